What follows belongs to an exercise in optimizing a design on an open flow for small area; a production flow would make more cautious choices. Where RTL was checked, it was by simulation tests only, not by an equivalence proof against the original. The runs stand in the order in which they began. Some may have run side by side, so a run need not build on the results above it, and the first need not be the original design. The series may have gaps, and a smaller design here may also do less where the tests do not look. Function not checked in runs 3 to 8: the RTL went through the layout flow alone. The clock cells of runs 7 to 12 come from the design's own scripts or RTL, not from TritonCTS. The clock input has no modelled driver; a real chip could not lean on it and would need a root buffer or a full tree. No activity file was given, so power comes from the tool's default toggle rates.

--- flow/config.mk ---
export PLATFORM = sky130hd
export DESIGN_NAME = top
export DESIGN_NICKNAME = top
export VERILOG_FILES = /design/flow/design.v
export SDC_FILE = /design/flow/constraint.sdc
export NUM_CORES = 4
export LEC_CHECK = 0
export CAP_MARGIN = 20
export CORE_MARGIN = 2
export CORE_UTILIZATION = 40
export SLEW_MARGIN = 20
--- flow/constraint.sdc ---
create_clock -name core_clock -period 10.0 [get_ports {clk}]
set_input_delay 2.0000 -clock core_clock [delete_from_list [all_inputs] [get_ports {clk}]]
set_output_delay 2.0000 -clock core_clock [all_outputs]
set_load 0.01 [all_outputs]
--- flow/design.v ---
module pwm #(
    parameter PWM_INTERVAL = 1200        
)(
    input logic clk, 
    input logic rst,
    input logic [$clog2(PWM_INTERVAL) - 1:0] pwm_value, 
    output logic pwm_out
);
    logic [$clog2(PWM_INTERVAL) - 1:0] pwm_count;
    always_ff @(posedge clk) begin
        if (rst) begin
            pwm_count <= 0;
        end
        else if (pwm_count == PWM_INTERVAL - 1) begin
            pwm_count <= 0;
        end
        else begin
            pwm_count <= pwm_count + 1;
        end
    end
    assign pwm_out = (pwm_count > pwm_value) ? 1'b0 : 1'b1;
endmodule
module fade #(
    parameter INITIAL_STATE = 3'b000,        
    parameter INC_DEC_INTERVAL = 12000,      
    parameter INC_DEC_MAX = 166,             
    parameter PWM_INTERVAL = 1200,           
    parameter INC_DEC_VAL = PWM_INTERVAL / INC_DEC_MAX
)(
    input logic clk, 
    input logic rst,
    output logic [$clog2(PWM_INTERVAL) - 1:0] pwm_value
);
    localparam PWM_INC = 3'b000;
    localparam PWM_HI = 3'b001;
    localparam PWM_HI2 = 3'b010;
    localparam PWM_DEC = 3'b011;
    localparam PWM_LO = 3'b100;
    localparam PWM_LO2 = 3'b101;
    logic [2:0] current_state;
    logic [2:0] next_state;
    logic [$clog2(INC_DEC_INTERVAL) - 1:0] count;
    logic [$clog2(INC_DEC_MAX) - 1:0] inc_dec_count;
    logic time_to_inc_dec;
    logic time_to_transition;
    assign time_to_inc_dec = (count == INC_DEC_INTERVAL - 1);
    assign time_to_transition = time_to_inc_dec && (inc_dec_count == INC_DEC_MAX - 1);
    always_ff @(posedge clk) begin
        if (rst)
            current_state <= INITIAL_STATE;
        else if (time_to_transition)
            current_state <= next_state;
    end
    always_comb begin
        next_state = PWM_INC;
        case (current_state)
            PWM_INC:
                next_state = PWM_HI;
            PWM_HI:
                next_state = PWM_HI2;
            PWM_HI2:
                next_state = PWM_DEC;
            PWM_DEC:
                next_state = PWM_LO;
            PWM_LO:
                next_state = PWM_LO2;
            PWM_LO2:
                next_state = PWM_INC;
            default:
                next_state = PWM_INC;
        endcase
    end
    always_ff @(posedge clk) begin
        if (rst) begin
            count <= 0;
        end
        else if (count == INC_DEC_INTERVAL - 1) begin
            count <= 0;
        end
        else begin
            count <= count + 1;
        end
    end
    always_ff @(posedge clk) begin
        if (rst) begin
            if (INITIAL_STATE == PWM_HI || INITIAL_STATE == PWM_HI2 || INITIAL_STATE == PWM_DEC)
                pwm_value <= INC_DEC_VAL * (INC_DEC_MAX);
            else
                pwm_value <= 0;
        end
        else if (time_to_inc_dec) begin
            case (current_state)
                PWM_INC:
                    pwm_value <= pwm_value + INC_DEC_VAL;
                PWM_DEC:
                    pwm_value <= pwm_value - INC_DEC_VAL;
                default: ;
            endcase
        end
    end
    always_ff @(posedge clk) begin
        if (rst) begin
            inc_dec_count <= 0;
        end
        else if (time_to_inc_dec) begin
            if (inc_dec_count == INC_DEC_MAX - 1) begin
                inc_dec_count <= 0;
            end
            else begin
                inc_dec_count <= inc_dec_count + 1;
            end
        end
    end
endmodule
module top #(
    parameter PWM_INTERVAL = 1200        
)(
    input logic     clk, 
    input logic     rst,
    output logic    RGB_R,
    output logic    RGB_G,
    output logic    RGB_B
);
    logic [$clog2(PWM_INTERVAL) - 1:0] rgb_r_pwm_value;
    logic [$clog2(PWM_INTERVAL) - 1:0] rgb_g_pwm_value;
    logic [$clog2(PWM_INTERVAL) - 1:0] rgb_b_pwm_value;
    logic rgb_r_pwm_out;
    logic rgb_g_pwm_out;
    logic rgb_b_pwm_out;
    fade #(
        .INITIAL_STATE  (3'b010),  
        .PWM_INTERVAL   (PWM_INTERVAL)
    ) u1 (
        .clk            (clk), 
        .rst            (rst),
        .pwm_value      (rgb_r_pwm_value)
    );
    pwm #(
        .PWM_INTERVAL   (PWM_INTERVAL)
    ) u2 (
        .clk            (clk), 
        .rst            (rst),
        .pwm_value      (rgb_r_pwm_value), 
        .pwm_out        (rgb_r_pwm_out)
    );
    fade #(
        .INITIAL_STATE  (3'b000),  
        .PWM_INTERVAL   (PWM_INTERVAL)
    ) u3 (
        .clk            (clk), 
        .rst            (rst),
        .pwm_value      (rgb_g_pwm_value)
    );
    pwm #(
        .PWM_INTERVAL   (PWM_INTERVAL)
    ) u4 (
        .clk            (clk), 
        .rst            (rst),
        .pwm_value      (rgb_g_pwm_value), 
        .pwm_out        (rgb_g_pwm_out)
    );
    fade #(
        .INITIAL_STATE  (3'b100),    
        .PWM_INTERVAL   (PWM_INTERVAL)
    ) u5 (
        .clk            (clk), 
        .rst            (rst),
        .pwm_value      (rgb_b_pwm_value)
    );
    pwm #(
        .PWM_INTERVAL   (PWM_INTERVAL)
    ) u6 (
        .clk            (clk), 
        .rst            (rst),
        .pwm_value      (rgb_b_pwm_value), 
        .pwm_out        (rgb_b_pwm_out)
    );
    assign RGB_R = ~rgb_r_pwm_out;
    assign RGB_G = ~rgb_g_pwm_out;
    assign RGB_B = ~rgb_b_pwm_out;
endmodule
--- flow/run.sh ---
#!/bin/bash
# synth_recipe.tcl (not shown) runs the flow's synth.tcl, then flattens the netlist and writes it again
# the make line also repeats each setting of config.mk as NAME=value (left out here)
make -C /OpenROAD-flow-scripts/flow DESIGN_CONFIG=/design/flow/config.mk WORK_HOME=/design/flow/orfs CLKGATE_MAP_FILE= SYNTH_SCRIPT=/design/flow/synth_recipe.tcl finish
==> results.sh, run 1 <==
export IMPL_cts_sinks=141
export IMPL_grt_max_degree=53
export IMPL_ys_warn_count=4
export IMPL_slew_limit_headroom_pct=30.3
export IMPL_fp_dieW_um=145
export IMPL_dr_total_vias=6164
export IMPL_grt_pass1_vias=5829
export IMPL_yosysSeqAreaShare_pct=35.6
export IMPL_rows=51
export IMPL_slew_viol_final=0
export IMPL_ir_drop_mv=0.110
export IMPL_coreArea_sq_um=19500
export IMPL_yosys_top_cells_area="dfxtp_1, ha_1, xor2_1"
export IMPL_clkTransAtPathRegs_ns=0.06
export IMPL_hold_viol=0
export IMPL_worst_slack_ns=5.44
export IMPL_wire_per_inst_um=12.3
export IMPL_final_area_sq_um=8830
export IMPL_period_needed_ns=4.56
export IMPL_regToRegSetupSlack_ns=6.83
export IMPL_place_area_sq_um=8260
export IMPL_p_leak_nw=3.46
export IMPL_crit_type="flop to output port"
export IMPL_clk_latency_ns=0.42
export IMPL_io_pins=5
export IMPL_dp_hpwl_mm=10.3
export IMPL_hold_buffers=0
export IMPL_hold_path_end="u2.pwm_count[0]"
export IMPL_cts_resized=0
export IMPL_drv_cap=0
export IMPL_syn_inst=934
export IMPL_htree_num_levels=4
export IMPL_min_path_type="flop to flop"
export IMPL_dr_first_iter_drc_count=173
export IMPL_maxUsedRoutingLayer="met4"
export IMPL_numCtsBuffers=17
export IMPL_viasPerCell=5.06
export IMPL_nets=1020
export IMPL_yosysMostFrequentCell="nor2_1"
export IMPL_route_met2_wl_mm=6.60
export IMPL_cts_setup_buffers=0
export IMPL_grt_use_total_pct=15.4
export IMPL_grt_setup_unrepaired="no"
export IMPL_yosys_area_top_type="dfxtp_1"
export IMPL_cp_end_kind="output port"
export IMPL_drive_gt1_share_pct=5.24
export IMPL_worstMarginPinSlew_ns=1.04
export IMPL_clock_skew_ns=0.00810
export IMPL_ys_types=62
export IMPL_period_share_pct=45.6
export IMPL_hold_ws_ns=0.461
export IMPL_antenna_left=0
export IMPL_port_buffers=4
export IMPL_clk_path_buf_depth=2
export IMPL_initial_core_util_pct=40.8
export IMPL_r2r_start="u1.current_state[1]"
export IMPL_outcome="timing/DRC/antenna clean"
export IMPL_syn2layout_area_growth_pct=11.4
export IMPL_ff2ff_path_depth=10
export IMPL_die_h_um=145
export IMPL_first_pass_iters=4
export IMPL_min_delay_start="u2.pwm_count[0]"
export IMPL_r2r_end="u1.pwm_value[10]"
export IMPL_fin_setup_tns_ns=0
export IMPL_setup_violations=0
export IMPL_path_max_fanout=3
export IMPL_synthTopCellsByCount="nor2_1, dfxtp_1, ha_1, nand2_1, xor2_1"
export IMPL_hold_depth=1
export IMPL_synth_fp_nets=1011
export IMPL_synth_area_sq_um=7930
export IMPL_fin_cells=1219
export IMPL_drc=0
export IMPL_antennaDiodeCount=0
export IMPL_p_per_area_nw_per_um2=140
export IMPL_gp_congestion=0.789
export IMPL_ys_ff_latch=141
export IMPL_wl_mm=15.0
export IMPL_cts_root_buffer="clkbuf_16"
export IMPL_m1WireLength_mm=7.94
export IMPL_ys_flop_type="dfxtp_1"
export IMPL_arrival_ns=2.56
export IMPL_synth_edf_count=0
export IMPL_grt_pass1_wl_mm=26.4
export IMPL_post_place_cells=1189
export IMPL_cp_data_required_time_ns=8.00
export IMPL_pre_cts_ws_ns=5.91
export IMPL_dieArea_sq_um=21000
export IMPL_antenna_found_initial=0
export IMPL_max_freq_mhz=219
export IMPL_start_kind="flop"
export IMPL_total_power_mw=1.23
export IMPL_route_met3_wl_um=243
export IMPL_synth_avg_cell_area_sq_um=8.49
export IMPL_cts_tree="yes"
export IMPL_ys_async_sr_fraction_pct=0
export IMPL_grt_overflow=0
export IMPL_final_util_pct=45.4
export IMPL_synth_top_area_share_pct=35.6
[state kept, by name, indices dropped and copies added, names as in the netlist]
register,cells
u1.count,14
u3.count,14
u5.count,14
u1.pwm_value,11
u2.pwm_count,11
u3.pwm_value,11
u4.pwm_count,11
u5.pwm_value,11
u6.pwm_count,11
u1.inc_dec_count,8
u3.inc_dec_count,8
u5.inc_dec_count,8
u1.current_state,3
u3.current_state,3
u5.current_state,3
[worst max-delay path, stage by stage (launching register included)]
cell and delay, ns:
dfxtp_1 0.35, inv_1 0.05, ha_1 0.30, a21o_1 0.16
a21oi_1 0.15, nor2b_1 0.06, a2111oi_0 0.45, a21oi_1 0.12
clkdlybuf4s50_1 0.50
[how the worst max path moves through the flow]
stage / from / to / slack, ns
4_1_cts: u3.pwm_value[6] / RGB_G / 5.45
3_3_place_gp: u3.pwm_value[6] / RGB_G / 5.90
6_report: u3.pwm_value[6] / RGB_G / 5.44
3_5_place_dp: u3.pwm_value[6] / RGB_G / 5.91
5_1_grt: u3.pwm_value[6] / RGB_G / 5.27
2_1_floorplan: u1.pwm_value[1] / RGB_R / 6.49
[cell usage in the layout (no fill, tap or decap), drive strengths merged, types with 5 or more instances in the layout]
| cell type | count |
|---|---|
| a211oi | 9 |
| a21o | 10 |
| a21oi | 48 |
| and3 | 10 |
| and4 | 8 |
| buf | 5 |
| clkbuf | 23 |
| dfxtp | 141 |
| ha | 72 |
| inv | 56 |
| mux2i | 7 |
| nand2 | 67 |
| nand3 | 58 |
| nand4 | 28 |
| nor2 | 151 |
| nor2b | 16 |
| nor3 | 8 |
| nor4 | 5 |
| nor4b | 5 |
| o21a | 17 |
| o21ai | 21 |
| o21bai | 5 |
| or2 | 6 |
| or3 | 5 |
| xnor2 | 33 |
| xor2 | 67 |
[logic make-up (layout without fill, tap and decap cells)]
group / Yosys count / after routing / share of synthesized area (%)
DFF: 141 / 141 / 35.6
AOI/OAI and AO/OA: 148 / 148 / 12.4
and+or+nand+nor: 388 / 388 / 24.3
adders and majority gates: 75 / 75 / 12.1
buffers and inverters: 74 / 94 / 3.63
muxes: 8 / 8 / 1.03
xor gates and xnor gates: 100 / 100 / 11.0
[layer usage]
metal	global-route usage (%)	up-vias
met3	3.13	18
met1	20.9	2820
li1	-	3274
met2	24.2	52
met4	5.67	0
met5	0	-
[final cells by class]
type | instances | area [sq um]
well taps | 265 | 332
flip-flops and latches | 141 | 2820
multi-input cells | 719 | 4830
clock buffers | 23 | 488
fillers | 1931 | 10600
clock inverters | 7 | 87.6
inverters | 56 | 210
repair buffers | 8 | 65.1
[where the power goes]
part / switching, mW / internal, mW
Combinational: 0.0233 / 0.0172
Sequential: 0.00698 / 0.568
Clock: 0.230 / 0.389
Total: 0.260 / 0.974
==> run 2, diff against run 1 <==
==> flow/design.v (replaced) <==
module pwm (
    input  logic       clk,
    input  logic       rst,
    output logic [7:0] c,
    output logic       wrap        
);
    logic [2:0] b;
    assign wrap = c[7] & c[5] & c[3] & c[2] & b[1];
    always_ff @(posedge clk) begin
        if (rst || wrap) begin
            b <= 3'd0;
            c <= 8'd0;
        end else begin
            b <= (b == 3'd6) ? 3'd0 : b + 3'd1;
            if (b == 3'd0)
                c <= c + 8'd1;
        end
    end
endmodule
module fade (
    input  logic       clk,
    input  logic       rst,
    input  logic       wrap,
    output logic [7:0] m,
    output logic [2:0] j
);
    logic [3:0] q;       
    logic       step;
    logic       up;
    logic       last;
    assign step = wrap & q[3] & q[0];    
    assign up   = j[0] ^ j[1] ^ j[2];
    assign last = up ? (m == 8'd165) : (m == 8'd1);
    always_ff @(posedge clk) begin
        if (rst)
            q <= 4'd0;
        else if (wrap)
            q <= step ? 4'd0 : q + 4'd1;
    end
    always_ff @(posedge clk) begin
        if (rst)
            m <= 8'd0;
        else if (step)
            m <= up ? m + 8'd1 : m - 8'd1;
    end
    always_ff @(posedge clk) begin
        if (rst)
            j <= 3'b001;
        else if (step && last)
            j <= {j[1], j[0], ~j[2]};
    end
endmodule
module top (
    input  logic clk,
    input  logic rst,
    output logic RGB_R,
    output logic RGB_G,
    output logic RGB_B
);
    logic [7:0] c;
    logic       wrap;
    logic [7:0] m;
    logic [2:0] j;
    pwm u_pwm (.clk(clk), .rst(rst), .c(c), .wrap(wrap));
    fade u_fade (.clk(clk), .rst(rst), .wrap(wrap), .m(m), .j(j));
    logic hi_on, ramp_on, lo_on;
    assign hi_on   = ~(c[7] & c[5] & (c[3] | (c[2] & c[1] & c[0])));   
    assign ramp_on = (c <= m);
    assign lo_on   = (c == 8'd0);
    function automatic logic chan(input logic x, input logic y,
                                  input logic h, input logic r, input logic l);
        chan = (x & y) ? h : ((x | y) ? r : l);
    endfunction
    assign RGB_G = ~chan( j[0],  j[1], hi_on, ramp_on, lo_on);
    assign RGB_R = ~chan(~j[1], ~j[2], hi_on, ramp_on, lo_on);
    assign RGB_B = ~chan( j[2], ~j[0], hi_on, ramp_on, lo_on);
endmodule
==> run 2 against run 1 <==
Against the previous run:
- utilization is 0.32 points higher
- first-iteration DRC count down 76%
- still clean
- design area shrank 79%
- highest routed layer unchanged
- largest cell class unchanged
- register-to-register slack improved by 1.0 ns
- count of clock-buffer cells in the layout is 20 lower
==> results.sh, run 2 <==
export IMPL_outcome="timing/DRC/antenna clean"
export IMPL_dr_first_iter_drc_count=42
export IMPL_cts_sinks=26
export IMPL_ys_async_sr_fraction_pct=0
export IMPL_dieArea_sq_um=4850
export IMPL_antennaDiodeCount=0
export IMPL_min_path_type="flop to flop"
export IMPL_clk_path_buf_depth=2
export IMPL_p_per_area_nw_per_um2=122
export IMPL_htree_num_levels=1
export IMPL_slew_limit_headroom_pct=48.3
export IMPL_grt_use_total_pct=14.0
export IMPL_crit_type="flop to output port"
export IMPL_clock_skew_ns=0.00511
export IMPL_largestRegisters="u_fade.m x8, u_pwm.c x8, u_fade.q x4"
export IMPL_gp_congestion=0.810
export IMPL_layout_common_cells="nor2_1, dfxtp_1, ha_1"
export IMPL_antenna_found_initial=0
export IMPL_io_pins=5
export IMPL_grt_setup_unrepaired="no"
export IMPL_wl_mm=3.22
export IMPL_hold_path_end="u_fade.q[3]"
export IMPL_min_delay_start="u_fade.q[3]"
export IMPL_syn2layout_area_growth_pct=8.27
export IMPL_path_max_fanout=7
export IMPL_ir_drop_mv=0.0860
export IMPL_synth_avg_cell_area_sq_um=8.46
export IMPL_n_fill_cell=432
export IMPL_regToRegSetupSlack_ns=7.85
export IMPL_yosys_area_top_type="dfxtp_1"
export IMPL_drv_cap=0
export IMPL_arrival_ns=2.59
export IMPL_hold_depth=2
export IMPL_rows=23
export IMPL_dr_total_vias=1328
export IMPL_worstMarginPinSlew_ns=0.771
export IMPL_period_share_pct=45.9
export IMPL_clkTransAtPathRegs_ns=0.09
export IMPL_synthTopCellsByCount="nor2_1, dfxtp_1, ha_1, inv_1, xnor2_1"
export IMPL_port_buffers=4
export IMPL_hold_viol=0
export IMPL_viasPerCell=5.17
export IMPL_cp_data_required_time_ns=8.00
export IMPL_clk_latency_ns=0.27
export IMPL_synth_top_area_share_pct=30.2
export IMPL_grt_pass1_wl_mm=5.56
export IMPL_synth_edf_count=0
export IMPL_ys_types=46
export IMPL_wire_per_inst_um=12.5
export IMPL_cts_setup_buffers=0
export IMPL_total_power_mw=0.228
export IMPL_r2r_start="u_fade.j[1]"
export IMPL_initial_core_util_pct=42.2
export IMPL_period_needed_ns=4.59
export IMPL_pre_cts_ws_ns=5.76
export IMPL_setup_violations=0
export IMPL_grt_overflow=0
export IMPL_ys_warn_count=3
export IMPL_place_area_sq_um=1800
export IMPL_fin_setup_tns_ns=0
export IMPL_ff2ff_path_depth=7
export IMPL_slew_viol_final=0
export IMPL_cts_tree="yes"
export IMPL_p_leak_nw=0.699
export IMPL_max_freq_mhz=218
export IMPL_synth_area_sq_um=1730
export IMPL_worst_slack_ns=5.41
export IMPL_ys_ff_latch=26
export IMPL_fp_dieW_um=69.7
export IMPL_drive_gt1_share_pct=8.21
export IMPL_ys_flop_type="dfxtp_1"
export IMPL_yosys_top_cells_area="dfxtp_1, ha_1, nor2_1"
export IMPL_nets=230
export IMPL_dp_hpwl_mm=2.40
export IMPL_yosysSeqAreaShare_pct=30.2
export IMPL_r2r_end="u_fade.m[2]"
export IMPL_numCtsBuffers=3
export IMPL_grt_max_degree=18
export IMPL_final_area_sq_um=1870
export IMPL_drc=0
export IMPL_final_util_pct=45.7
export IMPL_hold_buffers=0
export IMPL_start_kind="flop"
export IMPL_coreArea_sq_um=4090
export IMPL_grt_pass1_vias=1190
export IMPL_yosysMostFrequentCell="nor2_1"
export IMPL_die_h_um=69.7
export IMPL_antenna_left=0
export IMPL_synth_fp_nets=226
export IMPL_first_pass_iters=4
export IMPL_final_common_cell="nor2_1"
export IMPL_syn_inst=204
export IMPL_cts_root_buffer="clkbuf_8"
export IMPL_cts_resized=0
export IMPL_critPathLaunch="u_fade.m[1]"
export IMPL_cp_end_kind="output port"
run 2: cell types whose count changed after synthesis, moves of 14 or more:
cell,delta
a21oi_1,-38
dfxtp_1,-115
ha_1,-52
inv_1,-39
nand2_1,-56
nand3_1,-49
nand4_1,-25
nor2_1,-122
nor2b_1,-14
o21a_1,-17
xnor2_1,-21
xor2_1,-62
run 2: worst max-delay path by stage:
stage	to	cells after the start
final	RGB_G	8
after global routing	RGB_G	8
after CTS	RGB_G	8
after detailed placement	RGB_G	8
after global placement	RGB_G	8
after floorplan	RGB_G	7
run 2: metrics by stage:
step | hold WS (ns) | instances
5_1_grt | 0.529 | 257
3_5_place_dp | 0.469 | 253
2_1_floorplan | 0.443 | 204
6_report | 0.480 | 257
3_3_place_gp | 0.463 | 253
4_1_cts | 0.483 | 257
run 2: worst max-delay path, cell delays in order, from the launching register on:
cell and delay [ns]:
dfxtp_1 0.46, inv_1 0.14, ha_1 0.31, nor2b_1 0.13, o211ai_1 0.09, a21oi_1 0.16
o21ai_0 0.13, o311ai_0 0.31, clkdlybuf4s50_1 0.60
run 2: cell type report:
class                   instances  area [sq um]  area share (%)
repair buffers                  5          47.5            2.55
clock buffers                   3          41.3            2.21
clock inverters                 1          30.0            1.61
multi-input cells             155          1100            59.0
flip-flops and latches         26           520            27.9
well taps                      50          62.6            3.35
inverters                      17          63.8            3.42
run 2: routing by layer:
metal / track usage [%] / share of wire [%] / up-vias
met1: 19.5 / 53 / 605
met2: 21.9 / 44 / 11
met5: 0 / 0 / -
met3: 3.63 / 2.3 / 2
met4: 2.56 / 0.93 / 0
li1: - / - / 710
run 2: power by group:
part	internal [mW]	switching, mW
clock network	0.0535	0.0335
logic	0.0158	0.0158
registers	0.106	0.00301
run 2: cell families (layout without fill, tap and decap cells):
kind of cell | after synthesis | in the layout | synth area share [%]
flip-flops | 26 | 26 | 30.2
AND/OR/NAND/NOR | 82 | 82 | 25.0
multiplexers | 2 | 2 | 1.23
adder cells (fa/ha/maj) | 20 | 20 | 14.5
AO/OA/AOI/OAI | 33 | 33 | 12.9
XOR/XNOR | 18 | 18 | 10.2
buffers and inverters | 23 | 26 | 5.95
==> run 3, diff against run 2 <==
--- a/flow/design.v
+++ b/flow/design.v
@@ -5,14 +5,14 @@
     output logic       wrap        
 );
     logic [2:0] b;
-    assign wrap = c[7] & c[5] & c[3] & c[2] & b[1];
+    assign wrap = c[7] & c[5] & c[3] & c[2] & b[0];
     always_ff @(posedge clk) begin
         if (rst || wrap) begin
-            b <= 3'd0;
+            b <= 3'b001;
             c <= 8'd0;
         end else begin
-            b <= (b == 3'd6) ? 3'd0 : b + 3'd1;
-            if (b == 3'd0)
+            b <= {b[1:0], b[2] ^ b[1]};
+            if (b == 3'b001)
                 c <= c + 8'd1;
         end
     end
@@ -28,9 +28,15 @@
     logic       step;
     logic       up;
     logic       last;
+    logic [8:0] t;       
     assign step = wrap & q[3] & q[0];    
     assign up   = j[0] ^ j[1] ^ j[2];
-    assign last = up ? (m == 8'd165) : (m == 8'd1);
+    assign last = up ? (m[7] & m[5] & m[2] & m[0]) : (m[7:1] == 7'd0);
+    always_comb begin
+        t[0] = step;
+        for (int i = 0; i < 8; i++)
+            t[i+1] = t[i] & (m[i] ~^ up);
+    end
     always_ff @(posedge clk) begin
         if (rst)
             q <= 4'd0;
@@ -40,8 +46,8 @@
     always_ff @(posedge clk) begin
         if (rst)
             m <= 8'd0;
-        else if (step)
-            m <= up ? m + 8'd1 : m - 8'd1;
+        else
+            m <= m ^ t[7:0];
     end
     always_ff @(posedge clk) begin
         if (rst)
@@ -65,7 +71,11 @@
     fade u_fade (.clk(clk), .rst(rst), .wrap(wrap), .m(m), .j(j));
     logic hi_on, ramp_on, lo_on;
     assign hi_on   = ~(c[7] & c[5] & (c[3] | (c[2] & c[1] & c[0])));   
-    assign ramp_on = (c <= m);
+    always_comb begin
+        ramp_on = 1'b1;
+        for (int i = 0; i < 8; i++)
+            ramp_on = (m[i] & ~c[i]) | ((m[i] | ~c[i]) & ramp_on);
+    end
     assign lo_on   = (c == 8'd0);
     function automatic logic chan(input logic x, input logic y,
                                   input logic h, input logic r, input logic l);
==> flow/flow/run.sh (new file) <==
#!/bin/bash
# Standard ORFS layout, with two changes:
#  - synthesis maps logic with an area-oriented ABC script (flow/abc_area.script)
#    and without the half/full adder cell map; everything else in synthesis,
#    including flip-flop mapping and naming, is the standard synth_recipe.tcl.
#  - port buffers use the smallest buffer cell.
set -euo pipefail
cd "$(dirname "$0")/.."
W=$PWD
rm -rf "$W/scripts_area"
cp -r "$FLOW_HOME/scripts" "$W/scripts_area"
cp "$W/flow/abc_area.script" "$W/scripts_area/abc_speed.script"
bash standard.sh SCRIPTS_DIR="$W/scripts_area" ADDER_MAP_FILE= synth > "$W/synth.log" 2>&1
bash standard.sh "BUFFER_PORTS_ARGS=-buffer_cell sky130_fd_sc_hd__buf_1" finish > "$W/layout.log" 2>&1
==> flow/flow/abc_area.script (new file) <==
strash
dc2
dch -f
amap
strash
dc2
dch -f
amap
==> flow/standard.sh (new file) <==
#!/bin/bash
# synth_recipe.tcl (not shown) runs the flow's synth.tcl, then flattens the netlist and writes it again
# the make line also repeats each setting of config.mk as NAME=value (left out here)
make -C /OpenROAD-flow-scripts/flow DESIGN_CONFIG=/design/flow/config.mk WORK_HOME=/design/flow/orfs CLKGATE_MAP_FILE= SYNTH_SCRIPT=/design/flow/synth_recipe.tcl "${@:-finish}"
--- a/flow/config.mk
+++ b/flow/config.mk
@@ -8,4 +8,5 @@
 export CAP_MARGIN = 20
 export CORE_MARGIN = 2
 export CORE_UTILIZATION = 40
+export CTS_BUF_LIST = sky130_fd_sc_hd__clkbuf_8
 export SLEW_MARGIN = 20
removed: flow/run.sh
==> run 3 against run 2 <==
Against the previous run:
- still clean on timing, DRC and antenna
- routed wire length is 22% lower
- clock power decreased by 33%
- design area decreased by 29%
- clock skew decreased by 0.0035 ns
- critical path type unchanged
==> results.sh, run 3 <==
export IMPL_outcome="timing/DRC/antenna clean"
export IMPL_seqCellArea_sq_um=520
export IMPL_crit_type="flop to output port"
export IMPL_grt_pass1_wl_mm=4.46
export IMPL_cellInternalPower_mw=0.139
export IMPL_coreArea_sq_um=2980
export IMPL_yosysSeqAreaShare_pct=42.5
export IMPL_cts_resized=0
export IMPL_dr_first_iter_drc_count=42
export IMPL_grt_setup_unrepaired="no"
export IMPL_ys_flop_type="dfxtp_1"
export IMPL_grt_busiest_layer="met2"
export IMPL_start_kind="flop"
export IMPL_antenna_found_initial=0
export IMPL_arrival_ns=2.23
export IMPL_p_per_area_nw_per_um2=136
export IMPL_switching_share_pct=22.9
export IMPL_cts_root_buffer="clkbuf_8"
export IMPL_cp_data_required_time_ns=8.00
export IMPL_synth_avg_cell_area_sq_um=7.42
export IMPL_die_h_um=59.3
export IMPL_yosysMostFrequentCell="nor2_1"
export IMPL_io_pins=5
export IMPL_crit_end="RGB_B"
export IMPL_use_met3_pct=2.62
export IMPL_use_met2_pct=28.3
export IMPL_drc=0
export IMPL_hold_viol=0
export IMPL_clock_skew_ns=0.00163
export IMPL_ys_async_sr_fraction_pct=0
export IMPL_largestRegisters="u_fade.m x8, u_pwm.c x8, u_fade.q x4"
export IMPL_wire_per_inst_um=12.2
export IMPL_multi_input_area_sq_um=602
export IMPL_cts_sinks=26
export IMPL_syn2layout_area_growth_pct=7.98
export IMPL_grt_overflow=0
export IMPL_rows=20
export IMPL_slew_limit_headroom_pct=58.4
export IMPL_grt_pass1_vias=1059
export IMPL_synth_fp_nets=167
export IMPL_syn_inst=165
export IMPL_cp_end_kind="output port"
export IMPL_period_share_pct=42.3
export IMPL_port_buffers=4
export IMPL_clkTransAtPathRegs_ns=0.08
export IMPL_nets=176
export IMPL_htree_num_levels=1
export IMPL_grt_use_total_pct=16.4
export IMPL_total_power_mw=0.180
export IMPL_dr_total_vias=1155
export IMPL_r2r_end="u_fade.j[2]"
export IMPL_grt_use_met1_pct=19.9
export IMPL_yosys_area_top_type="dfxtp_1"
export IMPL_fin_setup_tns_ns=0
export IMPL_initial_core_util_pct=41.1
export IMPL_clk_latency_ns=0.27
export IMPL_min_path_type="flop to flop"
export IMPL_fp_dieW_um=59.3
export IMPL_ys_types=23
export IMPL_ff2ff_path_depth=10
export IMPL_wl_mm=2.50
export IMPL_antennaDiodeCount=0
export IMPL_viasPerCell=5.63
export IMPL_p_leak_nw=0.405
export IMPL_n_fill_cell=314
export IMPL_pwr_share_comb_pct=7.9
export IMPL_path_max_fanout=4
export IMPL_clock_power_share_pct=32.7
export IMPL_dp_hpwl_mm=1.95
export IMPL_layout_common_cells="nor2_1, clkinv_1, dfxtp_1"
export IMPL_ys_ff_latch=26
export IMPL_critPathLaunch="u_fade.m[1]"
export IMPL_synthTopCellsByCount="nor2_1, clkinv_1, dfxtp_1, nand2_1, nor3_1"
export IMPL_post_place_cells=202
export IMPL_gp_congestion=0.878
export IMPL_drive_gt1_share_pct=1.74
export IMPL_worstMarginPinSlew_ns=0.624
export IMPL_slew_viol_final=0
export IMPL_clk_path_buf_depth=2
export IMPL_regToRegSetupSlack_ns=7.06
export IMPL_antenna_left=0
export IMPL_place_area_sq_um=1280
export IMPL_p_switching_mw=0.0412
export IMPL_ir_drop_mv=0.0420
export IMPL_p_seq_share_pct=59.4
export IMPL_ys_warn_count=3
export IMPL_final_area_sq_um=1320
export IMPL_numCtsBuffers=3
export IMPL_grt_max_degree=16
export IMPL_setup_violations=0
export IMPL_period_needed_ns=4.23
export IMPL_final_common_cell="nor2_1"
export IMPL_r2r_start="u_fade.j[2]"
export IMPL_fin_cells=205
export IMPL_first_pass_iters=4
export IMPL_final_util_pct=44.4
export IMPL_max_freq_mhz=236
export IMPL_drv_cap=0
export IMPL_synth_top_area_share_pct=42.5
export IMPL_dieArea_sq_um=3520
export IMPL_cts_tree="yes"
export IMPL_hold_buffers=0
export IMPL_synth_edf_count=0
export IMPL_synth_area_sq_um=1220
export IMPL_yosys_top_cells_area="dfxtp_1, nor2_1, clkinv_1"
export IMPL_cts_setup_buffers=0
run 3: changes by cell type in the layout (fill, tap and decap cells not counted), moves of 4 or more:
cell / change
o221ai_1: +7
a211oi_1: +6
ha_1: -20
clkinv_1: +27
inv_1: -17
buf_1: +4
a22oi_1: +4
nand3_1: -5
xor2_1: -5
xnor2_1: -12
nor3_1: +7
clkdlybuf4s50_1: -4
run 3: worst max-delay path, cell delays in order, from the launching register on:
cell and delay (ns):
dfxtp_1 0.38, clkinv_1 0.13, o211ai_1 0.17, o221ai_1 0.13, o221ai_1 0.08, o221ai_1 0.13
o21ai_0 0.08, o21ai_0 0.09, o221ai_1 0.07, o221ai_1 0.13, o21a_1 0.15, a221o_1 0.29
buf_1 0.13
run 3: layout make-up:
cell class | count | share of cell area (%)
Multi-Input combinational cell | 112 | 45.5
Timing Repair Buffer | 4 | 1.14
Inverter | 27 | 7.67
Tap cell | 33 | 3.12
Sequential cell | 26 | 39.4
Clock buffer | 3 | 3.12
run 3: how the worst min path moves through the flow:
stage | from | endpoint | slack (ns) | cells past startpoint
2_1_floorplan | u_pwm.b[0] | u_pwm.b[1] | 0.42 | 2
3_3_place_gp | u_pwm.b[0] | u_pwm.b[1] | 0.44 | 2
3_5_place_dp | u_pwm.b[0] | u_pwm.b[1] | 0.43 | 2
4_1_cts | u_pwm.b[0] | u_pwm.b[1] | 0.45 | 2
5_1_grt | u_pwm.b[0] | u_pwm.b[1] | 0.46 | 2
6_report | u_pwm.b[0] | u_pwm.b[1] | 0.45 | 2
run 3: metrics by stage:
stage / hold slack (ns) / setup slack, ns
after floorplan: 0.419 / 6.26
after global placement: 0.439 / 6.10
after detailed placement: 0.432 / 6.05
after CTS: 0.448 / 5.75
after global routing: 0.458 / 5.55
final: 0.448 / 5.77
run 3: metal layers:
layer	share of wire (%)	wire length (um)	vias up
met3	1.7	43	5
li1	-	-	603
met2	48	1200	7
met4	1.8	46	0
met5	0	0	-
met1	48	1210	540
run 3: cells by family after synthesis:
group,synth area share [%]
buffers and inverters,8.28
AO/OA/AOI/OAI,25.9
flip-flops,42.5
AND/OR/NAND/NOR,23.3
run 3: power by group through the flow:
stage	clock [mW]	combinational, mW	sequential (mW)
floorplan	0	0.0110	0.109
global placement	0	0.0140	0.109
detailed placement	0	0.0142	0.109
CTS	0.0603	0.0143	0.107
global route	0.0645	0.0162	0.107
finish	0.0587	0.0142	0.107
==> run 4, diff against run 3 <==
==> flow/flow/run.sh (replaced) <==
#!/bin/bash
# Standard ORFS layout, with these changes:
#  - synthesis maps logic with an area-oriented ABC script (flow/abc_area.script)
#    and without the half/full adder cell map; everything else in synthesis,
#    including flip-flop mapping and naming, is the standard synth_recipe.tcl.
#  - port buffers use the smallest buffer cell.
#  - clock tree synthesis takes its arguments from flow/cts_args.
# Each tool's output goes to a log file in the work folder (synth.log, layout.log)
# besides ORFS's own per-step logs under orfs/logs.
set -euo pipefail
cd "$(dirname "$0")/.."
W=$PWD
rm -rf "$W/scripts_area"
cp -r "$FLOW_HOME/scripts" "$W/scripts_area"
cp "$W/flow/abc_area.script" "$W/scripts_area/abc_speed.script"
bash standard.sh SCRIPTS_DIR="$W/scripts_area" ADDER_MAP_FILE= synth > "$W/synth.log" 2>&1
bash standard.sh "BUFFER_PORTS_ARGS=-buffer_cell sky130_fd_sc_hd__buf_1" \
    "CTS_ARGS=$(cat "$W/flow/cts_args")" finish > "$W/layout.log" 2>&1
==> flow/flow/cts_args (new file) <==
-repair_clock_nets -root_buf sky130_fd_sc_hd__clkbuf_8 -buf_list sky130_fd_sc_hd__clkbuf_8
--- a/flow/config.mk
+++ b/flow/config.mk
@@ -8,5 +8,4 @@
 export CAP_MARGIN = 20
 export CORE_MARGIN = 2
 export CORE_UTILIZATION = 40
-export CTS_BUF_LIST = sky130_fd_sc_hd__clkbuf_8
 export SLEW_MARGIN = 20
==> run 4 against run 3 <==
Against the previous run:
- global-route usage unchanged
- via count unchanged
- die area unchanged
- critical path depth unchanged
- design area unchanged
- sequential power about the same
- clock skew unchanged
- synthesized area unchanged
- register-to-register slack about the same
- first-iteration DRC count unchanged
- critical path type unchanged
- largest cell class unchanged
- highest routed layer unchanged
==> results.sh, run 4 <==
export IMPL_ff2ff_path_depth=10
export IMPL_final_common_cell="nor2_1"
export IMPL_path_max_fanout=4
export IMPL_die_h_um=59.3
export IMPL_drive_gt1_share_pct=1.74
export IMPL_yosysMostFrequentCell="nor2_1"
export IMPL_cts_root_buffer="clkbuf_8"
export IMPL_outcome="timing/DRC/antenna clean"
export IMPL_rows=20
export IMPL_yosys_top_cells_area="dfxtp_1, nor2_1, clkinv_1"
export IMPL_hold_viol=0
export IMPL_ys_warn_count=3
export IMPL_p_leak_nw=0.405
export IMPL_r2r_start="u_fade.j[2]"
export IMPL_slew_limit_headroom_pct=58.4
export IMPL_syn_inst=165
export IMPL_min_delay_start="u_pwm.b[0]"
export IMPL_worstPathCellList="clkinv_1 > o211ai_1 > o221ai_1 > o221ai_1 > o221ai_1 > o21ai_0 > o21ai_0 > o221ai_1 > o221ai_1 > o21a_1 > a221o_1 > buf_1"
export IMPL_setup_violations=0
export IMPL_htree_num_levels=1
export IMPL_grt_pass1_wl_mm=4.46
export IMPL_n_fill_cell=314
export IMPL_hold_depth=2
export IMPL_start_kind="flop"
export IMPL_period_needed_ns=4.23
export IMPL_max_freq_mhz=236
export IMPL_synthTopCellsByCount="nor2_1, clkinv_1, dfxtp_1, nand2_1, nor3_1"
export IMPL_numCtsBuffers=3
export IMPL_clk_latency_ns=0.27
export IMPL_dp_hpwl_mm=1.95
export IMPL_syn2layout_area_growth_pct=7.98
export IMPL_io_pins=5
export IMPL_grt_pass1_vias=1059
export IMPL_period_share_pct=42.3
export IMPL_synth_avg_cell_area_sq_um=7.42
export IMPL_cts_tree="yes"
export IMPL_hold_path_end="u_pwm.b[1]"
export IMPL_antenna_left=0
export IMPL_cts_sinks=26
export IMPL_fin_setup_tns_ns=0
export IMPL_maxUsedRoutingLayer="met4"
export IMPL_worstMarginPinSlew_ns=0.624
export IMPL_place_area_sq_um=1280
export IMPL_post_place_cells=202
export IMPL_crit_path_max_incr_delay_ns=0.38
export IMPL_ys_ff_latch=26
export IMPL_route_met2_wl_mm=1.20
export IMPL_regToRegSetupSlack_ns=7.06
export IMPL_slew_viol_final=0
export IMPL_yosys_area_top_type="dfxtp_1"
export IMPL_grt_use_total_pct=16.4
export IMPL_synth_area_sq_um=1220
export IMPL_antennaDiodeCount=0
export IMPL_grt_overflow=0
export IMPL_route_met3_wl_um=43
export IMPL_cp_end_kind="output port"
export IMPL_nets=176
export IMPL_fin_cells=205
export IMPL_cts_resized=0
export IMPL_p_per_area_nw_per_um2=136
export IMPL_m1WireLength_mm=1.21
export IMPL_r2r_end="u_fade.j[2]"
export IMPL_min_path_type="flop to flop"
export IMPL_cp_slowest_cell="dfxtp_1"
export IMPL_synth_top_area_share_pct=42.5
export IMPL_wire_per_inst_um=12.2
export IMPL_wl_mm=2.50
export IMPL_coreArea_sq_um=2980
export IMPL_cts_setup_buffers=0
export IMPL_grt_max_degree=16
export IMPL_yosysSeqAreaShare_pct=42.5
export IMPL_layout_common_cells="nor2_1, clkinv_1, dfxtp_1"
export IMPL_arrival_ns=2.23
export IMPL_clkTransAtPathRegs_ns=0.08
export IMPL_initial_core_util_pct=41.1
export IMPL_grt_setup_unrepaired="no"
export IMPL_fp_dieW_um=59.3
export IMPL_gp_congestion=0.878
export IMPL_final_util_pct=44.4
export IMPL_clk_path_buf_depth=2
export IMPL_dr_total_vias=1155
export IMPL_hold_buffers=0
export IMPL_first_pass_iters=4
export IMPL_dr_first_iter_drc_count=42
export IMPL_drv_cap=0
export IMPL_ys_async_sr_fraction_pct=0
export IMPL_viasPerCell=5.63
export IMPL_synth_fp_nets=167
export IMPL_clock_skew_ns=0.00163
export IMPL_largestRegisters="u_fade.m x8, u_pwm.c x8, u_fade.q x4"
export IMPL_crit_top_cell="o221ai_1"
export IMPL_ys_types=23
export IMPL_cp_data_required_time_ns=8.00
export IMPL_ir_drop_mv=0.0420
export IMPL_port_buffers=4
export IMPL_antenna_found_initial=0
export IMPL_synth_edf_count=0
export IMPL_drc=0
export IMPL_final_area_sq_um=1320
export IMPL_dieArea_sq_um=3520
export IMPL_ys_flop_type="dfxtp_1"
export IMPL_crit_type="flop to output port"
## run 4: worst max-delay path: cells and delay by family, from the launching register on
| family | cells | cell delay (ns) |
|---|---|---|
| AO/OA/AOI/OAI | 10 | 1.32 |
| flip-flops | 1 | 0.38 |
| buffers and inverters | 2 | 0.26 |
## run 4: cell type report
class                   count  area [sq um]  share of cell area, %
flip-flops and latches     26           520                   39.4
multi-input cells         112           602                   45.5
inverters                  27           101                   7.67
well taps                  33          41.3                   3.12
repair buffers              4          15.0                   1.14
clock buffers               3          41.3                   3.12
## run 4: power by group
part / internal (mW) / switching, mW
logic: 0.00636 / 0.00785
registers: 0.105 / 0.00161
clock network: 0.0270 / 0.0317
## run 4: metrics by stage
| step | hold slack [ns] | setup WS, ns | total power [mW] |
|---|---|---|---|
| 3_3_place_gp | 0.439 | 6.10 | 0.123 |
| 5_1_grt | 0.458 | 5.55 | 0.188 |
| 4_1_cts | 0.448 | 5.75 | 0.181 |
| 2_1_floorplan | 0.419 | 6.26 | 0.120 |
| 3_5_place_dp | 0.432 | 6.05 | 0.123 |
| 6_report | 0.448 | 5.77 | 0.180 |
## run 4: how the worst max path moves through the flow
stage | depth (start not counted) | end | startpoint
after CTS | 12 | RGB_B | u_fade.m[1]
after floorplan | 11 | RGB_B | u_fade.m[1]
after detailed placement | 12 | RGB_B | u_fade.m[1]
final | 12 | RGB_B | u_fade.m[1]
after global placement | 12 | RGB_B | u_fade.m[1]
after global routing | 12 | RGB_B | u_fade.m[1]
## run 4: cells by family after synthesis
family          synth area share (%)
simple gates                    23.3
flops                           42.5
compound gates                  25.9
buf+inv                         8.28
## run 4: routing by layer
metal | GRT usage (%) | up-vias
met5 | 0 | -
met4 | 7.47 | 0
met3 | 2.62 | 5
met2 | 28.3 | 7
met1 | 19.9 | 540
li1 | - | 603
==> run 5, diff against run 4 <==
--- a/flow/flow/run.sh
+++ b/flow/flow/run.sh
@@ -4,7 +4,8 @@
 #    and without the half/full adder cell map; everything else in synthesis,
 #    including flip-flop mapping and naming, is the standard synth_recipe.tcl.
 #  - port buffers use the smallest buffer cell.
-#  - clock tree synthesis takes its arguments from flow/cts_args.
+#  - clock tree synthesis takes its arguments from flow/cts_args; then
+#    flow/post_cts.tcl resizes or collapses the tree as flow/clk_cells says.
 # Each tool's output goes to a log file in the work folder (synth.log, layout.log)
 # besides ORFS's own per-step logs under orfs/logs.
 set -euo pipefail
@@ -15,4 +16,5 @@
 cp "$W/flow/abc_area.script" "$W/scripts_area/abc_speed.script"
 bash standard.sh SCRIPTS_DIR="$W/scripts_area" ADDER_MAP_FILE= synth > "$W/synth.log" 2>&1
 bash standard.sh "BUFFER_PORTS_ARGS=-buffer_cell sky130_fd_sc_hd__buf_1" \
-    "CTS_ARGS=$(cat "$W/flow/cts_args")" finish > "$W/layout.log" 2>&1
+    "CTS_ARGS=$(cat "$W/flow/cts_args")" POST_CTS_TCL="$W/flow/post_cts.tcl" \
+    $(cat "$W/flow/clk_cells") finish > "$W/layout.log" 2>&1
==> flow/flow/clk_cells (new file) <==
CLK_COLLAPSE=1 CLK_LEAF_CELL=sky130_fd_sc_hd__clkbuf_8 CLK_ROOT_CELL=sky130_fd_sc_hd__clkbuf_16
==> flow/flow/cts_args (replaced) <==
-sink_clustering_enable -repair_clock_nets -buf_list sky130_fd_sc_hd__clkbuf_8
==> flow/flow/post_cts.tcl (new file) <==
# After clock tree synthesis: collapse the clock tree into one buffer.
# The clock port drives a single buffer (CLK_ROOT_CELL), which drives every
# register's clock pin; the leaf buffers CTS made are removed.
set block [ord::get_db_block]
set db [ord::get_db]
set root [$block findInst clkbuf_0_clk]
set rootnet [[$root findITerm X] getNet]
set leaves {}
foreach it [$rootnet getITerms] {
  set inst [$it getInst]
  if { $inst != $root && [string match "sky130_fd_sc_hd__clkbuf_*" [[$inst getMaster] getName]] } {
    lappend leaves $inst
  }
}
if { $::env(CLK_COLLAPSE) } {
  foreach inst $leaves {
    set leafnet [[$inst findITerm X] getNet]
    foreach it [$leafnet getITerms] {
      if { [$it getInst] != $inst } {
        $it disconnect
        $it connect $rootnet
      }
    }
    odb::dbInst_destroy $inst
    odb::dbNet_destroy $leafnet
  }
} else {
  foreach inst $leaves {
    $inst swapMaster [$db findMaster $::env(CLK_LEAF_CELL)]
  }
}
$root swapMaster [$db findMaster $::env(CLK_ROOT_CELL)]
detailed_placement
check_placement -verbose
==> run 5 against run 4 <==
Against the previous run:
- combinational power barely moved
- highest routed layer unchanged
- design area fell by 1.2%
- sequential cell count did not move
- power fell by 7.3%
- fmax rose by 2.1%
- die area did not move
- first-iteration DRC count rose by 140%
==> results.sh, run 5 <==
export IMPL_place_area_sq_um=1280
export IMPL_synth_top_area_share_pct=42.5
export IMPL_p_leak_nw=0.395
export IMPL_max_freq_mhz=241
export IMPL_crit_top_cell="o221ai_1"
export IMPL_slew_viol_final=0
export IMPL_min_delay_start="u_pwm.b[0]"
export IMPL_ff2ff_path_depth=10
export IMPL_period_needed_ns=4.14
export IMPL_arrival_ns=2.14
export IMPL_crit_type="flop to output port"
export IMPL_outcome="timing/DRC/antenna clean"
export IMPL_synth_edf_count=0
export IMPL_drv_cap=0
export IMPL_grt_pass1_wl_mm=4.39
export IMPL_antenna_found_initial=0
export IMPL_yosysSeqAreaShare_pct=42.5
export IMPL_drc=0
export IMPL_synth_fp_nets=167
export IMPL_antenna_left=0
export IMPL_nets=174
export IMPL_dr_first_iter_drc_count=102
export IMPL_initial_core_util_pct=41.1
export IMPL_ys_flop_type="dfxtp_1"
export IMPL_r2r_end="u_fade.j[2]"
export IMPL_worst_slack_ns=5.86
export IMPL_cp_slowest_cell="dfxtp_1"
export IMPL_largestRegisters="u_fade.m x8, u_pwm.c x8, u_fade.q x4"
export IMPL_min_path_type="flop to flop"
export IMPL_grt_setup_unrepaired="no"
export IMPL_period_share_pct=41.4
export IMPL_grt_max_degree=27
export IMPL_setup_violations=0
export IMPL_worstPathCellList="clkinv_1 > o211ai_1 > o221ai_1 > o221ai_1 > o221ai_1 > o21ai_0 > o21ai_0 > o221ai_1 > o221ai_1 > o21a_1 > a221o_1 > buf_1"
export IMPL_hold_depth=2
export IMPL_final_common_cell="nor2_1"
export IMPL_fp_dieW_um=59.3
export IMPL_dr_total_vias=1165
export IMPL_antennaDiodeCount=0
export IMPL_cp_data_required_time_ns=8.00
export IMPL_io_pins=5
export IMPL_final_area_sq_um=1310
export IMPL_rows=20
export IMPL_drive_gt1_share_pct=0.588
export IMPL_pre_cts_ws_ns=6.05
export IMPL_ys_warn_count=3
export IMPL_gp_congestion=0.878
export IMPL_regToRegSetupSlack_ns=7.06
export IMPL_ir_drop_mv=0.0630
export IMPL_crit_path_max_incr_delay_ns=0.39
export IMPL_coreArea_sq_um=2980
export IMPL_layout_common_cells="nor2_1, clkinv_1, dfxtp_1"
export IMPL_slew_limit_headroom_pct=58.5
export IMPL_viasPerCell=5.74
export IMPL_fin_setup_tns_ns=0
export IMPL_first_pass_iters=6
export IMPL_synth_avg_cell_area_sq_um=7.42
export IMPL_yosysMostFrequentCell="nor2_1"
export IMPL_synth_area_sq_um=1220
export IMPL_hold_ws_ns=0.448
export IMPL_yosys_area_top_type="dfxtp_1"
export IMPL_ys_types=23
export IMPL_grt_pass1_vias=1079
export IMPL_dieArea_sq_um=3520
export IMPL_syn2layout_area_growth_pct=6.65
export IMPL_clock_skew_ns=0.00346
export IMPL_p_per_area_nw_per_um2=128
export IMPL_path_max_fanout=4
export IMPL_total_power_mw=0.167
export IMPL_final_util_pct=43.8
export IMPL_clkTransAtPathRegs_ns=0.10
export IMPL_fin_cells=203
export IMPL_port_buffers=4
export IMPL_hold_viol=0
export IMPL_worstMarginPinSlew_ns=0.623
export IMPL_wl_mm=2.55
export IMPL_synthTopCellsByCount="nor2_1, clkinv_1, dfxtp_1, nand2_1, nor3_1"
export IMPL_clk_latency_ns=0.16
export IMPL_syn_inst=165
export IMPL_grt_overflow=0
export IMPL_hold_path_end="u_pwm.b[1]"
export IMPL_r2r_start="u_fade.j[2]"
export IMPL_dp_hpwl_mm=1.95
export IMPL_post_place_cells=202
export IMPL_yosys_top_cells_area="dfxtp_1, nor2_1, clkinv_1"
export IMPL_start_kind="flop"
export IMPL_grt_use_total_pct=18.4
export IMPL_ys_ff_latch=26
export IMPL_ys_async_sr_fraction_pct=0
export IMPL_cp_end_kind="output port"
export IMPL_wire_per_inst_um=12.6
export IMPL_die_h_um=59.3
export IMPL_cts_sinks=26
==> run 5: where the power goes <==
group	total [mW]	switching, mW	internal (mW)
clock	0.0455	0.0270	0.0185
combinational	0.0143	0.00794	0.00636
sequential	0.107	0.00157	0.105
total	0.167	0.0365	0.130
==> run 5: final cells by class <==
| type | instances | area (sq um) |
|---|---|---|
| fill | 313 | 1670 |
| clock buffer | 1 | 25.0 |
| inverter | 27 | 101 |
| tap | 33 | 41.3 |
| sequential | 26 | 520 |
| timing repair buffer | 4 | 15.0 |
| multi-input combinational | 112 | 602 |
==> run 5: cell families after synthesis <==
kind of cell,synth area share [%]
DFF,42.5
buffers and inverters,8.28
and+or+nand+nor,23.3
AOI/OAI and AO/OA,25.9
==> run 5: routing by layer <==
metal	vias up	wire [um]	global-route usage, %
met5	-	0	0
met3	2	116	2.18
met1	539	1160	23.0
met2	25	1260	32.8
li1	599	-	-
met4	0	19	5.84
==> run 5: worst max-delay path by stage <==
stage                      startpoint    end  slack, ns  cells past startpoint
after detailed placement  u_fade.m[1]  RGB_B       6.05                     12
after floorplan           u_fade.m[1]  RGB_B       6.26                     11
after global routing      u_fade.m[1]  RGB_B       5.62                     12
final                     u_fade.m[1]  RGB_B       5.86                     12
after global placement    u_fade.m[1]  RGB_B       6.10                     12
==> run 5: critical path: cells and delay by family, from the launching register on <==
family	cells	cell delay, ns
buffers and inverters	2	0.26
AOI/OAI and AO/OA	10	1.32
DFF	1	0.39
==> run 6, diff against run 5 <==
==> flow/flow/clk_cells (replaced) <==
CLK_COLLAPSE=0 CLK_LEAF_CELL=sky130_fd_sc_hd__clkbuf_8 CLK_ROOT_CELL=sky130_fd_sc_hd__clkbuf_2
==> run 6 against run 5 <==
Against the previous run:
- still clean
- worst setup slack got worse by 0.12 ns
- synthesized cell count unchanged
- utilization increased by 0.25 points
- via count decreased by 0.69%
- routed wire length decreased by 1.4%
- design area increased by 0.58%
- clock power increased by 16%
- die area unchanged
- global-route usage decreased by 2.0 points
- count of clock-buffer cells in the layout increased by 2
- sequential share of layout area decreased by 0.23 points
- largest cell class unchanged
- largest power group unchanged
==> results.sh, run 6 <==
export IMPL_ys_flop_type="dfxtp_1"
export IMPL_r2r_start="u_fade.j[2]"
export IMPL_coreArea_sq_um=2980
export IMPL_crit_family="compound AO/OA/AOI/OAI gates"
export IMPL_grt_overflow=0
export IMPL_min_path_type="flop to flop"
export IMPL_cts_tree="yes"
export IMPL_r2r_end="u_fade.j[2]"
export IMPL_clock_skew_ns=0.00126
export IMPL_synthTopCellsByCount="nor2_1, clkinv_1, dfxtp_1, nand2_1, nor3_1"
export IMPL_fin_cells=205
export IMPL_synth_edf_count=0
export IMPL_drive_gt1_share_pct=1.74
export IMPL_hold_viol=0
export IMPL_first_pass_iters=4
export IMPL_grt_use_total_pct=16.4
export IMPL_wire_per_inst_um=12.3
export IMPL_cp_end_kind="output port"
export IMPL_wl_mm=2.51
export IMPL_antennaDiodeCount=0
export IMPL_ff2ff_path_depth=10
export IMPL_dp_hpwl_mm=1.95
export IMPL_hold_path_end="u_pwm.b[1]"
export IMPL_worstPathCellList="clkinv_1 > o211ai_1 > o221ai_1 > o221ai_1 > o221ai_1 > o21ai_0 > o21ai_0 > o221ai_1 > o221ai_1 > o21a_1 > a221o_1 > buf_1"
export IMPL_cts_sinks=26
export IMPL_hold_depth=2
export IMPL_ys_types=23
export IMPL_slew_viol_final=0
export IMPL_dr_total_vias=1157
export IMPL_die_h_um=59.3
export IMPL_yosys_top_cells_area="dfxtp_1, nor2_1, clkinv_1"
export IMPL_dr_first_iter_drc_count=43
export IMPL_drv_cap=0
export IMPL_dieArea_sq_um=3520
export IMPL_path_max_fanout=4
export IMPL_grt_pass1_wl_mm=4.46
export IMPL_worst_path_buf_inv=2
export IMPL_crit_type="flop to output port"
export IMPL_ys_async_sr_fraction_pct=0
export IMPL_fp_dieW_um=59.3
export IMPL_syn2layout_area_growth_pct=7.26
export IMPL_nets=176
export IMPL_synth_area_sq_um=1220
export IMPL_grt_max_degree=16
export IMPL_yosysMostFrequentCell="nor2_1"
export IMPL_drc=0
export IMPL_arrival_ns=2.27
export IMPL_clkTransAtPathRegs_ns=0.08
export IMPL_cp_data_required_time_ns=8.00
export IMPL_setup_violations=0
export IMPL_worstMarginPinSlew_ns=0.620
export IMPL_rows=20
export IMPL_gp_congestion=0.878
export IMPL_viasPerCell=5.64
export IMPL_slew_limit_headroom_pct=58.6
export IMPL_post_place_cells=202
export IMPL_p_per_area_nw_per_um2=132
export IMPL_crit_top_cell="o221ai_1"
export IMPL_min_delay_start="u_pwm.b[0]"
export IMPL_clk_latency_ns=0.30
export IMPL_p_leak_nw=0.402
export IMPL_yosys_area_top_type="dfxtp_1"
export IMPL_final_area_sq_um=1310
export IMPL_initial_core_util_pct=41.1
export IMPL_layout_common_cells="nor2_1, clkinv_1, dfxtp_1"
export IMPL_synth_top_area_share_pct=42.5
export IMPL_antenna_found_initial=0
export IMPL_ys_ff_latch=26
export IMPL_grt_setup_unrepaired="no"
export IMPL_final_common_cell="nor2_1"
export IMPL_ir_drop_mv=0.0419
export IMPL_max_freq_mhz=234
export IMPL_regToRegSetupSlack_ns=7.06
export IMPL_antenna_left=0
export IMPL_period_share_pct=42.7
export IMPL_outcome="timing/DRC/antenna clean"
export IMPL_fin_setup_tns_ns=0
export IMPL_largestRegisters="u_fade.m x8, u_pwm.c x8, u_fade.q x4"
export IMPL_synth_fp_nets=167
export IMPL_io_pins=5
export IMPL_cp_slowest_cell="dfxtp_1"
export IMPL_syn_inst=165
export IMPL_crit_path_max_incr_delay_ns=0.38
export IMPL_period_needed_ns=4.27
export IMPL_synth_avg_cell_area_sq_um=7.42
export IMPL_start_kind="flop"
export IMPL_ys_warn_count=3
export IMPL_yosysSeqAreaShare_pct=42.5
export IMPL_grt_pass1_vias=1059
export IMPL_place_area_sq_um=1280
export IMPL_port_buffers=4
-- run 6: cell counts after synthesis --
Identical to the previous run, type by type.
-- run 6: logic make-up (layout without fill, tap and decap cells) --
family	count (synthesis)	count (layout)	share of synthesized area (%)
compound gates	46	46	25.9
buf+inv	27	34	8.28
flops	26	26	42.5
simple gates	66	66	23.3
-- run 6: stage by stage --
stage | hold slack (ns) | setup slack (ns) | total power [mW] | util [%]
2_1_floorplan | 0.419 | 6.26 | 0.120 | -
3_3_place_gp | 0.439 | 6.10 | 0.123 | 43.0
3_5_place_dp | 0.432 | 6.05 | 0.123 | 43.0
5_1_grt | 0.458 | 5.51 | 0.182 | 44.1
6_report | 0.450 | 5.73 | 0.174 | 44.1
-- run 6: metal layers --
metal | global-route usage (%) | routed length (um)
met1 | 19.9 | 1200
met2 | 28.3 | 1220
met3 | 2.62 | 44
met4 | 7.47 | 46
met5 | 0 | 0
-- run 6: worst register-to-register path, stage by stage, from the launching register on --
cell      delay (ns)
dfxtp_1         0.38
clkinv_1        0.16
a21oi_1         0.28
nor2_1          0.06
a21oi_1         0.39
clkinv_1        0.27
nor3_1          0.27
a31oi_1         0.11
nor3_1          0.44
clkinv_1        0.17
a221oi_1        0.30
-- run 6: power breakdown --
| part | internal (mW) | switching, mW |
|---|---|---|
| Clock | 0.0208 | 0.0319 |
| Sequential | 0.105 | 0.00161 |
| Combinational | 0.00636 | 0.00787 |
| Total | 0.132 | 0.0414 |
-- run 6: worst max-delay path by stage --
stage / cells after the start / to / from / slack (ns)
after global placement: 12 / RGB_B / u_fade.m[1] / 6.10
final: 12 / RGB_B / u_fade.m[1] / 5.73
after global routing: 12 / RGB_B / u_fade.m[1] / 5.51
after detailed placement: 12 / RGB_B / u_fade.m[1] / 6.05
after floorplan: 11 / RGB_B / u_fade.m[1] / 6.26
-- run 6: final cells by class --
class,count,area (sq um)
Multi-Input combinational cell,112,602
Timing Repair Buffer,4,15.0
Tap cell,33,41.3
Fill cell,314,1670
Sequential cell,26,520
Clock buffer,3,32.5
Inverter,27,101
==> run 7, diff against run 6 <==
--- a/flow/flow/run.sh
+++ b/flow/flow/run.sh
@@ -5,7 +5,7 @@
 #    including flip-flop mapping and naming, is the standard synth_recipe.tcl.
 #  - port buffers use the smallest buffer cell.
 #  - clock tree synthesis takes its arguments from flow/cts_args; then
-#    flow/post_cts.tcl resizes or collapses the tree as flow/clk_cells says.
+#    flow/post_cts.tcl replaces the tree by the cells in flow/clk_chain.
 # Each tool's output goes to a log file in the work folder (synth.log, layout.log)
 # besides ORFS's own per-step logs under orfs/logs.
 set -euo pipefail
@@ -17,4 +17,4 @@
 bash standard.sh SCRIPTS_DIR="$W/scripts_area" ADDER_MAP_FILE= synth > "$W/synth.log" 2>&1
 bash standard.sh "BUFFER_PORTS_ARGS=-buffer_cell sky130_fd_sc_hd__buf_1" \
     "CTS_ARGS=$(cat "$W/flow/cts_args")" POST_CTS_TCL="$W/flow/post_cts.tcl" \
-    $(cat "$W/flow/clk_cells") finish > "$W/layout.log" 2>&1
+    "CLK_CHAIN=$(cat "$W/flow/clk_chain")" finish > "$W/layout.log" 2>&1
==> flow/flow/clk_chain (new file) <==
sky130_fd_sc_hd__inv_1 sky130_fd_sc_hd__inv_12
==> flow/flow/post_cts.tcl (replaced) <==
# After clock tree synthesis: replace the clock tree by a chain of cells
# given in CLK_CHAIN (one buffer, or two inverters, for example). The clock
# port drives the first cell, the last one drives every register's clock pin.
set block [ord::get_db_block]
set db [ord::get_db]
set clkport [$block findBTerm clk]
set clknet [$clkport getNet]

# Remove the buffers CTS made, collecting the clock pins they drove.
set sinks {}
set todo [list $clknet]
set loc {}
while { [llength $todo] } {
  set net [lindex $todo 0]
  set todo [lrange $todo 1 end]
  foreach it [$net getITerms] {
    if { [[$it getMTerm] getIoType] ne "INPUT" } { continue }
    set inst [$it getInst]
    set master [[$inst getMaster] getName]
    if { [string match "sky130_fd_sc_hd__clkbuf_*" $master] } {
      if { $loc eq {} } { set loc [$inst getLocation] }
      set out [[$inst findITerm X] getNet]
      lappend todo $out
    } else {
      lappend sinks $it
    }
  }
}
foreach inst [$block getInsts] {
  if { [string match "sky130_fd_sc_hd__clkbuf_*" [[$inst getMaster] getName]] } {
    set out [[$inst findITerm X] getNet]
    foreach it [$out getITerms] { $it disconnect }
    [$inst findITerm A] disconnect
    odb::dbInst_destroy $inst
    odb::dbNet_destroy $out
  }
}
foreach it $sinks { $it disconnect }

set prev $clknet
set i 0
foreach cell $::env(CLK_CHAIN) {
  set master [$db findMaster $cell]
  set inst [odb::dbInst_create $block $master "clkchain_$i"]
  set in ""
  set out ""
  foreach mt [$master getMTerms] {
    if { [$mt getSigType] ne "SIGNAL" } { continue }
    if { [$mt getIoType] eq "INPUT" } { set in [$mt getName] } else { set out [$mt getName] }
  }
  [$inst findITerm $in] connect $prev
  set net [odb::dbNet_create $block "clknet_chain_$i"]
  $net setSigType CLOCK
  [$inst findITerm $out] connect $net
  $inst setLocation [lindex $loc 0] [lindex $loc 1]
  $inst setPlacementStatus PLACED
  set prev $net
  incr i
}
foreach it $sinks { $it connect $prev }
detailed_placement
check_placement -verbose
estimate_parasitics -placement
report_clock_min_period
removed: flow/flow/clk_cells
==> run 7 against run 6 <==
Against the previous run:
- combinational power about the same
- critical path depth did not move
- sequential power barely moved
- global-route usage down 0.68 points
- utilization decreased by 0.42 points
- final cell count shrank 0.49%
- worst setup slack improved by 0.060 ns
- fmax rose by 1.4%
- via count down 0.95%
- design area down 0.95%
- largest cell class unchanged
- largest power group unchanged
==> results.sh, run 7 <==
export IMPL_path_max_fanout=4
export IMPL_fin_cells=204
export IMPL_ys_flop_type="dfxtp_1"
export IMPL_cp_slowest_cell="dfxtp_1"
export IMPL_nets=175
export IMPL_final_area_sq_um=1300
export IMPL_p_per_area_nw_per_um2=125
export IMPL_grt_pass1_wl_mm=4.40
export IMPL_yosys_top_cells_area="dfxtp_1, nor2_1, clkinv_1"
export IMPL_cp_data_required_time_ns=8.00
export IMPL_synth_top_area_share_pct=42.5
export IMPL_antenna_left=0
export IMPL_yosys_area_top_type="dfxtp_1"
export IMPL_outcome="timing/DRC/antenna clean"
export IMPL_viasPerCell=5.62
export IMPL_hold_viol=0
export IMPL_synth_edf_count=0
export IMPL_yosysSeqAreaShare_pct=42.5
export IMPL_place_area_sq_um=1280
export IMPL_multi_input_area_sq_um=602
export IMPL_period_share_pct=42.1
export IMPL_yosysMostFrequentCell="nor2_1"
export IMPL_clk_latency_ns=0.23
export IMPL_post_place_cells=202
export IMPL_dp_hpwl_mm=1.95
export IMPL_rows=20
export IMPL_coreArea_sq_um=2980
export IMPL_regToRegSetupSlack_ns=7.06
export IMPL_drc=0
export IMPL_layout_common_cells="nor2_1, clkinv_1, dfxtp_1"
export IMPL_ir_drop_mv=0.0544
export IMPL_drv_cap=0
export IMPL_fp_dieW_um=59.3
export IMPL_dr_first_iter_drc_count=42
export IMPL_dr_total_vias=1146
export IMPL_clkTransAtPathRegs_ns=0.10
export IMPL_crit_type="flop to output port"
export IMPL_synth_avg_cell_area_sq_um=7.42
export IMPL_initial_core_util_pct=41.1
export IMPL_antennaDiodeCount=0
export IMPL_syn_inst=165
export IMPL_largestRegisters="u_fade.m x8, u_pwm.c x8, u_fade.q x4"
export IMPL_min_path_type="flop to flop"
export IMPL_seqCellArea_sq_um=520
export IMPL_antenna_found_initial=0
export IMPL_ys_ff_latch=26
export IMPL_worstPathCellList="clkinv_1 > o211ai_1 > o221ai_1 > o221ai_1 > o221ai_1 > o21ai_0 > o21ai_0 > o221ai_1 > o221ai_1 > o21a_1 > a221o_1 > buf_1"
export IMPL_worst_slack_ns=5.79
export IMPL_fin_setup_tns_ns=0
export IMPL_ys_warn_count=3
export IMPL_grt_pass1_vias=1043
export IMPL_start_kind="flop"
export IMPL_pre_cts_ws_ns=6.05
export IMPL_slew_viol_final=0
export IMPL_gp_congestion=0.878
export IMPL_ys_types=23
export IMPL_first_pass_iters=4
export IMPL_grt_use_total_pct=15.7
export IMPL_n_fill_cell=314
export IMPL_worstMarginPinSlew_ns=0.610
export IMPL_die_h_um=59.3
export IMPL_cp_end_kind="output port"
export IMPL_slew_limit_headroom_pct=59.3
export IMPL_final_util_pct=43.7
export IMPL_syn2layout_area_growth_pct=6.24
export IMPL_synth_fp_nets=167
export IMPL_setup_violations=0
export IMPL_cts_sinks=26
export IMPL_p_leak_nw=0.396
export IMPL_io_pins=5
export IMPL_grt_overflow=0
export IMPL_crit_path_max_incr_delay_ns=0.39
export IMPL_wl_mm=2.46
export IMPL_arrival_ns=2.21
export IMPL_drive_gt1_share_pct=0.585
export IMPL_synth_area_sq_um=1220
export IMPL_ys_async_sr_fraction_pct=0
export IMPL_period_needed_ns=4.21
export IMPL_final_common_cell="nor2_1"
export IMPL_dieArea_sq_um=3520
export IMPL_wire_per_inst_um=12.0
export IMPL_clock_skew_ns=0.00326
export IMPL_grt_setup_unrepaired="no"
export IMPL_max_freq_mhz=238
export IMPL_grt_max_degree=27
export IMPL_synthTopCellsByCount="nor2_1, clkinv_1, dfxtp_1, nand2_1, nor3_1"
export IMPL_port_buffers=4
export IMPL_crit_top_cell="o221ai_1"
==> run 7: layout make-up <==
| class | instances | area share [%] |
|---|---|---|
| timing repair buffer | 4 | 1.15 |
| tap | 33 | 3.18 |
| inverter | 29 | 9.34 |
| multi-input combinational | 112 | 46.3 |
| sequential | 26 | 40.0 |
==> run 7: final timing paths <==
kind,startpoint,end,cells past startpoint
setup reg to reg,u_fade.j[2],u_fade.j[2],10
hold / removal,u_pwm.b[0],u_pwm.b[1],2
hold reg to reg,u_pwm.b[0],u_pwm.b[1],2
setup / recovery,u_fade.m[1],RGB_B,12
==> run 7: metal layers <==
layer	wire length [um]	global-route usage [%]	vias up
met3	42	2.18	2
met1	1170	19.3	536
met4	17	3.57	0
met2	1230	28.7	6
met5	0	0	-
li1	-	-	602
==> run 7: kinds of logic (layout without fill, tap and decap cells) <==
| kind of cell | count (synthesis) | in the layout | synth area share (%) |
|---|---|---|---|
| compound gates | 46 | 46 | 25.9 |
| buf+inv | 27 | 33 | 8.28 |
| flops | 26 | 26 | 42.5 |
| simple gates | 66 | 66 | 23.3 |
==> run 7: worst max-delay path: cells and delay by family (launching register included) <==
| kind | cells | cell delay [ns] |
|---|---|---|
| AO/OA/AOI/OAI | 10 | 1.34 |
| flip-flops | 1 | 0.39 |
| buffers and inverters | 2 | 0.26 |
==> run 7: metrics by stage <==
step                total power, mW  hold WS (ns)
floorplan                     0.120         0.419
detailed placement            0.123         0.432
finish                        0.162         0.449
global route                  0.170         0.461
global placement              0.123         0.439
==> run 7: power by group <==
group | leakage [nW] | internal, mW | switching, mW
clock | 0.0126 | 0.00572 | 0.0351
sequential | 0.211 | 0.105 | 0.00162
combinational | 0.172 | 0.00636 | 0.00785
total | 0.396 | 0.117 | 0.0446
==> run 8, diff against run 7 <==
==> flow/flow/clk_chain (replaced) <==
sky130_fd_sc_hd__inv_1 sky130_fd_sc_hd__inv_8
==> run 8 against run 7 <==
Against the previous run:
- fmax rose by 0.29%
- synthesized area did not move
- worst hold slack gained 0.0044 ns
- utilization is 0.17 points lower
- register-to-register slack is essentially flat
- sequential cell count is the same
- design area down 0.39%
- power decreased by 2.5%
- global-route usage is the same
- final cell count did not move
- routed wire length unchanged
- critical endpoint unchanged
==> results.sh, run 8 <==
export IMPL_grt_max_degree=27
export IMPL_initial_core_util_pct=41.1
export IMPL_ys_warn_count=3
export IMPL_die_h_um=59.3
export IMPL_dr_total_vias=1146
export IMPL_max_freq_mhz=238
export IMPL_period_share_pct=41.9
export IMPL_ys_async_sr_fraction_pct=0
export IMPL_slew_viol_final=0
export IMPL_drive_gt1_share_pct=0.585
export IMPL_cp_data_required_time_ns=8.00
export IMPL_ff2ff_path_depth=10
export IMPL_synth_avg_cell_area_sq_um=7.42
export IMPL_period_needed_ns=4.19
export IMPL_nets=175
export IMPL_dieArea_sq_um=3520
export IMPL_grt_use_total_pct=15.7
export IMPL_worst_slack_ns=5.81
export IMPL_syn_inst=165
export IMPL_worstMarginPinSlew_ns=0.607
export IMPL_min_path_type="flop to flop"
export IMPL_r2r_start="u_fade.j[2]"
export IMPL_clk_latency_ns=0.21
export IMPL_start_kind="flop"
export IMPL_wl_mm=2.46
export IMPL_antennaDiodeCount=0
export IMPL_fp_dieW_um=59.3
export IMPL_r2r_end="u_fade.j[2]"
export IMPL_final_common_cell="nor2_1"
export IMPL_first_pass_iters=4
export IMPL_synth_fp_nets=167
export IMPL_regToRegSetupSlack_ns=7.05
export IMPL_largestRegisters="u_fade.m x8, u_pwm.c x8, u_fade.q x4"
export IMPL_ir_drop_mv=0.0514
export IMPL_synth_area_sq_um=1220
export IMPL_yosys_area_top_type="dfxtp_1"
export IMPL_grt_pass1_vias=1043
export IMPL_layout_common_cells="nor2_1, clkinv_1, dfxtp_1"
export IMPL_synth_edf_count=0
export IMPL_grt_pass1_wl_mm=4.40
export IMPL_min_delay_start="u_pwm.b[0]"
export IMPL_ys_types=23
export IMPL_cts_sinks=26
export IMPL_drv_cap=0
export IMPL_dr_first_iter_drc_count=36
export IMPL_cp_end_kind="output port"
export IMPL_pre_cts_ws_ns=6.05
export IMPL_slew_limit_headroom_pct=59.5
export IMPL_clkTransAtPathRegs_ns=0.13
export IMPL_hold_path_end="u_pwm.b[1]"
export IMPL_clock_skew_ns=0.00327
export IMPL_viasPerCell=5.62
export IMPL_antenna_left=0
export IMPL_p_leak_nw=0.394
export IMPL_p_per_area_nw_per_um2=122
export IMPL_ys_ff_latch=26
export IMPL_yosysMostFrequentCell="nor2_1"
export IMPL_yosysSeqAreaShare_pct=42.5
export IMPL_wire_per_inst_um=12.0
export IMPL_dp_hpwl_mm=1.95
export IMPL_grt_setup_unrepaired="no"
export IMPL_path_max_fanout=4
export IMPL_synth_top_area_share_pct=42.5
export IMPL_grt_overflow=0
export IMPL_yosys_top_cells_area="dfxtp_1, nor2_1, clkinv_1"
export IMPL_syn2layout_area_growth_pct=5.83
export IMPL_io_pins=5
export IMPL_arrival_ns=2.19
export IMPL_hold_depth=2
export IMPL_hold_ws_ns=0.453
export IMPL_synthTopCellsByCount="nor2_1, clkinv_1, dfxtp_1, nand2_1, nor3_1"
export IMPL_antenna_found_initial=0
export IMPL_crit_type="flop to output port"
export IMPL_coreArea_sq_um=2980
export IMPL_drc=0
export IMPL_gp_congestion=0.878
export IMPL_fin_setup_tns_ns=0
export IMPL_setup_violations=0
export IMPL_port_buffers=4
export IMPL_rows=20
export IMPL_hold_viol=0
export IMPL_ys_flop_type="dfxtp_1"
export IMPL_outcome="timing/DRC/antenna clean"
[run 8: changes by cell type in the layout (fill, tap and decap cells not counted)]
cell,before,now
inv_8,0,1
inv_12,1,0
[run 8: stage by stage]
stage | utilization (%) | area (sq um) | cells | power [mW]
floorplan | - | 1220 | 165 | 0.120
global placement | 43.0 | 1280 | 202 | 0.123
detailed placement | 43.0 | 1280 | 202 | 0.123
global route | 43.5 | 1290 | 204 | 0.166
finish | 43.5 | 1290 | 204 | 0.158
[run 8: metal layers]
metal | track usage, % | wire, um | up-vias
met4 | 3.57 | 17 | 0
li1 | - | - | 602
met2 | 28.7 | 1230 | 6
met1 | 19.3 | 1170 | 536
met5 | 0 | 0 | -
met3 | 2.18 | 42 | 2
[run 8: cell families after synthesis]
group / share of synthesized area (%)
AND/OR/NAND/NOR: 23.3
AO/OA/AOI/OAI: 25.9
flip-flops: 42.5
buffers and inverters: 8.28
[run 8: layout make-up]
class	instances	area, sq um
fillers	317	1680
inverters	29	116
multi-input cells	112	602
flip-flops and latches	26	520
well taps	33	41.3
repair buffers	4	15.0
[run 8: worst max-delay path by stage]
stage | startpoint | endpoint | slack (ns)
5_1_grt | u_fade.m[1] | RGB_B | 5.57
3_5_place_dp | u_fade.m[1] | RGB_B | 6.05
3_3_place_gp | u_fade.m[1] | RGB_B | 6.10
6_report | u_fade.m[1] | RGB_B | 5.81
2_1_floorplan | u_fade.m[1] | RGB_B | 6.26
[run 8: critical path: stages (launching register included)]
cell and delay [ns]:
dfxtp_1 0.40, clkinv_1 0.13, o211ai_1 0.17, o221ai_1 0.13
o221ai_1 0.08, o221ai_1 0.13, o21ai_0 0.08, o21ai_0 0.09
o221ai_1 0.08, o221ai_1 0.14, o21a_1 0.15, a221o_1 0.29
buf_1 0.13
[run 8: report_power, final]
group          total (mW)  internal [mW]  leakage (nW)  switching, mW
Combinational      0.0142        0.00636         0.172        0.00786
Clock              0.0367        0.00441        0.0114         0.0323
Sequential          0.107          0.105         0.211        0.00162
Total               0.158          0.116         0.394         0.0417
==> run 9, diff against run 8 <==
--- a/flow/design.v
+++ b/flow/design.v
@@ -5,15 +5,17 @@
     output logic       wrap        
 );
     logic [2:0] b;
+    logic [7:0] cn;      
+    assign c = ~cn;
     assign wrap = c[7] & c[5] & c[3] & c[2] & b[0];
     always_ff @(posedge clk) begin
         if (rst || wrap) begin
             b <= 3'b001;
-            c <= 8'd0;
+            cn <= 8'hff;
         end else begin
             b <= {b[1:0], b[2] ^ b[1]};
             if (b == 3'b001)
-                c <= c + 8'd1;
+                cn <= cn - 8'd1;
         end
     end
 endmodule
==> flow/flow/abc_area.script (replaced) <==
&get -n
&st
&deepsyn -T 60
&dch -f
&nf -R 1000 -p -a
&put
==> flow/flow/clk_chain (replaced) <==
sky130_fd_sc_hd__inv_1 sky130_fd_sc_hd__inv_12
--- a/flow/flow/post_cts.tcl
+++ b/flow/flow/post_cts.tcl
@@ -5,6 +5,14 @@
 set db [ord::get_db]
 set clkport [$block findBTerm clk]
 set clknet [$clkport getNet]
+
+# Remove the dummy loads CTS hung on its nets.
+foreach inst [$block getInsts] {
+  if { [string match "clkload*" [$inst getName]] } {
+    foreach it [$inst getITerms] { $it disconnect }
+    odb::dbInst_destroy $inst
+  }
+}
 
 # Remove the buffers CTS made, collecting the clock pins they drove.
 set sinks {}
--- a/flow/config.mk
+++ b/flow/config.mk
@@ -6,6 +6,6 @@
 export NUM_CORES = 4
 export LEC_CHECK = 0
 export CAP_MARGIN = 20
-export CORE_MARGIN = 2
-export CORE_UTILIZATION = 40
+export CORE_AREA = 2 2 73 73
+export DIE_AREA = 0 0 75 75
 export SLEW_MARGIN = 20
==> run 9 against run 8 <==
Against the previous run:
- highest routed layer is now met3
- synthesized cell count fell by 16%
- critical path type unchanged
- largest power group unchanged
- synthesized area fell by 4.0%
- critical endpoint is now RGB_R
- still clean
- global-route usage fell by 8.3 points
==> results.sh, run 9 <==
export IMPL_arrival_ns=2.29
export IMPL_crit_type="flop to output port"
export IMPL_path_max_fanout=10
export IMPL_synthTopCellsByCount="dfxtp_1, nor2_1, a21oi_1, nand2_1, o21ai_0"
export IMPL_cp_slowest_cell="dfxtp_1"
export IMPL_period_needed_ns=4.29
export IMPL_coreArea_sq_um=4790
export IMPL_wire_per_inst_um=9.91
export IMPL_grt_overflow=0
export IMPL_layout_common_cells="dfxtp_1, nor2_1, a21oi_1"
export IMPL_outcome="timing/DRC/antenna clean"
export IMPL_period_share_pct=42.9
export IMPL_clock_skew_ns=0.00507
export IMPL_synth_avg_cell_area_sq_um=8.51
export IMPL_ys_async_sr_fraction_pct=0
export IMPL_switching_share_pct=27.8
export IMPL_min_path_type="flop to flop"
export IMPL_ys_ff_latch=26
export IMPL_die_h_um=75
export IMPL_antenna_left=0
export IMPL_grt_use_total_pct=7.43
export IMPL_wl_mm=2.09
export IMPL_fp_dieW_um=75
export IMPL_setup_violations=0
export IMPL_slew_viol_final=0
export IMPL_seqCellArea_sq_um=520
export IMPL_yosys_top_cells_area="dfxtp_1, a21oi_1, nor2_1"
export IMPL_yosysSeqAreaShare_pct=44.3
export IMPL_p_leak_nw=0.467
export IMPL_p_seq_share_pct=66.4
export IMPL_grt_setup_unrepaired="no"
export IMPL_dieArea_sq_um=5630
export IMPL_viasPerCell=4.58
export IMPL_max_freq_mhz=233
export IMPL_drive_gt1_share_pct=0.694
export IMPL_clkTransAtPathRegs_ns=0.10
export IMPL_antenna_found_initial=0
export IMPL_yosys_area_top_type="dfxtp_1"
export IMPL_clk_latency_ns=0.23
export IMPL_worstPathCellList="a211oi_1 > o21ai_0 > o21ai_0 > a21oi_1 > a221oi_1 > nor2_1 > maj3_1 > a221oi_1 > buf_1"
export IMPL_nets=148
export IMPL_worstMarginPinSlew_ns=0.600
export IMPL_final_common_cell="dfxtp_1"
export IMPL_p_switching_mw=0.0448
export IMPL_synth_fp_nets=140
export IMPL_syn_inst=138
export IMPL_worst_path_buf_inv=1
export IMPL_initial_core_util_pct=24.5
export IMPL_slew_limit_headroom_pct=59.9
export IMPL_drv_cap=0
export IMPL_ys_types=31
export IMPL_crit_path_max_incr_delay_ns=0.41
export IMPL_pwr_share_comb_pct=7.5
export IMPL_yosysMostFrequentCell="dfxtp_1"
export IMPL_post_place_cells=209
export IMPL_dp_hpwl_mm=1.57
export IMPL_cts_sinks=26
export IMPL_multi_input_area_sq_um=651
export IMPL_gp_congestion=0.793
export IMPL_ir_drop_mv=0.0582
export IMPL_ys_warn_count=3
export IMPL_rows=25
export IMPL_hold_viol=0
export IMPL_synth_edf_count=0
export IMPL_p_per_area_nw_per_um2=125
export IMPL_drc=0
export IMPL_dr_total_vias=966
export IMPL_synth_area_sq_um=1170
export IMPL_port_buffers=4
export IMPL_fin_setup_tns_ns=0
export IMPL_grt_max_degree=27
export IMPL_first_pass_iters=4
export IMPL_io_pins=5
export IMPL_start_kind="flop"
export IMPL_cp_end_kind="output port"
export IMPL_cellInternalPower_mw=0.116
export IMPL_grt_pass1_wl_mm=3.39
export IMPL_dr_first_iter_drc_count=42
export IMPL_ys_flop_type="dfxtp_1"
export IMPL_cp_data_required_time_ns=8.00
export IMPL_antennaDiodeCount=0
export IMPL_largestRegisters="u_fade.m x8, u_pwm.cn x8, u_fade.q x4"
export IMPL_fin_cells=211
export IMPL_syn2layout_area_growth_pct=10.1
export IMPL_clock_power_share_pct=26.1
export IMPL_crit_family="compound AO/OA/AOI/OAI gates"
export IMPL_grt_pass1_vias=784
export IMPL_n_fill_cell=532
export IMPL_synth_top_area_share_pct=44.3
==> run 9: worst reg2reg max path, stage by stage (launching register included) <==
cell and delay (ns):
dfxtp_1 0.47, xnor2_1 0.14, xnor2_1 0.43, and2_0 0.27, nand4_1 0.12, a211oi_1 0.45
nor2_1 0.14, a22o_1 0.21
==> run 9: power by group through the flow <==
stage               sequential, mW  clock [mW]  combinational (mW)
finish                       0.107      0.0421              0.0121
global route                 0.107      0.0469              0.0139
detailed placement           0.109           0              0.0122
global placement             0.109           0              0.0121
floorplan                    0.109           0             0.00937
==> run 9: final cells by class <==
type | count | share of cell area [%]
multi-input combinational | 111 | 50.3
sequential | 26 | 40.2
tap | 67 | 6.48
inverter | 3 | 1.84
timing repair buffer | 4 | 1.16
==> run 9: metal layers <==
metal | track usage (%) | vias to the layer above | wire length, um
li1 | - | 522 | -
met1 | 10.1 | 440 | 1120
met2 | 12.6 | 4 | 910
met3 | 2.01 | 0 | 58
met4 | 0 | 0 | 0
met5 | 0 | - | 0
==> run 9: kinds of logic after synthesis <==
group	count (synthesis)	synth area share, %
AO/OA/AOI/OAI	46	25.1
XOR/XNOR	8	5.96
adder cells (fa/ha/maj)	1	0.852
buffers and inverters	1	0.319
flip-flops	26	44.3
AND/OR/NAND/NOR	56	23.4
==> run 9: final timing paths <==
| check | cells past startpoint | to | from | slack (ns) |
|---|---|---|---|---|
| setup / recovery | 9 | RGB_R | u_fade.m[1] | 5.71 |
| hold / removal | 1 | u_fade.q[1] | u_fade.q[1] | 0.47 |
| setup reg to reg | 7 | u_fade.j[1] | u_fade.j[2] | 7.68 |
| hold reg to reg | 1 | u_fade.q[1] | u_fade.q[1] | 0.47 |
==> run 9: stage by stage <==
step	utilization [%]	worst slack, ns	hold slack [ns]	power, mW	instance area, sq um
5_1_grt	27.0	5.45	0.499	0.168	1290
6_report	27.0	5.71	0.474	0.161	1290
2_1_floorplan	-	6.12	0.436	0.118	1170
3_5_place_dp	26.6	5.98	0.462	0.122	1270
3_3_place_gp	26.6	6.01	0.455	0.121	1270
==> run 10, diff against run 9 <==
--- a/flow/design.v
+++ b/flow/design.v
@@ -81,7 +81,7 @@
     assign lo_on   = (c == 8'd0);
     function automatic logic chan(input logic x, input logic y,
                                   input logic h, input logic r, input logic l);
-        chan = (x & y) ? h : ((x | y) ? r : l);
+        chan = l | ((x | y) & r) | (x & y & h);
     endfunction
     assign RGB_G = ~chan( j[0],  j[1], hi_on, ramp_on, lo_on);
     assign RGB_R = ~chan(~j[1], ~j[2], hi_on, ramp_on, lo_on);
==> flow/flow/run.sh (replaced) <==
#!/bin/bash
# Standard ORFS layout, with these changes:
#  - synthesis maps logic with an area-oriented ABC script (flow/abc_area.script,
#    which holds a random seed SEED for ABC's &deepsyn) and without the
#    half/full adder cell map. It is run for seeds 0..3 and the netlist with the
#    smallest cell area is kept. Everything else in synthesis, including
#    flip-flop mapping and naming, is the standard synth_recipe.tcl.
#  - port buffers use the smallest buffer cell.
#  - clock tree synthesis takes its arguments from flow/cts_args; then
#    flow/post_cts.tcl replaces the tree by the cells in flow/clk_chain.
# Each tool's output goes to a log file in the work folder (synth_N.log,
# layout.log) besides ORFS's own per-step logs under orfs/logs.
set -euo pipefail
cd "$(dirname "$0")/.."
W=$PWD
best=""
best_area=""
for s in 0 1 2 3; do
  rm -rf "$W/scripts_$s" "$W/trial_$s"
  cp -r "$FLOW_HOME/scripts" "$W/scripts_$s"
  sed "s/SEED/$s/" "$W/flow/abc_area.script" > "$W/scripts_$s/abc_speed.script"
  make -C "$FLOW_HOME" DESIGN_CONFIG="$W/config.mk" WORK_HOME="$W/trial_$s" \
      CLKGATE_MAP_FILE= SYNTH_SCRIPT="$W/synth_recipe.tcl" \
      SCRIPTS_DIR="$W/scripts_$s" ADDER_MAP_FILE= synth > "$W/synth_$s.log" 2>&1 &
done
wait
for s in 0 1 2 3; do
  stat="$W/trial_$s/reports/$FLOW_PLATFORM/top/base/synth_stat.txt"
  [[ -f "$stat" && -f "$W/trial_$s/results/$FLOW_PLATFORM/top/base/1_synth.odb" ]] || continue
  a=$(awk '/Chip area for module/ {print $NF}' "$stat")
  echo "seed $s: area $a" >> "$W/synth_pick.log"
  if [[ -z "$best" ]] || awk -v a="$a" -v b="$best_area" 'BEGIN {exit !(a < b)}'; then
    best=$s
    best_area=$a
  fi
done
echo "picked seed $best" >> "$W/synth_pick.log"
rm -rf "$W/orfs"
cp -a "$W/trial_$best" "$W/orfs"
bash standard.sh "BUFFER_PORTS_ARGS=-buffer_cell sky130_fd_sc_hd__buf_1" \
    "CTS_ARGS=$(cat "$W/flow/cts_args")" POST_CTS_TCL="$W/flow/post_cts.tcl" \
    "CLK_CHAIN=$(cat "$W/flow/clk_chain")" finish > "$W/layout.log" 2>&1
==> flow/flow/abc_area.script (replaced) <==
&get -n
&st
&deepsyn -T 60 -S SEED
&dch -f
&nf -R 1000 -p -a
&put
==> run 10 against run 9 <==
Against the previous run:
- fmax grew 5.6%
- design area shrank 0.39%
- die area is the same
- sequential share of layout area grew 0.16 points
- final cell count grew 1.9%
- utilization shrank 0.10 points
- global-route usage grew 0.91 points
==> results.sh, run 10 <==
export IMPL_outcome="timing/DRC/antenna clean"
export IMPL_largestRegisters="u_fade.m x8, u_pwm.cn x8, u_fade.q x4"
export IMPL_yosysSeqAreaShare_pct=44.5
export IMPL_hold_path_end="u_pwm.b[2]"
export IMPL_grt_busiest_layer="met2"
export IMPL_regToRegSetupSlack_ns=7.37
export IMPL_dr_total_vias=990
export IMPL_ys_flop_type="dfxtp_1"
export IMPL_r2r_end="u_fade.m[5]"
export IMPL_dieArea_sq_um=5630
export IMPL_drive_gt1_share_pct=0.676
export IMPL_wl_mm=2.17
export IMPL_yosysMostFrequentCell="dfxtp_1"
export IMPL_viasPerCell=4.60
export IMPL_grt_pass1_wl_mm=3.65
export IMPL_fin_setup_tns_ns=0
export IMPL_hold_viol=0
export IMPL_ir_drop_mv=0.0618
export IMPL_grt_use_total_pct=8.34
export IMPL_synth_area_sq_um=1170
export IMPL_gp_congestion=0.762
export IMPL_period_needed_ns=4.06
export IMPL_antennaDiodeCount=0
export IMPL_ys_warn_count=3
export IMPL_cp_data_required_time_ns=8.00
export IMPL_final_common_cell="dfxtp_1"
export IMPL_p_per_area_nw_per_um2=124
export IMPL_worstMarginPinSlew_ns=0.644
export IMPL_final_area_sq_um=1290
export IMPL_rows=25
export IMPL_grt_pass1_vias=827
export IMPL_nets=152
export IMPL_min_path_type="flop to flop"
export IMPL_ys_types=28
export IMPL_synth_top_area_share_pct=44.5
export IMPL_grt_setup_unrepaired="no"
export IMPL_syn_inst=142
export IMPL_first_pass_iters=4
export IMPL_drc=0
export IMPL_period_share_pct=40.6
export IMPL_crit_type="flop to output port"
export IMPL_antenna_left=0
export IMPL_slew_viol_final=0
export IMPL_yosys_area_top_type="dfxtp_1"
export IMPL_slew_limit_headroom_pct=56.9
export IMPL_synth_fp_nets=144
export IMPL_hold_depth=1
export IMPL_synth_avg_cell_area_sq_um=8.24
export IMPL_ff2ff_path_depth=10
export IMPL_p_leak_nw=0.450
export IMPL_start_kind="flop"
export IMPL_port_buffers=4
export IMPL_cts_sinks=26
export IMPL_cp_end_kind="output port"
export IMPL_syn2layout_area_growth_pct=10.2
export IMPL_arrival_ns=2.06
export IMPL_die_h_um=75
export IMPL_clock_skew_ns=0.00434
export IMPL_layout_common_cells="dfxtp_1, nor2_1, nand2_1, o21ai_0, a21oi_1"
export IMPL_place_area_sq_um=1270
export IMPL_grt_overflow=0
export IMPL_wire_per_inst_um=10.1
export IMPL_use_met2_pct=12.4
export IMPL_initial_core_util_pct=24.4
export IMPL_total_power_mw=0.160
export IMPL_grt_max_degree=27
export IMPL_min_delay_start="u_pwm.b[1]"
export IMPL_fp_dieW_um=75
export IMPL_ys_async_sr_fraction_pct=0
export IMPL_synthTopCellsByCount="dfxtp_1, nor2_1, nand2_1, o21ai_0, a21oi_1"
export IMPL_hold_ws_ns=0.492
export IMPL_drv_cap=0
export IMPL_path_max_fanout=9
export IMPL_dr_first_iter_drc_count=66
export IMPL_use_met3_pct=2.01
export IMPL_antenna_found_initial=0
export IMPL_dp_hpwl_mm=1.59
export IMPL_yosys_top_cells_area="dfxtp_1, o21ai_0, nor2_1"
export IMPL_coreArea_sq_um=4790
export IMPL_max_freq_mhz=246
export IMPL_grt_use_met1_pct=11.8
export IMPL_r2r_start="u_pwm.cn[2]"
export IMPL_synth_edf_count=0
export IMPL_ys_ff_latch=26
export IMPL_clk_latency_ns=0.23
export IMPL_io_pins=5
export IMPL_clkTransAtPathRegs_ns=0.10
export IMPL_setup_violations=0
-- run 10: cell type report --
| cell class | instances | area (sq um) |
|---|---|---|
| repair buffers | 4 | 15.0 |
| well taps | 67 | 83.8 |
| inverters | 4 | 27.5 |
| multi-input cells | 114 | 642 |
| flip-flops and latches | 26 | 520 |
| fillers | 509 | 3500 |
-- run 10: how the worst max path moves through the flow --
stage,startpoint,endpoint,depth (start not counted)
global route,u_fade.m[1],RGB_B,9
finish,u_fade.m[1],RGB_B,9
floorplan,u_fade.m[1],RGB_B,8
global placement,u_fade.m[1],RGB_B,9
detailed placement,u_fade.m[1],RGB_B,9
-- run 10: per-layer routing --
metal / vias up / wire [um] / part of all wire [%]
met5: - / 0 / 0
li1: 539 / - / -
met3: 2 / 68 / 3.1
met4: 0 / 23 / 1.1
met2: 10 / 923 / 43
met1: 439 / 1150 / 53
-- run 10: kinds of logic (layout without fill, tap and decap cells) --
kind of cell    after synthesis  count (layout)  share of synthesized area [%]
simple gates                 66              66                           28.3
compound gates               43              43                           22.8
buf+inv                       2               8                          0.642
flops                        26              26                           44.5
xor+xnor                      5               5                           3.74
-- run 10: through the flow --
stage          setup slack (ns)  util, %  instances
2_1_floorplan              6.37        -        142
3_3_place_gp               6.25     26.5        213
3_5_place_dp               6.23     26.5        213
5_1_grt                    5.60     26.9        215
6_report                   5.94     26.9        215
-- run 10: where the power goes --
| part | internal (mW) | switching [mW] | leakage, nW | total (mW) |
|---|---|---|---|---|
| clock network | 0.00572 | 0.0354 | 0.0126 | 0.0411 |
| logic | 0.00458 | 0.00665 | 0.227 | 0.0112 |
| registers | 0.105 | 0.00188 | 0.211 | 0.107 |
-- run 10: worst max-delay path, stage by stage, from the launching register on --
cell and delay [ns]:
dfxtp_1 0.40, a22oi_1 0.20, a21oi_1 0.08, a221oi_1 0.21, nor2_1 0.08, a221oi_1 0.19, o21ai_0 0.18, o21ai_0 0.11
nor3b_1 0.21, buf_1 0.17
==> run 11, diff against run 10 <==
==> flow/flow/clk_chain (replaced) <==
sky130_fd_sc_hd__inv_1 sky130_fd_sc_hd__inv_8
--- a/flow/config.mk
+++ b/flow/config.mk
@@ -8,4 +8,5 @@
 export CAP_MARGIN = 20
 export CORE_AREA = 2 2 73 73
 export DIE_AREA = 0 0 75 75
+export PLACE_DENSITY = 0.85
 export SLEW_MARGIN = 20
==> run 11 against run 10 <==
Against the previous run:
- still clean
- worst setup slack got worse by 0.0026 ns
- routed wire length grew 2.4%
- synthesized cell count unchanged
- critical path type unchanged
- highest routed layer unchanged
==> results.sh, run 11 <==
export IMPL_grt_max_degree=27
export IMPL_viasPerCell=4.91
export IMPL_port_buffers=4
export IMPL_gp_congestion=0.734
export IMPL_syn2layout_area_growth_pct=9.73
export IMPL_first_pass_iters=4
export IMPL_synth_top_family_by_area="simple AND/OR/NAND/NOR gates"
export IMPL_layout_common_cells="dfxtp_1, nor2_1, nand2_1, o21ai_0, a21oi_1"
export IMPL_fin_setup_tns_ns=0
export IMPL_ir_drop_mv=0.0598
export IMPL_antenna_left=0
export IMPL_drc=0
export IMPL_cp_data_required_time_ns=8.00
export IMPL_ys_warn_count=3
export IMPL_ys_async_sr_fraction_pct=0
export IMPL_grt_pass1_wl_mm=3.88
export IMPL_ys_flop_type="dfxtp_1"
export IMPL_wire_per_inst_um=10.3
export IMPL_initial_core_util_pct=24.4
export IMPL_worstMarginPinSlew_ns=0.587
export IMPL_synth_fa_ha_area_share_pct=0
export IMPL_grt_setup_unrepaired="no"
export IMPL_grt_busiest_layer="met2"
export IMPL_p_per_area_nw_per_um2=120
export IMPL_cp_end_kind="output port"
export IMPL_crit_type="flop to output port"
export IMPL_rows=25
export IMPL_period_share_pct=40.6
export IMPL_ys_ff_latch=26
export IMPL_n_fill_cell=520
export IMPL_final_common_cell="dfxtp_1"
export IMPL_synth_edf_count=0
export IMPL_hold_ws_ns=0.496
export IMPL_die_h_um=75
export IMPL_antennaDiodeCount=0
export IMPL_period_needed_ns=4.06
export IMPL_io_pins=5
export IMPL_total_power_mw=0.154
export IMPL_synthSimpleGateAreaFrac_pct=28.3
export IMPL_grt_use_total_pct=8.66
export IMPL_grt_pass1_vias=942
export IMPL_use_met3_pct=2.54
export IMPL_dp_hpwl_mm=1.64
export IMPL_nets=152
export IMPL_dieArea_sq_um=5630
export IMPL_p_leak_nw=0.449
export IMPL_coreArea_sq_um=4790
export IMPL_synth_top_area_share_pct=44.5
export IMPL_yosysSeqAreaShare_pct=44.5
export IMPL_start_kind="flop"
export IMPL_synthMuxAreaShare_pct=0
export IMPL_synth_area_sq_um=1170
export IMPL_clkTransAtPathRegs_ns=0.12
export IMPL_grt_overflow=0
export IMPL_synth_fp_nets=144
export IMPL_largestRegisters="u_fade.m x8, u_pwm.cn x8, u_fade.q x4"
export IMPL_path_max_fanout=9
export IMPL_yosysMostFrequentCell="dfxtp_1"
export IMPL_slew_limit_headroom_pct=60.9
export IMPL_setup_violations=0
export IMPL_ys_types=28
export IMPL_dr_first_iter_drc_count=48
export IMPL_yosys_top_cells_area="dfxtp_1, o21ai_0, nor2_1"
export IMPL_yosys_area_top_type="dfxtp_1"
export IMPL_drive_gt1_share_pct=0.676
export IMPL_use_met2_pct=14.3
export IMPL_drv_cap=0
export IMPL_hold_viol=0
export IMPL_max_freq_mhz=246
export IMPL_synthXorXnorAreaFrac_pct=3.74
export IMPL_cts_sinks=26
export IMPL_min_path_type="flop to flop"
export IMPL_synth_compound_area_share_pct=22.8
export IMPL_dr_total_vias=1056
export IMPL_fp_dieW_um=75
export IMPL_synth_avg_cell_area_sq_um=8.24
export IMPL_slew_viol_final=0
export IMPL_syn_inst=142
export IMPL_grt_use_met1_pct=10.6
export IMPL_antenna_found_initial=0
export IMPL_clk_latency_ns=0.20
export IMPL_arrival_ns=2.06
export IMPL_wl_mm=2.22
export IMPL_synthTopCellsByCount="dfxtp_1, nor2_1, nand2_1, o21ai_0, a21oi_1"
export IMPL_outcome="timing/DRC/antenna clean"
export IMPL_clock_skew_ns=0.00425
run 11: cell counts after synthesis:
Identical to the previous run, type by type.
run 11: worst paths after layout:
| kind | start | endpoint | slack (ns) | cells past startpoint |
|---|---|---|---|---|
| max | u_fade.m[1] | RGB_B | 5.94 | 9 |
| min | u_pwm.b[1] | u_pwm.b[2] | 0.50 | 1 |
| max reg2reg | u_pwm.cn[2] | u_fade.m[7] | 7.33 | 10 |
| min reg2reg | u_pwm.b[1] | u_pwm.b[2] | 0.50 | 1 |
run 11: critical path: stages, from the launching register on:
cell and delay (ns):
dfxtp_1 0.40, a22oi_1 0.20, a21oi_1 0.09, a221oi_1 0.21, nor2_1 0.08, a221oi_1 0.20, o21ai_0 0.18, o21ai_0 0.10
nor3b_1 0.23, buf_1 0.18
run 11: final cells by class:
type / count / area [sq um] / share of cell area (%)
inverters: 4 / 22.5 / 1.75
multi-input cells: 114 / 642 / 50.0
flip-flops and latches: 26 / 520 / 40.5
well taps: 67 / 83.8 / 6.53
repair buffers: 4 / 15.0 / 1.17
run 11: cell families after synthesis:
family	Yosys count
flops	26
buf+inv	2
simple gates	66
compound gates	43
xor+xnor	5
run 11: through the flow:
stage | std cells | instance area (sq um) | worst slack (ns) | utilization (%)
2_1_floorplan | 142 | 1170 | 6.37 | -
3_3_place_gp | 213 | 1270 | 6.28 | 26.5
3_5_place_dp | 213 | 1270 | 6.21 | 26.5
5_1_grt | 215 | 1280 | 5.69 | 26.8
6_report | 215 | 1280 | 5.94 | 26.8
run 11: metal layers:
layer	vias to the layer above	part of all wire [%]
met5	-	0
met4	0	1.0
met3	2	3.4
met2	16	46
met1	491	50
li1	547	-
run 11: power by group:
part | switching, mW | internal (mW) | total [mW]
logic | 0.00702 | 0.00459 | 0.0116
registers | 0.00174 | 0.105 | 0.107
clock network | 0.0311 | 0.00439 | 0.0355
total | 0.0399 | 0.114 | 0.154
==> run 12, diff against run 11 <==
--- a/flow/design.v
+++ b/flow/design.v
@@ -27,6 +27,8 @@
     output logic [2:0] j
 );
     logic [3:0] q;       
+    logic [3:0] qn;      
+    assign q = ~qn;
     logic       step;
     logic       up;
     logic       last;
@@ -41,9 +43,9 @@
     end
     always_ff @(posedge clk) begin
         if (rst)
-            q <= 4'd0;
+            qn <= 4'hf;
         else if (wrap)
-            q <= step ? 4'd0 : q + 4'd1;
+            qn <= step ? 4'hf : qn - 4'd1;
     end
     always_ff @(posedge clk) begin
         if (rst)
==> flow/flow/clk_chain (replaced) <==
sky130_fd_sc_hd__inv_1 sky130_fd_sc_hd__inv_12
--- a/flow/config.mk
+++ b/flow/config.mk
@@ -8,5 +8,4 @@
 export CAP_MARGIN = 20
 export CORE_AREA = 2 2 73 73
 export DIE_AREA = 0 0 75 75
-export PLACE_DENSITY = 0.85
 export SLEW_MARGIN = 20
==> run 12 against run 11 <==
Against the previous run:
- global-route usage fell by 0.73 points
- first-iteration DRC count grew 71%
- sequential cell count did not move
- worst setup slack better by 0.0056 ns
- fmax up 0.14%
- via count shrank 8.2%
- synthesized area fell by 0.11%
- combinational power up 12%
- utilization increased by 0.078 points
- critical endpoint is now RGB_G
- largest cell class unchanged
==> results.sh, run 12 <==
export IMPL_outcome="timing/DRC/antenna clean"
export IMPL_clock_skew_ns=0.00206
export IMPL_fp_dieW_um=75
export IMPL_grt_pass1_wl_mm=3.66
export IMPL_period_share_pct=40.5
export IMPL_pre_cts_ws_ns=6.23
export IMPL_max_freq_mhz=247
export IMPL_grt_use_total_pct=7.92
export IMPL_initial_core_util_pct=24.4
export IMPL_period_needed_ns=4.05
export IMPL_wire_per_inst_um=9.84
export IMPL_ys_flop_type="dfxtp_1"
export IMPL_hold_viol=0
export IMPL_fin_cells=211
export IMPL_start_kind="flop"
export IMPL_worstPathCellList="o22ai_1 > o21ai_0 > o221ai_1 > a21oi_1 > a221oi_1 > o21ai_0 > o21a_1 > a311oi_1 > buf_1"
export IMPL_grt_setup_unrepaired="no"
export IMPL_synth_top_area_share_pct=44.5
export IMPL_clk_latency_ns=0.23
export IMPL_slew_viol_final=0
export IMPL_min_delay_start="u_fade.qn[3]"
export IMPL_critPathLaunch="u_fade.m[2]"
export IMPL_drv_cap=0
export IMPL_crit_family="compound AO/OA/AOI/OAI gates"
export IMPL_path_max_fanout=11
export IMPL_ys_warn_count=3
export IMPL_port_buffers=4
export IMPL_yosys_area_top_type="dfxtp_1"
export IMPL_worstMarginPinSlew_ns=0.842
export IMPL_final_util_pct=26.9
export IMPL_yosysSeqAreaShare_pct=44.5
export IMPL_ff2ff_path_depth=12
export IMPL_final_common_cell="dfxtp_1"
export IMPL_yosysMostFrequentCell="dfxtp_1"
export IMPL_cp_end_kind="output port"
export IMPL_die_h_um=75
export IMPL_dp_hpwl_mm=1.56
export IMPL_min_path_type="flop to flop"
export IMPL_worst_slack_ns=5.95
export IMPL_first_pass_iters=4
export IMPL_drive_gt1_share_pct=0.694
export IMPL_post_place_cells=209
export IMPL_rows=25
export IMPL_grt_pass1_vias=859
export IMPL_n_fill_cell=521
export IMPL_crit_path_max_incr_delay_ns=0.52
export IMPL_p_leak_nw=0.467
export IMPL_antenna_left=0
export IMPL_dr_total_vias=969
export IMPL_grt_overflow=0
export IMPL_crit_end="RGB_G"
export IMPL_path_depth=9
export IMPL_dieArea_sq_um=5630
export IMPL_synth_fp_nets=140
export IMPL_slew_limit_headroom_pct=43.6
export IMPL_p_per_area_nw_per_um2=125
export IMPL_worst_path_buf_inv=1
export IMPL_cp_data_required_time_ns=8.00
export IMPL_cts_sinks=26
export IMPL_nets=148
export IMPL_io_pins=5
export IMPL_syn_inst=138
export IMPL_clkTransAtPathRegs_ns=0.10
export IMPL_antennaDiodeCount=0
export IMPL_gp_congestion=0.771
export IMPL_ys_types=32
export IMPL_syn2layout_area_growth_pct=10.2
export IMPL_synthTopCellsByCount="dfxtp_1, nand2_1, nor2_1, a21oi_1, o21ai_0"
export IMPL_antenna_found_initial=0
export IMPL_yosys_top_cells_area="dfxtp_1, nand2_1, a21oi_1"
export IMPL_drc=0
export IMPL_arrival_ns=2.05
export IMPL_synth_edf_count=0
export IMPL_coreArea_sq_um=4790
export IMPL_ys_ff_latch=26
export IMPL_dr_first_iter_drc_count=82
export IMPL_r2r_end="u_fade.m[6]"
export IMPL_largestRegisters="u_fade.m x8, u_pwm.cn x8, u_fade.qn x4"
export IMPL_r2r_start="u_pwm.cn[7]"
export IMPL_layout_common_cells="dfxtp_1, nand2_1, nor2_1"
export IMPL_crit_type="flop to output port"
export IMPL_cp_slowest_cell="dfxtp_1"
export IMPL_fin_setup_tns_ns=0
export IMPL_synth_avg_cell_area_sq_um=8.47
export IMPL_synth_area_sq_um=1170
export IMPL_ys_async_sr_fraction_pct=0
export IMPL_ir_drop_mv=0.0707
export IMPL_crit_top_cell="o21ai_0"
export IMPL_final_area_sq_um=1290
export IMPL_regToRegSetupSlack_ns=7.58
export IMPL_setup_violations=0
export IMPL_grt_max_degree=27
export IMPL_viasPerCell=4.59
export IMPL_wl_mm=2.08
export IMPL_place_area_sq_um=1270
-- run 12: logic make-up after synthesis --
family | synth area share, %
xor+xnor | 3.75
simple gates | 25.6
buf+inv | 0.321
flops | 44.5
compound gates | 24.9
mux | 0.857
-- run 12: area by class of cell --
| class | count | area [sq um] | share of cell area, % |
|---|---|---|---|
| Inverter | 3 | 23.8 | 1.85 |
| Multi-Input combinational cell | 111 | 644 | 50.0 |
| Sequential cell | 26 | 520 | 40.4 |
| Tap cell | 67 | 83.8 | 6.51 |
| Timing Repair Buffer | 4 | 15.0 | 1.17 |
-- run 12: per-layer routing --
layer	wire (um)	vias to the layer above	track usage (%)
li1	-	522	-
met1	1100	436	11.2
met2	914	11	13.1
met3	61	0	2.01
met4	0	0	0
met5	0	-	0
-- run 12: worst min path at each step --
stage          cells past startpoint           end  slack [ns]
2_1_floorplan                      2  u_fade.qn[3]        0.42
3_3_place_gp                       2  u_fade.qn[3]        0.43
3_5_place_dp                       2  u_fade.qn[0]        0.45
5_1_grt                            2  u_fade.qn[3]        0.48
6_report                           2  u_fade.qn[3]        0.46
-- run 12: worst min-delay path: cells and delay by family, from the launching register on --
| family | cells | cell delay, ns |
|---|---|---|
| flops | 1 | 0.32 |
| simple gates | 2 | 0.09 |
-- run 12: where the power goes --
part / switching (mW) / internal (mW) / total (mW)
Sequential: 0.00220 / 0.106 / 0.108
Combinational: 0.00692 / 0.00609 / 0.0130
Clock: 0.0347 / 0.00573 / 0.0404
Total: 0.0438 / 0.117 / 0.161
-- run 12: through the flow --
step / power [mW] / hold WS, ns
after detailed placement: 0.123 / 0.447
after global routing: 0.171 / 0.479
after global placement: 0.123 / 0.434
final: 0.161 / 0.457
after floorplan: 0.120 / 0.422

## what the ideal ports hide
The flow's constraints put no driver on any port. The routed layouts listed below were extracted and timed again, unchanged, in two steps. Step 1 assumes that a clkbuf_16 drives the clock port and a buf_2 every other input. Step 2 moves the port delays by t, midway between the first and last clock arrival at a register: inputs arrive t later, outputs are due t later. That takes back most of the time a late clock gives input paths. Three values: no drivers, after step 1, after step 2; two values: the first two.
| run | t (ns) | setup slack, ns | latest minus earliest clock arrival (ns) | worst register clock-pin slew, ns | cell pins on the clock port's net |
|---|---|---|---|---|---|
| run 1 | 0.454 | 5.438 / 5.397 / 5.851 | 0.009 / 0.009 | 0.06 / 0.06 | 1 |
| run 2 | 0.294 | 5.409 / 5.384 / 5.678 | 0.005 / 0.005 | 0.09 / 0.09 | 1 |
| run 3 | 0.291 | 5.767 / 5.744 / 6.036 | 0.001 / 0.001 | 0.08 / 0.08 | 1 |
| run 4 | 0.291 | 5.767 / 5.744 / 6.036 | 0.001 / 0.001 | 0.08 / 0.08 | 1 |
| run 5 | 0.189 | 5.855 / 5.828 / 6.017 | 0.004 / 0.004 | 0.10 / 0.10 | 1 |
| run 6 | 0.324 | 5.734 / 5.714 / 6.037 | 0.001 / 0.001 | 0.08 / 0.08 | 1 |
| run 7 | 0.251 | 5.794 / 5.772 / 6.023 | 0.004 / 0.003 | 0.10 / 0.10 | 1 |
| run 8 | 0.228 | 5.806 / 5.784 / 6.012 | 0.003 / 0.003 | 0.13 / 0.13 | 1 |
| run 9 | 0.251 | 5.714 / 5.693 / 5.944 | 0.005 / 0.005 | 0.10 / 0.10 | 1 |
| run 10 | 0.253 | 5.943 / 5.918 / 6.171 | 0.004 / 0.004 | 0.10 / 0.10 | 1 |
| run 11 | 0.227 | 5.940 / 5.914 / 6.141 | 0.004 / 0.004 | 0.12 / 0.12 | 1 |
| run 12 | 0.246 | 5.946 / 5.925 / 6.171 | 0.002 / 0.002 | 0.10 / 0.10 | 1 |
After both steps setup and hold are still met in every run listed.
